From an optimization exercise on the open Yosys and OpenROAD flow, aimed at small area and a short achievable clock period; shortcuts taken in it are not production practice. Where RTL was checked, it was by simulation tests only, not by an equivalence proof against the original. Order is by start time. A run may have started before the one above it ended, and the first run may already hold edits. Not every run is shown, and edits may drop behaviour that the tests do not exercise. No functional check of the RTL was part of runs 1 and 2.

==> design.v <==
`default_nettype none
module async_reg(clk, ena, rst, d, q);
parameter N = 1;
input wire clk, ena, rst;
input wire [N-1:0] d;
output logic [N-1:0] q;
always_ff @(posedge clk, posedge rst) begin
  if (rst) begin
    q <= 0;
  end
  else begin
    if (ena) begin
      q <= d;
    end
  end
end
endmodule
`timescale 1ns / 100ps
`default_nettype none
module tapped_delay_block(b, x_in, x_out, y_in, y_out, clk, ena, rst);
parameter N = 32;
input  wire  signed [N-1:0] b;      
input  wire  signed [N-1:0] x_in;   
input  wire  signed [N-1:0] y_in;   
output logic signed [N-1:0] x_out;  
output logic signed [N-1:0] y_out;  
input  wire                 clk;
input  wire                 ena;
input  wire                 rst;
async_reg #(.N(N)) REGISTER(   
    .clk(clk),
    .ena(ena),
    .rst(rst),
    .d(x_in),
    .q(x_out)
);
always_comb begin : output_logic
    y_out = (x_in * b) + y_in;   
end
endmodule
`default_nettype wire  
`timescale 1ns / 100ps
`default_nettype none
module fir_n(x_in, y_out, b, clk, ena, rst);
parameter DELAYS = 3;   
parameter N = 32;
input  wire  signed [N-1:0]            x_in;   
output logic signed [N-1:0]            y_out;  
input  wire         [(DELAYS+1)*N-1:0] b;      
input  wire                            clk;    
input  wire                            ena;
input  wire                            rst;
logic signed [N-1:0] x_in_sync;
async_reg #(.N(N)) SYNCHRONIZER_X_IN(
    .clk(clk),
    .ena(ena),
    .rst(rst),
    .d(x_in),
    .q(x_in_sync)
);
wire [DELAYS * N -1:0] x_wire;  
wire [DELAYS * N -1:0] y_wire;  
generate
    genvar i;
    for(i = 0; i <= DELAYS; i++) begin
        if (i == 0) begin
            tapped_delay_block #(.N(N)) TDB0(   
                .b(b         [N-1 : 0]),
                .x_in(x_in_sync),  
                .x_out(x_wire[N-1 : 0]),
                .y_in(0),  
                .y_out(y_wire[N-1 : 0]),
                .clk(clk),
                .ena(ena),
                .rst(rst)
            );
        end else if (i == DELAYS) begin
            tapped_delay_block #(.N(N)) TDBD(   
                .b(b         [(DELAYS+1)*N-1  :  DELAYS*N]),
                .x_in(x_wire [ DELAYS*N -1    : (DELAYS-1)*N]),
                .y_in(y_wire [ DELAYS*N -1    : (DELAYS-1)*N]),
                .y_out(y_out),  
                .clk(clk),
                .ena(ena),
                .rst(rst)
            );
        end else begin
            tapped_delay_block #(.N(N)) TDBI(   
                .b(b         [(i+1)*N-1 :  i*N]),
                .x_in(x_wire [ i*N-1    : (i-1)*N]),
                .x_out(x_wire[(i+1)*N-1 :  i*N]),
                .y_in(y_wire [ i*N -1   : (i-1)*N]),
                .y_out(y_wire[(i+1)*N-1 :  i*N]),
                .clk(clk),
                .ena(ena),
                .rst(rst)
            );
        end
    end
endgenerate
task print_io();
    $display("%d,%d", x_in, y_out);
endtask
endmodule
`default_nettype wire  
==> run.sh <==
#!/bin/bash
# synth_recipe.tcl (not shown) runs the flow's synth.tcl, then flattens the netlist and writes it again
# the make line also repeats each setting of config.mk as NAME=value (left out here)
make -C /OpenROAD-flow-scripts/flow DESIGN_CONFIG=/design/flow/config.mk WORK_HOME=/design/flow/orfs CLKGATE_MAP_FILE= SYNTH_SCRIPT=/design/flow/synth_recipe.tcl finish
==> config.mk <==
export PLATFORM = sky130hd
export DESIGN_NAME = fir_n
export DESIGN_NICKNAME = fir_n
export VERILOG_FILES = /design/flow/design.v
export SDC_FILE = /design/flow/constraint.sdc
export NUM_CORES = 4
export LEC_CHECK = 0
export CAP_MARGIN = 20
export CORE_MARGIN = 2
export CORE_UTILIZATION = 40
export PLACE_DENSITY = 0.6
export SLEW_MARGIN = 20
==> constraint.sdc <==
create_clock -name core_clock -period 16.0 [get_ports {clk}]
set_input_delay 3.2000 -clock core_clock [delete_from_list [all_inputs] [get_ports {clk}]]
set_output_delay 3.2000 -clock core_clock [all_outputs]
set_load 0.01 [all_outputs]
==> results of run 1 <==
-- Yosys cell counts (all sizes together) --
master	n
mux2	129
a221oi	1
a21o	13
nor2	16
o211ai	2
o21bai	4
o41ai	1
o21ai	13
xnor2	231
inv	2034
o2111ai	1
nand3b	1
a21oi	22
ha	573
nand2	1153
or3	2
o22ai	1
xor2	54
a21boi	2
fa	1796
nand4	2
xnor3	1
o21a	1
a31o	1
nor2b	4
nand2b	6
and2	966
and3	2
a311oi	1
dfrtp	128
clkbuf	367
nand3	3
o31ai	2
nor3	2
a211oi	1
a211o	1
buf	11
-- per-stage QoR --
step	util	std cells	setup TNS [ps]	setup WS, ps
floorplan	-	7548	0	1422
global placement	0.4360	9901	-79.99	-79.99
detailed placement	0.4360	9901	-106.8	-106.8
CTS	0.4399	9934	0	4.190
global route	0.4403	9935	0	14.69
finish	0.4403	9938	0	315.5
-- logic make-up (layout without fill, tap and decap cells) --
logic type | Yosys count | after routing | synth area share
AND/OR/NAND/NOR | 2157 | 2157 | 0.1502
adder cells (fa/ha/maj) | 2369 | 2369 | 0.6130
other | 0 | 4 | 0
AO/OA/AOI/OAI | 67 | 67 | 0.006047
flip-flops | 128 | 128 | 0.04553
XOR/XNOR | 286 | 286 | 0.03580
multiplexers | 129 | 129 | 0.02065
buffers and inverters | 2412 | 2473 | 0.1289
-- state kept, by name, indices dropped and copies added, names as in the netlist --
signal,flops
SYNCHRONIZER_X_IN.q,32
genblk1.genblk1.TDB0.REGISTER.q,32
genblk1.genblk1.genblk1.TDBI.REGISTER.q,64
-- cell type report --
type,count,share of cell area
multi-input cells,5008,0.7571
inverters,2034,0.09949
repair buffers,407,0.05499
flip-flops and latches,128,0.04174
well taps,2325,0.03788
clock buffers,18,0.005719
clock inverters,14,0.002965
diodes,4,0.0001304
-- placed cells by master, fill, tap and decap left out, types with 5 or more instances in the layout --
| cell type | synthesis | layout |
|---|---|---|
| a21o_1 | 13 | 13 |
| a21oi_1 | 21 | 21 |
| and2_1 | 966 | 966 |
| buf_12 | 0 | 53 |
| buf_4 | 1 | 158 |
| bufinv_16 | 0 | 5 |
| clkbuf_16 | 0 | 17 |
| clkdlybuf4s50_1 | 0 | 186 |
| dfrtp_1 | 128 | 126 |
| dlymetal6s2s_1 | 0 | 6 |
| fa_1 | 1796 | 1796 |
| ha_1 | 573 | 573 |
| inv_1 | 2034 | 2033 |
| inv_6 | 0 | 5 |
| mux2_2 | 129 | 129 |
| nand2_1 | 1153 | 1153 |
| nand2b_1 | 6 | 6 |
| nor2_1 | 16 | 16 |
| o21ai_0 | 12 | 12 |
| xnor2_1 | 231 | 228 |
| xor2_1 | 54 | 54 |
-- metal layers --
| metal | GRT usage | share of wire | vias up |
|---|---|---|---|
| met5 | 0 | 0 | - |
| met4 | 0.09312 | 0.042 | 0 |
| met3 | 0.03782 | 0.064 | 399 |
| met2 | 0.4206 | 0.48 | 1788 |
| met1 | 0.3324 | 0.41 | 26382 |
| li1 | - | - | 21200 |
-- repair_timing --
item,CTS,global route
resized for setup,2,17
setup buffers,1,0
pin swaps,1,1
hold buffers,0,0
cloned,0,0
setup endpoints to repair,3,8
-- path summary, 6_finish.rpt --
check	start	end	slack, ps
setup / recovery	b[67]	y_out[23]	320
hold / removal	genblk1[2].genblk1.genblk1.TDBI.REGISTER.q[31]	genblk1[2].genblk1.genblk1.TDBI.REGISTER.q[31]	520
setup reg to reg	SYNCHRONIZER_X_IN.q[13]	genblk1[0].genblk1.TDB0.REGISTER.q[13]	14510
hold reg to reg	genblk1[2].genblk1.genblk1.TDBI.REGISTER.q[31]	genblk1[2].genblk1.genblk1.TDBI.REGISTER.q[31]	520
max in group asynchronous	rst	genblk1[2].genblk1.genblk1.TDBI.REGISTER.q[1]	11160
min in group asynchronous	rst	SYNCHRONIZER_X_IN.q[0]	3350
==> run notes, run 1 <==
required arrival time at the worst endpoint=12800 ps; final hold slack=520.3 ps; Tightest Pin Transition=1169 ps; Reg area=3206 µm²; slowest stage delay, CP=640 ps; Root Driver=clkbuf_16; mean instance size in the synthesized netlist=9.321 µm²; Via Count=49769; 1st-iter DRT viols=3365; Routed Wire Length=218300 µm; Num CTS Buffers=17; type of the worst setup path=in -> out; Cells on Worst Hold Path=1; aggregate global-route resource usage=0.2522; clock-pin slew on the worst setup and hold paths=80 ps; via density per instance=5.008; class of the tightest hold or removal check=reg -> reg; Top-Level Pins=195; fraction of synthesized cell area taken by the top area cell type=0.5111; number of max-cap violations=0; Finished Cell Area=76790 µm²; maximum clock path buffer count=2; Slew Limit Headroom=0.2204; critical path endpoint category=primary output; most common cell type on the critical path=fa_1; fillers=16839; total die area=179300 µm²; Yosys reg bits=128; most area-hungry cell type in the Yosys netlist=fa_1; core box area=174400 µm²; synthesized netlist cell count=7548; Area Overhead vs Synth=9.148%; final critical-path required period=15680 ps; area of the mapped netlist=70350 µm²; register area share after synthesis=0.04553; period utilisation layout=0.9803; TritonCTS clock tree=built; Max Freq=0.06376 GHz; critical path launch point type=input port; total area of multi-input combinational cells=58140 µm²; slowest stage cell on the critical path=clkdlybuf4s50_1; number of clock sinks=128; initial standard-cell utilization of the core=0.4034; path depth of the worst reg2reg path=1; die extent in x=423.4 µm; total number of placement rows=153; overall overflow remaining after global route=0; Top delay family on crit path=adder cells; CP max FO=20; Remaining DRCs=0; pin count of the biggest net entering global routing=83; post-synth net total=10080; sum of buffers and inverters on the critical path=13; count of final max-slew check failures=0; Initial DRT Pass Iterations=6; arrival time of data at the critical path endpoint=12480 ps; average wire length per cell after detail routing=21.97 µm; Placer Congestion=0.9464; count of endpoints failing hold in the final timing report=0; final HPWL from detailed placement=185500 µm; share of post-route cells with drive strength above 1=0.05099; initial antenna violation count=3; Placed Instance Area=76040 µm²; worst clock skew=19.61 ps; number of distinct standard cells referenced by the synthesized netlist=42; logic depth of the worst setup path including buffers=35; global-route wire length before repair=339600 µm; # nets final=10128; outcome=complete, no violations; endpoints failing setup=0; die height=423.4 µm; number of synthesis warnings=2; number of global-route vias before repair=55712; Port Buffer Count=194; clock insertion delay at the later pin of the skew report=540 ps; unrepaired setup endpoints after global routing=no; antenna viol nets, final=0; Area contributors post-synth=fa_1 51%, inv_1 11%, ha_1 10%, and2_1 8.6%, nand2_1 6.2%; H-tree level count=4
Power of run 1 is not shown: default switching activity piles up to over one toggle a cycle in this logic, so the estimate is an artifact.
## Run 2: large edit since run 1, in outline
design.v: 105 -> 3467 lines; modules unchanged: 2
  fir_n: edited, 61 -> 3420 lines, shown in part
  fa_cell: new, 4 lines
  code outside the modules changed too, not shown
==> module fir_n as of run 2, first 54 of 3420 lines <==
module fir_n(x_in, y_out, b, clk, ena, rst);
input  wire [31:0]  x_in;
output wire [31:0]  y_out;
input  wire [127:0] b;
input  wire         clk;
input  wire         ena;
input  wire         rst;
logic [31:0] s0, s1, s2, s3;
always_ff @(posedge clk, posedge rst) begin
  if (rst) begin
    s0 <= '0; s1 <= '0; s2 <= '0; s3 <= '0;
  end else if (ena) begin
    s0 <= x_in; s1 <= s0; s2 <= s1; s3 <= s2;
  end
end
wire [15:0] one0, two0, neg0;
wire [31:0] c0 = b[31:0];
assign one0[0] = s0[0] ^ 1'b0;
assign two0[0] = (s0[1] ^ s0[0]) & ~one0[0];
assign neg0[0] = s0[1];
assign one0[1] = s0[2] ^ s0[1];
assign two0[1] = (s0[3] ^ s0[2]) & ~one0[1];
assign neg0[1] = s0[3];
assign one0[2] = s0[4] ^ s0[3];
assign two0[2] = (s0[5] ^ s0[4]) & ~one0[2];
assign neg0[2] = s0[5];
assign one0[3] = s0[6] ^ s0[5];
assign two0[3] = (s0[7] ^ s0[6]) & ~one0[3];
assign neg0[3] = s0[7];
assign one0[4] = s0[8] ^ s0[7];
assign two0[4] = (s0[9] ^ s0[8]) & ~one0[4];
assign neg0[4] = s0[9];
assign one0[5] = s0[10] ^ s0[9];
assign two0[5] = (s0[11] ^ s0[10]) & ~one0[5];
assign neg0[5] = s0[11];
assign one0[6] = s0[12] ^ s0[11];
assign two0[6] = (s0[13] ^ s0[12]) & ~one0[6];
assign neg0[6] = s0[13];
assign one0[7] = s0[14] ^ s0[13];
assign two0[7] = (s0[15] ^ s0[14]) & ~one0[7];
assign neg0[7] = s0[15];
assign one0[8] = s0[16] ^ s0[15];
assign two0[8] = (s0[17] ^ s0[16]) & ~one0[8];
assign neg0[8] = s0[17];
assign one0[9] = s0[18] ^ s0[17];
assign two0[9] = (s0[19] ^ s0[18]) & ~one0[9];
assign neg0[9] = s0[19];
assign one0[10] = s0[20] ^ s0[19];
assign two0[10] = (s0[21] ^ s0[20]) & ~one0[10];
assign neg0[10] = s0[21];
assign one0[11] = s0[22] ^ s0[21];
assign two0[11] = (s0[23] ^ s0[22]) & ~one0[11];
assign neg0[11] = s0[23];
assign one0[12] = s0[24] ^ s0[23];
==> module fa_cell as of run 2 <==
module fa_cell(input wire a, b, c, output wire s, co);
assign s = a ^ b ^ c;
assign co = (a & b) | (c & (a ^ b));
endmodule
--- a/config.mk
+++ b/config.mk
@@ -6,4 +6,5 @@
 export NUM_CORES = 4
 export LEC_CHECK = 0
+export ABC_AREA = 1
 export CAP_MARGIN = 20
 export CORE_MARGIN = 2
@@ -11,2 +12,4 @@
 export PLACE_DENSITY = 0.6
 export SLEW_MARGIN = 20
+export SYNTH_HIERARCHICAL = 1
+export SYNTH_MINIMUM_KEEP_SIZE = 0
==> run 2 against run 1 <==
Still clean on timing, DRC and antenna. Register-to-register slack worse by 280 ps. Area after synthesis is 31% lower. Clock-buffer cell count is 1 higher. Global-route usage is 13 points higher. Maximum frequency is 3.7% higher. First-iteration DRC count is 81% higher. Via count is 12% lower. Critical path depth is 10 lower. Wire length is 8.1% higher. Hold slack better by 32 ps. Final cell count is 30% lower. Largest cell class unchanged.
==> run notes, run 2 <==
class of the tightest hold or removal check=reg -> reg; number of hold buffers added after CTS=0; number of clock sinks=128; top library cells by usage in the layout, fill and taps aside=1093 x xor2_1, 964 x fa_1, 962 x o22ai_1; number of global-route vias before repair=43834; most common cell in the netlist=xor2_1; Initial DRT Pass Iterations=6; number of max-cap violations=0; initial standard-cell utilization of the core=0.4038; aggregate global-route resource usage=0.3777; number of flops mapped to enable cells by yosys=0; overall overflow remaining after global route=0; period utilisation layout=0.9456; required arrival time at the worst endpoint=12800 ps; post-synth net total=6620; clock insertion delay at the later pin of the skew report=530 ps; global-route wire length before repair=333700 µm; most instantiated flip-flop cell in the synthesis netlist=dfrtp_1; Area contributors post-synth=fa_1 40%, xor2_1 20%, o22ai_1 12%, dfrtp_1 6.6%, nand2_1 6.0%; # nets final=6518; via density per instance=6.277; outcome=complete, no violations; number of distinct standard cells referenced by the synthesized netlist=47; area of the mapped netlist=48450 µm²; clock-pin slew on the worst setup and hold paths=70 ps; Slew Limit Headroom=0.1593; critical path launch point type=input port; Routed Wire Length=236000 µm; CP max FO=18; Root Driver=clkbuf_16; Gates resized, CTS repair=0; TritonCTS clock tree=built; Area Overhead vs Synth=7.792%; Placer Congestion=1.036; synthesized netlist cell count=5432; die extent in x=352.0 µm; count of endpoints failing hold in the final timing report=0; Post-CTS Setup Repair Bufs=0; die height=352.0 µm; Tightest Pin Transition=1257 ps; initial antenna violation count=5; share of post-route cells with drive strength above 1=0.04997; type of the worst setup path=in -> out; final critical-path required period=15130 ps; critical path endpoint category=primary output; number of synthesis warnings=7; fraction of synthesized cell area taken by the top area cell type=0.3984; total number of placement rows=127; worst clock skew=14.03 ps; unrepaired setup endpoints after global routing=no; most used standard cells in the synthesized netlist=1094 x xor2_1, 964 x fa_1, 962 x o22ai_1; Top-Level Pins=195; commonest non-fill, non-tap cell in the layout=xor2_1; endpoints failing setup=0; H-tree level count=4; Remaining DRCs=0; Num CTS Buffers=17; most area-hungry cell type in the Yosys netlist=fa_1; core box area=120000 µm²; average wire length per cell after detail routing=33.93 µm; fraction of synthesis flops using an asynchronous set or reset pin=1.000; pin count of the biggest net entering global routing=104; Yosys reg bits=128; maximum clock path buffer count=2; arrival time of data at the critical path endpoint=11930 ps; Final TNS setup=0 ps; total die area=123900 µm²; 1st-iter DRT viols=6088; Via Count=43667; Max Freq=0.06610 GHz; mean instance size in the synthesized netlist=8.918 µm²; antenna viol nets, final=0; final HPWL from detailed placement=190500 µm; count of final max-slew check failures=0; Port Buffer Count=194; register area share after synthesis=0.06612
## run 2: cell types whose count changed after synthesis, moves of 49 or more
cell	delta
and2_1	-951
buf_1	+69
clkbuf_1	-49
fa_1	-832
ha_1	-512
inv_1	-1716
mux2_2	-121
nand2_1	-373
nand3_1	+160
nor2_1	+80
o21ai_0	+123
o22ai_1	+961
xnor2_1	-190
xor2_1	+1040
## run 2: worst max-delay path, cell delays in order
cell	delay, ps
clkdlybuf4s50_1	540
clkinv_1	660
o22ai_1	370
xor2_1	270
fa_1	460
fa_1	510
fa_1	470
fa_1	460
fa_1	450
fa_1	440
fa_1	390
fa_1	550
fa_1	430
ha_1	430
ha_1	440
nand2_1	120
nor4_1	380
nand4_1	140
nand2_1	140
a21oi_1	70
buf_4	210
inv_1	70
nand2_1	50
nand2_1	80
clkdlybuf4s50_1	560
## run 2: logic make-up after synthesis
group / count (synthesis) / share of synthesized area
compound gates: 1189 / 0.1492
xor+xnor: 1135 / 0.2052
fa+ha+maj: 1025 / 0.4141
buf+inv: 848 / 0.07028
flops: 128 / 0.06612
mux: 8 / 0.001860
simple gates: 1099 / 0.09326
## run 2: layer usage
| layer | global-route usage | part of all wire | vias up | routed length, µm |
|---|---|---|---|---|
| met3 | 0.1166 | 0.12 | 689 | 28750 |
| met5 | 0 | 0.00019 | - | 46 |
| li1 | - | - | 17843 | - |
| met4 | 0.2916 | 0.096 | 6 | 22550 |
| met1 | 0.4637 | 0.36 | 21877 | 84810 |
| met2 | 0.5531 | 0.42 | 3252 | 99860 |
## run 2: per-module statistics from Yosys (local to each module, per instance)
module   times used  flip-flops and latches
fir_n             1                     128
fa_cell         963                       0
## run 2: final cells by class
cell class                 instances  area, µm²
sequential                       128       3221
antenna                            2      5.005
clock inverter                    13      209.0
tap                             1612       2017
fill                           11799      67750
multi-input combinational       4456      41860
timing repair buffer             329       2959
inverter                         398       1508
clock buffer                      19      442.9
## run 2: metrics by stage
step / instances / cell area, µm² / hold WS, ps / worst slack, ps / util
finish: 6957 / 52220 / 552.5 / 870.4 / 0.4353
global route: 6955 / 52220 / 570.1 / 619.2 / 0.4352
CTS: 6955 / 52210 / 551.7 / 1040 / 0.4351
detailed placement: 6923 / 51550 / 543.3 / 1058 / 0.4297
global placement: 6923 / 51550 / 509.7 / 1092 / 0.4297
floorplan: 5432 / 48450 / 474.6 / 3085 / -
## run 2: final timing paths
kind	slack, ps	to	start	cells past startpoint
setup / recovery	870	y_out[31]	b[47]	25
hold / removal	550	s3[6]	s3[6]	2
setup reg to reg	14230	s3[15]	s2[15]	3
hold reg to reg	550	s3[6]	s3[6]	2
max in group asynchronous	11390	s0[7]	rst	3
min in group asynchronous	3190	s3[31]	rst	2
Power of run 2 is left out for the same reason.
--- run 3: outline of the changes from run 2 ---
design.v: 3467 -> 3595 lines; modules unchanged: 3
  fir_n: edited, 3420 -> 3548 lines, shown in part
==> module fir_n, changes in run 3, first 55 of 4021 lines <==
@@ -6,4 +6,37 @@
 input  wire         ena;
 input  wire         rst;
+wire [31:0] x_enc;
+assign x_enc[1] = x_in[1];
+assign x_enc[0] = x_in[0];
+assign x_enc[3] = x_in[3];
+assign x_enc[2] = x_in[2] ^ x_in[1];
+assign x_enc[5] = x_in[5];
+assign x_enc[4] = x_in[4] ^ x_in[3];
+assign x_enc[7] = x_in[7];
+assign x_enc[6] = x_in[6] ^ x_in[5];
+assign x_enc[9] = x_in[9];
+assign x_enc[8] = x_in[8] ^ x_in[7];
+assign x_enc[11] = x_in[11];
+assign x_enc[10] = x_in[10] ^ x_in[9];
+assign x_enc[13] = x_in[13];
+assign x_enc[12] = x_in[12] ^ x_in[11];
+assign x_enc[15] = x_in[15];
+assign x_enc[14] = x_in[14] ^ x_in[13];
+assign x_enc[17] = x_in[17];
+assign x_enc[16] = x_in[16] ^ x_in[15];
+assign x_enc[19] = x_in[19];
+assign x_enc[18] = x_in[18] ^ x_in[17];
+assign x_enc[21] = x_in[21];
+assign x_enc[20] = x_in[20] ^ x_in[19];
+assign x_enc[23] = x_in[23];
+assign x_enc[22] = x_in[22] ^ x_in[21];
+assign x_enc[25] = x_in[25];
+assign x_enc[24] = x_in[24] ^ x_in[23];
+assign x_enc[27] = x_in[27];
+assign x_enc[26] = x_in[26] ^ x_in[25];
+assign x_enc[29] = x_in[29];
+assign x_enc[28] = x_in[28] ^ x_in[27];
+assign x_enc[31] = x_in[31];
+assign x_enc[30] = x_in[30] ^ x_in[29];
 logic [31:0] s0, s1, s2, s3;
 always_ff @(posedge clk, posedge rst) begin
@@ -11,59 +44,61 @@
     s0 <= '0; s1 <= '0; s2 <= '0; s3 <= '0;
   end else if (ena) begin
-    s0 <= x_in; s1 <= s0; s2 <= s1; s3 <= s2;
+    s0 <= x_enc; s1 <= s0; s2 <= s1; s3 <= s2;
   end
 end
 wire [15:0] one0, two0, neg0;
 wire [31:0] c0 = b[31:0];
-assign one0[0] = s0[0] ^ 1'b0;
-assign two0[0] = (s0[1] ^ s0[0]) & ~one0[0];
+assign one0[0] = s0[0];
+assign two0[0] = (s0[1] ^ 1'b0) & ~s0[0];
 assign neg0[0] = s0[1];
-assign one0[1] = s0[2] ^ s0[1];
-assign two0[1] = (s0[3] ^ s0[2]) & ~one0[1];
+assign one0[1] = s0[2];
==> run 3 against run 2 <==
Final cell count decreased by 3.2%. First-iteration DRC count increased by 5.8%. Hold slack improved by 9.0 ps. Setup slack got worse by 430 ps. Global-route usage increased by 0.40 points. Synthesized cell count decreased by 2.8%. Critical path type unchanged. Largest cell class unchanged.
==> run notes, run 3 <==
register-to-register setup slack=14150 ps; type of the worst setup path=in -> out; initial antenna violation count=5; pin count of the biggest net entering global routing=92; Num CTS Buffers=17; die height=348.7 µm; antenna viol nets, final=0; total number of placement rows=126; number of synthesis warnings=7; endpoints failing setup=0; Final TNS setup=0 ps; Area contributors post-synth=fa_1 41%, xor2_1 19%, o22ai_1 13%, dfrtp_1 6.7%, nand2_1 5.3%; number of distinct standard cells referenced by the synthesized netlist=50; 1st-iter DRT viols=6443; critical path endpoint category=primary output; maximum clock path buffer count=2; number of hold buffers added after CTS=0; required arrival time at the worst endpoint=12800 ps; count of endpoints failing hold in the final timing report=0; register area share after synthesis=0.06738; # nets final=6350; aggregate global-route resource usage=0.3817; Via Count=43039; share of post-route cells with drive strength above 1=0.05932; overall overflow remaining after global route=0; Root Driver=clkbuf_16; Placer Congestion=1.058; Yosys reg bits=128; Slew Limit Headroom=0.2188; H-tree level count=4; unrepaired setup endpoints after global routing=no; average wire length per cell after detail routing=34.62 µm; top library cells by usage in the layout, fill and taps aside=1018 x xor2_1, 972 x o22ai_1, 962 x fa_1; fillers=11640; Initial DRT Pass Iterations=7; die extent in x=348.7 µm; commonest non-fill, non-tap cell in the layout=xor2_1; number of clock sinks=128; period utilisation layout=0.9725; Routed Wire Length=233000 µm; Crit. Startpoint=b[5]; class of the tightest hold or removal check=reg -> reg; worst clock skew=27.26 ps; final HPWL from detailed placement=188700 µm; number of flops mapped to enable cells by yosys=0; clock insertion delay at the later pin of the skew report=560 ps; initial standard-cell utilization of the core=0.4031; mean instance size in the synthesized netlist=9.000 µm²; critical path launch point type=input port; total die area=121600 µm²; CP max FO=17; outcome=complete, no violations; Tightest Pin Transition=1169 ps; Remaining DRCs=0; fraction of synthesized cell area taken by the top area cell type=0.4051; global-route wire length before repair=327700 µm; capturing instance or port of the critical path=y_out[28]; most common cell in the netlist=xor2_1; TritonCTS clock tree=built; critical register-to-register path startpoint=s1[13]; path depth of the worst reg2reg path=2; number of global-route vias before repair=42630; most instantiated flip-flop cell in the synthesis netlist=dfrtp_1; clock-pin slew on the worst setup and hold paths=70 ps; Top-Level Pins=195; count of final max-slew check failures=0; number of max-cap violations=0; destination of the worst register-to-register timing path=s1[13]; Gates resized, CTS repair=0; fraction of synthesis flops using an asynchronous set or reset pin=1.000; arrival time of data at the critical path endpoint=12360 ps; Post-CTS Setup Repair Bufs=0; post-synth net total=6453; Port Buffer Count=194; most area-hungry cell type in the Yosys netlist=fa_1; Max Freq=0.06427 GHz; area of the mapped netlist=47540 µm²; synthesized netlist cell count=5282; core box area=117900 µm²; via density per instance=6.394; most used standard cells in the synthesized netlist=1018 x xor2_1, 972 x o22ai_1, 962 x fa_1; final critical-path required period=15560 ps; Area Overhead vs Synth=7.807%
==> run 3: cell types whose count changed after synthesis, sizes merged, moves of 19 or more <==
| cell | change |
|---|---|
| and2 | -19 |
| inv | +40 |
| nand2 | -117 |
| nand3 | -47 |
| o21ai | +34 |
| o22ai | +21 |
| xor2 | -74 |
==> run 3: worst min-delay path by stage <==
stage            from  endpoint  cells past startpoint
2_1_floorplan  s0[31]    s1[31]                      2
3_3_place_gp   s2[20]    s3[20]                      2
3_5_place_dp   s2[20]    s3[20]                      2
4_1_cts        s2[20]    s3[20]                      2
5_1_grt        s2[22]    s3[22]                      2
6_report       s2[22]    s3[22]                      2
==> run 3: layout make-up <==
cell class | instances | area (µm²) | share of cell area
Inverter | 432 | 1629 | 0.03179
Timing Repair Buffer | 350 | 3134 | 0.06116
Multi-Input combinational cell | 4250 | 40750 | 0.7950
Sequential cell | 128 | 3214 | 0.06272
Antenna cell | 3 | 7.507 | 0.0001465
Tap cell | 1536 | 1922 | 0.03750
Clock buffer | 19 | 442.9 | 0.008643
Clock inverter | 13 | 153.9 | 0.003003
==> run 3: metal layers <==
| layer | vias to the layer above | wire [µm] | GRT usage | share of wire |
|---|---|---|---|---|
| met5 | - | 13 | 0 | 0.000056 |
| met2 | 3110 | 97100 | 0.5471 | 0.42 |
| met1 | 21957 | 86640 | 0.4897 | 0.37 |
| met4 | 2 | 20660 | 0.2701 | 0.089 |
| met3 | 626 | 28630 | 0.1157 | 0.12 |
| li1 | 17344 | - | - | - |
==> run 3: critical path: stages <==
cell and delay (ps):
clkdlybuf4s50_1 500, clkinv_1 600, buf_4 440, o22ai_1 190
xor2_1 150, fa_1 410, fa_1 520, fa_1 420
fa_1 410, fa_1 460, fa_1 450, fa_1 460
fa_1 400, fa_1 500, ha_1 470, nand4_1 290
nor3_1 330, nand3_1 270, nand3_1 260, nand3_1 110
nand2_1 240, a31oi_1 150, xor2_1 450, clkdlybuf4s50_1 640
==> run 3: stage by stage <==
step                worst slack (ps)  hold slack [ps]    util  std cells  area (µm²)
detailed placement             730.7            527.2  0.4294       6696       50640
finish                         439.8            561.5  0.4346       6731       51250
global route                   367.0            579.8  0.4345       6728       51240
CTS                            699.3            544.4  0.4345       6728       51240
global placement               616.4            525.4  0.4292       6695       50610
floorplan                       3026            474.2       -       5282       47540
==> run 3: cells by family (layout without fill, tap and decap cells) <==
logic type,count (synthesis),after routing,share of synthesized area
flops,128,128,0.06738
compound gates,1250,1250,0.1621
mux,1,1,0.0002106
xor+xnor,1066,1066,0.1967
buf+inv,904,814,0.07596
simple gates,925,925,0.08038
other cells,0,3,0
fa+ha+maj,1008,1008,0.4172
==> run 3: per-module statistics from Yosys (local to each module, per instance) <==
module / flops+latches / area, µm²
fir_n: 128 / 28300
fa_cell: 0 / 20.02
Power of run 3 is left out for the same reason.
==> run 4, diff against run 3 <==
==> flow/run.sh (new file) <==
#!/bin/bash
# The standard layout (standard.sh), with one change: the port buffers are
# plain buf_2 cells instead of buffer_ports' default pick (a clock delay
# buffer, clkdlybuf4s50_1, which is slower and twice the area).
set -euo pipefail
export BUFFER_PORTS_ARGS="-buffer_cell sky130_fd_sc_hd__buf_2"
bash standard.sh > standard.log 2>&1
==> standard.sh (new file) <==
#!/bin/bash
# synth_recipe.tcl (not shown) runs the flow's synth.tcl, then flattens the netlist and writes it again
# the make line also repeats each setting of config.mk as NAME=value (left out here)
make -C /OpenROAD-flow-scripts/flow DESIGN_CONFIG=/design/flow/config.mk WORK_HOME=/design/flow/orfs CLKGATE_MAP_FILE= SYNTH_SCRIPT=/design/flow/synth_recipe.tcl "${@:-finish}"
removed: run.sh
==> run 4 against run 3 <==
Global-route usage rose by 0.95 points. Die area is the same. Area after synthesis is the same. Sequential share of layout area is 0.15 points higher. First-iteration DRC count up 12%. Critical path type unchanged.
==> run notes, run 4 <==
outcome=complete, no violations; number of hold buffers added after CTS=0; Max Freq=0.06800 GHz; TritonCTS clock tree=built; final hold slack=520.5 ps; Top-Level Pins=195; number of synthesis warnings=7; type of the worst setup path=in -> out; slowest stage cell on the critical path=o22ai_1; synthesized netlist cell count=5282; initial antenna violation count=4; final critical-path required period=14700 ps; total area of multi-input combinational cells=40750 µm²; unrepaired setup endpoints after global routing=no; Root Driver=clkbuf_16; global-route wire length before repair=333300 µm; class of the tightest hold or removal check=reg -> reg; average wire length per cell after detail routing=35.62 µm; overall overflow remaining after global route=0; post-synth net total=6453; Initial DRT Pass Iterations=6; Final Non-Filler Cells=6699; Post-CTS Setup Repair Bufs=0; most common cell in the netlist=xor2_1; clock insertion delay at the later pin of the skew report=580 ps; Slew Limit Headroom=0.1944; required arrival time at the worst endpoint=12800 ps; count of final max-slew check failures=0; number of global-route vias before repair=42540; Area Overhead vs Synth=5.256%; die extent in x=348.7 µm; Num CTS Buffers=17; antenna viol nets, final=0; Routed Wire Length=238600 µm; fillers=11822; Placer Congestion=1.130; number of flops mapped to enable cells by yosys=0; critical path launch point type=input port; mean instance size in the synthesized netlist=9.000 µm²; most instantiated flip-flop cell in the synthesis netlist=dfrtp_1; initial standard-cell utilization of the core=0.4031; Gates resized, CTS repair=0; final HPWL from detailed placement=187900 µm; count of endpoints failing hold in the final timing report=0; Final TNS setup=0 ps; fraction of synthesis flops using an asynchronous set or reset pin=1.000; 1st-iter DRT viols=7188; via density per instance=6.485; Tightest Pin Transition=1200 ps; # nets final=6316; CP max FO=12; number of clock sinks=128; register area share after synthesis=0.06738; area of the mapped netlist=47540 µm²; total die area=121600 µm²; Reg area=3212 µm²; die height=348.7 µm; pin count of the biggest net entering global routing=74; most used standard cells in the synthesized netlist=1018 x xor2_1, 972 x o22ai_1, 962 x fa_1; worst clock skew=27.25 ps; clock-pin slew on the worst setup and hold paths=90 ps; H-tree level count=4; slowest stage delay, CP=700 ps; Yosys reg bits=128; Port Buffer Count=194; Via Count=43445; maximum clock path buffer count=2; Area contributors post-synth=fa_1 41%, xor2_1 19%, o22ai_1 13%, dfrtp_1 6.7%, nand2_1 5.3%; critical path endpoint category=primary output; aggregate global-route resource usage=0.3912; arrival time of data at the critical path endpoint=11500 ps; Remaining DRCs=0; commonest non-fill, non-tap cell in the layout=xor2_1; period utilisation layout=0.9191; number of max-cap violations=0; dpl cells=6661; endpoints failing setup=0; top library cells by usage in the layout, fill and taps aside=1018 x xor2_1, 972 x o22ai_1, 962 x fa_1; fraction of synthesized cell area taken by the top area cell type=0.4051; share of post-route cells with drive strength above 1=0.09015; total number of placement rows=126; most area-hungry cell type in the Yosys netlist=fa_1; number of distinct standard cells referenced by the synthesized netlist=50; core box area=117900 µm²
==> run 4: kinds of logic after synthesis <==
group                    after synthesis  share of synthesized area
multiplexers                           1                  0.0002106
AND/OR/NAND/NOR                      925                    0.08038
adder cells (fa/ha/maj)             1008                     0.4172
XOR/XNOR                            1066                     0.1967
AO/OA/AOI/OAI                       1250                     0.1621
buffers and inverters                904                    0.07596
flip-flops                           128                    0.06738
==> run 4: cell type report <==
| class | instances | share of cell area |
|---|---|---|
| Clock buffer | 18 | 0.008577 |
| Tap cell | 1536 | 0.03841 |
| Sequential cell | 128 | 0.06419 |
| Timing Repair Buffer | 316 | 0.03803 |
| Multi-Input combinational cell | 4250 | 0.8144 |
| Antenna cell | 5 | 0.0002501 |
| Clock inverter | 14 | 0.003601 |
| Inverter | 432 | 0.03256 |
==> run 4: critical path, delay by kind of cell <==
kind / cells / cell delay, ps
AO/OA/AOI/OAI: 1 / 700
AND/OR/NAND/NOR: 13 / 1730
adder cells (fa/ha/maj): 10 / 4810
XOR/XNOR: 1 / 180
buffers and inverters: 4 / 840
==> run 4: Yosys stat by module (local to each module, per instance) <==
module / cells inside / cell area (µm²) / copies in the design
fir_n: 4321 / 28300 / 1
fa_cell: 1 / 20.02 / 961
==> run 4: through the flow <==
step                      worst slack, ps  utilization  instance area (µm²)
after floorplan                      3026            -                47540
after detailed placement             1461       0.4188                49390
after CTS                            1436       0.4240                50000
after global placement               1499       0.4188                49380
final                                1295       0.4243                50040
after global routing                 1062       0.4242                50020
==> run 4: worst paths after layout <==
kind	startpoint	endpoint	slack, ps	cells after the start
setup / recovery	b[37]	y_out[31]	1300	29
hold reg to reg	s2[10]	s3[10]	520	2
min in group asynchronous	rst	s1[28]	2640	2
max in group asynchronous	rst	s1[1]	11970	3
hold / removal	s2[10]	s3[10]	520	2
setup reg to reg	s1[13]	s1[13]	14010	3
==> run 4: layer usage <==
metal / part of all wire / global-route usage / vias up
met4: 0.083 / 0.2552 / 0
li1: - / - / 17277
met3: 0.13 / 0.1182 / 648
met2: 0.41 / 0.5582 / 3505
met5: 0 / 0 / -
met1: 0.37 / 0.5125 / 22015
Power of run 4 is left out for the same reason.
==> run 5: too many edits to list; what changed since run 4 <==
design.v: 3595 -> 4086 lines; modules unchanged: 3
  fir_n: edited, 3548 -> 4003 lines, shown in part
  pp_cell: new, 3 lines
  dec_cell: new, 6 lines
  cninv_c: new, 3 lines
  pp0_cell: new, 3 lines
  inv_c: new, 3 lines
  nand2_c: new, 3 lines
  nor2_c: new, 3 lines
  aoi21_c: new, 3 lines
  oai21_c: new, 3 lines
  xor2_c: new, 3 lines
  xnor2_c: new, 3 lines
==> module fir_n, changes in run 5, first 54 of 6557 lines <==
@@ -6,37 +6,13 @@
 input  wire         ena;
 input  wire         rst;
-wire [31:0] x_enc;
-assign x_enc[1] = x_in[1];
-assign x_enc[0] = x_in[0];
-assign x_enc[3] = x_in[3];
-assign x_enc[2] = x_in[2] ^ x_in[1];
-assign x_enc[5] = x_in[5];
-assign x_enc[4] = x_in[4] ^ x_in[3];
-assign x_enc[7] = x_in[7];
-assign x_enc[6] = x_in[6] ^ x_in[5];
-assign x_enc[9] = x_in[9];
-assign x_enc[8] = x_in[8] ^ x_in[7];
-assign x_enc[11] = x_in[11];
-assign x_enc[10] = x_in[10] ^ x_in[9];
-assign x_enc[13] = x_in[13];
-assign x_enc[12] = x_in[12] ^ x_in[11];
-assign x_enc[15] = x_in[15];
-assign x_enc[14] = x_in[14] ^ x_in[13];
-assign x_enc[17] = x_in[17];
-assign x_enc[16] = x_in[16] ^ x_in[15];
-assign x_enc[19] = x_in[19];
-assign x_enc[18] = x_in[18] ^ x_in[17];
-assign x_enc[21] = x_in[21];
-assign x_enc[20] = x_in[20] ^ x_in[19];
-assign x_enc[23] = x_in[23];
-assign x_enc[22] = x_in[22] ^ x_in[21];
-assign x_enc[25] = x_in[25];
-assign x_enc[24] = x_in[24] ^ x_in[23];
-assign x_enc[27] = x_in[27];
-assign x_enc[26] = x_in[26] ^ x_in[25];
-assign x_enc[29] = x_in[29];
-assign x_enc[28] = x_in[28] ^ x_in[27];
-assign x_enc[31] = x_in[31];
-assign x_enc[30] = x_in[30] ^ x_in[29];
+wire [16:0] k;
+wire [31:0] x_rec;
+assign k[0] = 1'b0;
+genvar gi;
+generate for (gi = 0; gi < 16; gi = gi + 1) begin : rec
+  assign x_rec[2*gi]   = x_in[2*gi] ^ k[gi];
+  assign x_rec[2*gi+1] = x_in[2*gi+1] ^ (x_in[2*gi] & k[gi]);
+  assign k[gi+1]       = x_in[2*gi+1] & (x_in[2*gi] | k[gi]);
+end endgenerate
 logic [31:0] s0, s1, s2, s3;
 always_ff @(posedge clk, posedge rst) begin
@@ -44,3269 +20,3009 @@
     s0 <= '0; s1 <= '0; s2 <= '0; s3 <= '0;
   end else if (ena) begin
-    s0 <= x_enc; s1 <= s0; s2 <= s1; s3 <= s2;
+    s0 <= x_rec; s1 <= s0; s2 <= s1; s3 <= s2;
   end
 end
==> module pp_cell as of run 5 <==
module pp_cell(input wire p1, c, n1, cn, p2, cm, output wire q);
assign q = ~((p1 & c) | (n1 & cn) | (p2 & cm));
endmodule
==> module dec_cell as of run 5 <==
module dec_cell(input wire a, b, output wire p1, p2, n1, nn);
assign p1 = ~a & b;
assign p2 = a & ~b;
assign n1 = a & b;
assign nn = ~(p1 | p2);
endmodule
==> module cninv_c as of run 5 <==
module cninv_c(input wire a, output wire y);
assign y = ~a;
endmodule
==> module pp0_cell as of run 5 <==
module pp0_cell(input wire n1, c, p1, cn, p2, output wire q);
assign q = ~((n1 & c) | (p1 & cn) | p2);
endmodule
==> module inv_c as of run 5 <==
module inv_c(input wire a, output wire y);
assign y = ~a;
endmodule
==> module nand2_c as of run 5 <==
module nand2_c(input wire a, b, output wire y);
assign y = ~(a & b);
endmodule
==> module nor2_c as of run 5 <==
module nor2_c(input wire a, b, output wire y);
assign y = ~(a | b);
endmodule
==> module aoi21_c as of run 5 <==
module aoi21_c(input wire a, b, c, output wire y);
assign y = ~((a & b) | c);
endmodule
==> module oai21_c as of run 5 <==
module oai21_c(input wire a, b, c, output wire y);
assign y = ~((a | b) & c);
endmodule
==> module xor2_c as of run 5 <==
module xor2_c(input wire a, b, output wire y);
assign y = a ^ b;
endmodule
==> module xnor2_c as of run 5 <==
module xnor2_c(input wire a, b, output wire y);
assign y = ~(a ^ b);
endmodule
==> flow/run.sh (replaced) <==
#!/bin/bash
# Own flow: the standard layout (standard.sh) with three changes.
#  1. fir_n.sv's one-cell helper modules are tied to the library cells they
#     describe (fa_cell -> fa_1, pp_cell -> a222oi_1, pp2_cell -> a22oi_1),
#     see flow/cellmap.py; ABC does not find a222oi on its own.
#  2. The port buffers are buf_4 cells instead of buffer_ports' default pick
#     (clkdlybuf4s50_1, a clock delay cell: slower and twice the area).
#  3. The standard synthesis runs first, and the flip-flops of ours are
#     checked against it (same names and cell types).
# Every tool's output goes to a log file of its own in this folder.
set -euo pipefail
W=$(pwd)
R=orfs/results/sky130hd/fir_n/base

bash standard.sh synth > std_synth.log 2>&1
cp $R/1_2_yosys.v std_1_2_yosys.v
rm -rf orfs

python3 flow/cellmap.py design.v design_mapped.v > cellmap.log 2>&1
export BUFFER_PORTS_ARGS="-buffer_cell sky130_fd_sc_hd__buf_4"
bash standard.sh synth VERILOG_FILES=$W/design_mapped.v > synth.log 2>&1
python3 flow/regcheck.py std_1_2_yosys.v $R/1_2_yosys.v > regcheck.log 2>&1
bash standard.sh finish VERILOG_FILES=$W/design_mapped.v > standard.log 2>&1
==> flow/cellmap.py (new file) <==
#!/usr/bin/env python3
"""Rewrite the design so that the one-cell helper modules of fir_n.sv are
library cells: fa_cell -> sky130 fa_1 (c on CIN), pp_cell -> a222oi_1,
pp2_cell -> a22oi_1, pp0_cell -> a221oi_1,
and the gate helpers (inv_c, nand2_c, ...) -> their _1 cells.  Each keeps its function; only the mapping is fixed.
usage: cellmap.py IN.v OUT.v"""
import re, sys

WRAP = {
    'fa_cell': ('module fa_cell(input wire a, b, c, output wire s, co);\n'
                'sky130_fd_sc_hd__fa_1 fa (.A(a), .B(b), .CIN(c), .SUM(s), .COUT(co));\n'
                'endmodule\n'),
    'pp_cell': ('module pp_cell(input wire p1, c, n1, cn, p2, cm, output wire q);\n'
                'sky130_fd_sc_hd__a222oi_1 g (.A1(p1), .A2(c), .B1(n1), .B2(cn), .C1(p2), .C2(cm), .Y(q));\n'
                'endmodule\n'),
    'pp2_cell': ('module pp2_cell(input wire p1, c, n1, cn, output wire q);\n'
                 'sky130_fd_sc_hd__a22oi_1 g (.A1(p1), .A2(c), .B1(n1), .B2(cn), .Y(q));\n'
                 'endmodule\n'),
    'dec_cell': ('module dec_cell(input wire a, b, output wire p1, p2, n1, nn);\n'
                 'sky130_fd_sc_hd__nor2b_1 g1 (.A(a), .B_N(b), .Y(p1));\n'
                 'sky130_fd_sc_hd__nor2b_1 g2 (.A(b), .B_N(a), .Y(p2));\n'
                 'sky130_fd_sc_hd__and2_1 g3 (.A(a), .B(b), .X(n1));\n'
                 'sky130_fd_sc_hd__nor2_1 g4 (.A(p1), .B(p2), .Y(nn));\n'
                 'endmodule\n'),
    'pp0_cell': ('module pp0_cell(input wire n1, c, p1, cn, p2, output wire q);\n'
                 'sky130_fd_sc_hd__a221oi_1 g (.A1(n1), .A2(c), .B1(p1), .B2(cn), .C1(p2), .Y(q));\n'
                 'endmodule\n'),
}
for nm, cell, ins, out in [('inv_c', 'inv_1', 'A', 'Y'), ('cninv_c', 'inv_4', 'A', 'Y'), ('nand2_c', 'nand2_1', 'AB', 'Y'),
                           ('nor2_c', 'nor2_1', 'AB', 'Y'), ('aoi21_c', 'a21oi_1', ['A1', 'A2', 'B1'], 'Y'),
                           ('oai21_c', 'o21ai_1', ['A1', 'A2', 'B1'], 'Y'), ('xor2_c', 'xor2_1', 'AB', 'X'),
                           ('xnor2_c', 'xnor2_1', 'AB', 'Y')]:
    ports = 'abc'[:len(ins)]
    WRAP[nm] = ('module %s(input wire %s, output wire y);\n' % (nm, ', '.join(ports)) +
                'sky130_fd_sc_hd__%s g (%s, .%s(y));\n' % (cell, ', '.join('.%s(%s)' % (pin, pt) for pin, pt in zip(ins, ports)), out) +
                'endmodule\n')
t = open(sys.argv[1]).read()
for name, body in WRAP.items():
    pat = re.compile(r'\bmodule\s+' + name + r'\b.*?\bendmodule\b', re.S)
    t, n = pat.subn(body.rstrip('\n'), t)
    print(name, 'replaced', n)
    if n > 1 or (n == 0 and name in ('fa_cell', 'pp_cell')):
        sys.exit('module %s found %d times' % (name, n))
open(sys.argv[2], 'w').write(t)
==> flow/regcheck.py (new file) <==
#!/usr/bin/env python3
"""Compare the flip-flops of two netlists: same instance names, same cell
types (drive strength aside).  usage: regcheck.py STD.v OURS.v"""
import re, sys


def flops(path):
    t = open(path).read()
    out = {}
    for typ, name in re.findall(r'^\s*(sky130_fd_sc_hd__(?:df|dl|edf|sdf|sedf)\w*)\s+(\S+)\s*\(', t, re.M):
        out[name] = re.sub(r'_\d+$', '', typ)
    return out


a, b = flops(sys.argv[1]), flops(sys.argv[2])
print('standard', len(a), 'ours', len(b))
bad = [n for n in set(a) | set(b) if a.get(n) != b.get(n)]
for n in sorted(bad)[:20]:
    print('differs:', n, a.get(n), b.get(n))
sys.exit(1 if bad else 0)
--- a/config.mk
+++ b/config.mk
@@ -8,7 +8,9 @@
 export ABC_AREA = 1
 export CAP_MARGIN = 20
+export CELL_PAD_IN_SITES_DETAIL_PLACEMENT = 1
+export CELL_PAD_IN_SITES_GLOBAL_PLACEMENT = 2
 export CORE_MARGIN = 2
-export CORE_UTILIZATION = 40
-export PLACE_DENSITY = 0.6
+export CORE_UTILIZATION = 30
+export PLACE_DENSITY = 0.45
 export SLEW_MARGIN = 20
 export SYNTH_HIERARCHICAL = 1
==> run 5 against run 4 <==
Still clean. Register-to-register slack improved by 860 ps. Clock-buffer cell count grew 12. Wire length grew 18%. Critical endpoint unchanged. Highest routed layer unchanged.
==> run notes, run 5 <==
outcome=complete, no violations; final HPWL from detailed placement=221100 µm; period utilisation layout=0.8823; maximum clock path buffer count=3; number of global-route vias before repair=44991; unrepaired setup endpoints after global routing=no; most used standard cells in the synthesized netlist=1024 x a222oi_1, 963 x fa_1, 304 x nand2_1; number of max-cap violations=0; synthesized netlist cell count=3517; 1st-iter DRT viols=11847; Final TNS setup=0 ps; Num CTS Buffers=25; adder-cell area share of the yosys netlist=0.4973; TritonCTS clock tree=built; core box area=135600 µm²; number of distinct standard cells referenced by the synthesized netlist=23; clock-pin slew on the worst setup and hold paths=50 ps; Max Freq=0.07084 GHz; endpoints failing setup=0; Tightest Pin Transition=1308 ps; class of the tightest hold or removal check=reg -> reg; Top-Level Pins=195; # nets final=5061; via density per instance=7.621; Initial DRT Pass Iterations=17; worst clock skew=18.08 ps; xor and xnor fraction of the mapped netlist area=0.03351; register area share after synthesis=0.07806; Post-CTS Setup Repair Bufs=0; fraction of synthesis flops using an asynchronous set or reset pin=1.000; final critical-path required period=14120 ps; fillers=14802; CP max FO=31; Placer Congestion=1.085; antenna viol nets, final=0; Yosys reg bits=128; count of final max-slew check failures=0; die height=373.8 µm; Via Count=42938; Routed Wire Length=282000 µm; most area-hungry cell type in the Yosys netlist=fa_1; most common cell in the netlist=a222oi_1; combinational family with the most area after synthesis=adder cells; fraction of synthesized cell area taken by the top area cell type=0.4698; area of the mapped netlist=41030 µm²; top library cells by usage in the layout, fill and taps aside=1024 x a222oi_1, 963 x fa_1, 330 x buf_4; H-tree level count=4; Port Buffer Count=194; pin count of the biggest net entering global routing=75; average wire length per cell after detail routing=50.06 µm; critical path launch point type=input port; Gates resized, CTS repair=0; Area contributors post-synth=fa_1 47%, a222oi_1 25%, dfrtp_1 7.8%, xor2_1 2.9%, nand2_1 2.8%; number of hold buffers added after CTS=0; commonest non-fill, non-tap cell in the layout=a222oi_1; initial antenna violation count=2; count of endpoints failing hold in the final timing report=0; final hold slack=544.5 ps; die extent in x=373.8 µm; Slew Limit Headroom=0.1277; simple-gate area share of the yosys netlist=0.06989; Synth Area in Compound Gates=0.2876; type of the worst setup path=in -> out; total number of placement rows=135; arrival time of data at the critical path endpoint=10920 ps; share of post-route cells with drive strength above 1=0.1410; critical path endpoint category=primary output; Root Driver=clkbuf_16; initial standard-cell utilization of the core=0.3025; number of flops mapped to enable cells by yosys=0; number of synthesis warnings=7; post-synth net total=4733; number of clock sinks=128; overall overflow remaining after global route=0; most instantiated flip-flop cell in the synthesis netlist=dfrtp_1; Area Overhead vs Synth=13.13%; clock insertion delay at the later pin of the skew report=510 ps; required arrival time at the worst endpoint=12800 ps; mean instance size in the synthesized netlist=11.67 µm²; total die area=139800 µm²; multiplexer share of the synthesized area=0; aggregate global-route resource usage=0.3935; Remaining DRCs=0; global-route wire length before repair=384200 µm; core utilization of the finished layout=0.3423
run 5: cell count changes in the layout (fill, tap and decap cells not counted), sizes merged, moves of 106 or more:
cell,before,now
a222oi,0,1024
nor2b,0,128
inv,399,232
nand2,676,304
nand3,121,15
o22ai,984,0
xor2,1020,137
run 5: Yosys stat by module, one instance, submodules excluded, excerpt:
module,flip-flops and latches,copies in the design,cells
aoi21_c,0,72,1
dec_cell,0,64,4
fir_n,128,1,699
inv_c,0,8,1
nand2_c,0,52,1
pp0_cell,0,64,1
xnor2_c,0,20,1
xor2_c,0,137,1
run 5: area by class of cell:
cell class              instances  area [µm²]  share of cell area
clock inverters                 2       10.01           0.0002156
clock buffers                  30       674.4             0.01453
well taps                    1781        2228             0.04800
inverters                     233        1201             0.02587
flip-flops and latches        128        3203             0.06900
diodes                          3       7.507           0.0001617
multi-input cells            3127       36620              0.7889
repair buffers                330        2477             0.05337
run 5: per-stage QoR:
step	setup slack (ps)	instance area, µm²	cells
global route	1759	46420	5632
finish	1884	46420	5634
detailed placement	2054	45730	5599
CTS	2035	46410	5631
floorplan	3729	41030	3517
global placement	2052	45720	5598
run 5: worst max-delay path, stage by stage:
cell	delay (ps)
buf_4	320
inv_4	260
a222oi_1	710
fa_1	570
fa_1	730
fa_1	520
fa_1	420
fa_1	460
fa_1	450
fa_1	420
fa_1	520
fa_1	480
ha_1	380
ha_1	480
nand2_1	120
nor2_1	170
nand2_1	90
o21ai_1	140
a21oi_1	70
xnor2_1	200
buf_4	160
run 5: worst paths after layout:
path                            startpoint   endpoint  slack, ps  cells past startpoint
worst max-delay path                 b[65]  y_out[31]       1880                     21
worst min-delay path                s3[26]     s3[26]        540                      2
worst max register to register       s1[8]      s2[8]      14870                      2
worst min register to register      s3[26]     s3[26]        540                      2
max in group asynchronous              rst     s1[18]      11810                      3
min in group asynchronous              rst      s3[4]       2760                      2
run 5: cells by family (layout without fill, tap and decap cells):
logic type               count (synthesis)  count (layout)
flip-flops                             128             128
adder cells (fa/ha/maj)               1053            1053
XOR/XNOR                               157             157
other                                    0               3
AND/OR/NAND/NOR                        631             631
AO/OA/AOI/OAI                         1286            1286
buffers and inverters                  262             595
run 5: layer usage:
layer / wire length (µm) / up-vias / share of wire / global-route usage
met3: 29500 / 828 / 0.10 / 0.07153
met4: 29220 / 0 / 0.10 / 0.3243
met1: 97390 / 22577 / 0.35 / 0.4766
li1: - / 15651 / - / -
met2: 125900 / 3882 / 0.45 / 0.6119
met5: 0 / - / 0 / 0
Power of run 5 is left out for the same reason.
==> run 6, diff against run 5 <==
--- a/config.mk
+++ b/config.mk
@@ -8,9 +8,9 @@
 export ABC_AREA = 1
 export CAP_MARGIN = 20
-export CELL_PAD_IN_SITES_DETAIL_PLACEMENT = 1
-export CELL_PAD_IN_SITES_GLOBAL_PLACEMENT = 2
+export CELL_PAD_IN_SITES_DETAIL_PLACEMENT = 2
+export CELL_PAD_IN_SITES_GLOBAL_PLACEMENT = 3
 export CORE_MARGIN = 2
-export CORE_UTILIZATION = 30
-export PLACE_DENSITY = 0.45
+export CORE_UTILIZATION = 25
+export PLACE_DENSITY = 0.4
 export SLEW_MARGIN = 20
 export SYNTH_HIERARCHICAL = 1
==> run 6 against run 5 <==
Flip-flop and latch count unchanged. Cell area up 1.1%. Die area up 20%. Critical path depth unchanged. Sequential share of layout area down 0.075 points. Core utilization down 5.4 points. First-iteration DRC count down 3.0%. Synthesized cell count unchanged. Highest routed layer is now met5.
==> run notes, run 6 <==
mean instance size in the synthesized netlist=11.67 µm²; most common cell type on the critical path=fa_1; critical register-to-register path startpoint=s1[10]; Placer Congestion=0.9792; unrepaired setup endpoints after global routing=no; Synth Area in Compound Gates=0.2876; H-tree level count=4; critical path endpoint category=primary output; Root Driver=clkbuf_16; initial standard-cell utilization of the core=0.2518; global-route wire length before repair=422700 µm; count of endpoints failing hold in the final timing report=0; Final TNS setup=0 ps; total number of placement rows=148; average wire length per cell after detail routing=52.27 µm; pin count of the biggest net entering global routing=85; Placed Instance Area=46170 µm²; Reg area=3203 µm²; register-to-register setup slack=14760 ps; TritonCTS clock tree=built; fraction of synthesized cell area taken by the top area cell type=0.4698; Post-Place Worst Slack=1685 ps; type of the worst setup path=in -> out; class of the tightest hold or removal check=reg -> reg; cell breakdown of the critical path=buf_4 > inv_4 > a222oi_1 > fa_1 > fa_1 > fa_1 > fa_1 > fa_1 > fa_1 > fa_1 > fa_1 > fa_1 > ha_1 > ha_1 > a21oi_1 > o21ai_1 > a21oi_1 > o21ai_1 > a21oi_1 > xnor2_1 > buf_4; path depth of the worst reg2reg path=2; Tightest Pin Transition=1316 ps; fillers=17697; Finished Cell Area=46930 µm²; most common cell in the netlist=a222oi_1; initial antenna violation count=8; worst clock skew=22.27 ps; Via Count=42858; xor and xnor fraction of the mapped netlist area=0.03351; die extent in x=409.1 µm; number of hold buffers added after CTS=0; critical path launch point type=input port; number of max-cap violations=0; Area Overhead vs Synth=14.37%; Max Freq=0.06902 GHz; simple-gate area share of the yosys netlist=0.06989; share of post-route cells with drive strength above 1=0.1427; arrival time of data at the critical path endpoint=11290 ps; Top-Level Pins=195; required arrival time at the worst endpoint=12800 ps; number of global-route vias before repair=46260; antenna viol nets, final=0; Post-CTS Setup Repair Bufs=0; most area-hungry cell type in the Yosys netlist=fa_1; Gates resized, CTS repair=0; Routed Wire Length=314700 µm; clock-pin slew on the worst setup and hold paths=60 ps; number of flops mapped to enable cells by yosys=0; total die area=167400 µm²; overall overflow remaining after global route=0; Port Buffer Count=194; endpoints failing setup=0; # nets final=5050; die height=409.1 µm; period utilisation layout=0.9055; Cells on Worst Hold Path=2; Slew Limit Headroom=0.1224; Initial DRT Pass Iterations=14; multiplexer share of the synthesized area=0; Num CTS Buffers=25; clock insertion delay at the later pin of the skew report=500 ps; destination of the worst register-to-register timing path=s2[10]; via density per instance=7.118; final hold slack=555.0 ps; final HPWL from detailed placement=251100 µm; 1st-iter DRT viols=11494; area of the mapped netlist=41030 µm²; Yosys reg bits=128; commonest non-fill, non-tap cell in the layout=a222oi_1; combinational family with the most area after synthesis=adder cells; total area of multi-input combinational cells=36670 µm²; core box area=163000 µm²; slowest stage cell on the critical path=a222oi_1; hold endpoint=s3[29]; outcome=complete, no violations; number of distinct standard cells referenced by the synthesized netlist=23; number of clock sinks=128; number of synthesis warnings=7; slowest stage delay, CP=690 ps; CP max FO=24; PnR worst setup slack=1511 ps; top library cells by usage in the layout, fill and taps aside=1024 x a222oi_1, 963 x fa_1, 314 x buf_4; count of final max-slew check failures=0; synthesized netlist cell count=3517; aggregate global-route resource usage=0.3668; Area contributors post-synth=fa_1 47%, a222oi_1 25%, dfrtp_1 7.8%, xor2_1 2.9%, nand2_1 2.8%; most instantiated flip-flop cell in the synthesis netlist=dfrtp_1; fraction of synthesis flops using an asynchronous set or reset pin=1.000; adder-cell area share of the yosys netlist=0.4973; Remaining DRCs=0; post-synth net total=4733; startpoint of the tightest hold check path=s3[29]; most used standard cells in the synthesized netlist=1024 x a222oi_1, 963 x fa_1, 304 x nand2_1; final critical-path required period=14490 ps; maximum clock path buffer count=3; register area share after synthesis=0.07806
run 6: cell types whose count changed in the layout (fill, tap and decap cells not counted), moves of 2 or more:
| cell | delta |
|---|---|
| and2_1 | -5 |
| and2_2 | +5 |
| buf_2 | +5 |
| buf_4 | -16 |
| clkbuf_1 | -2 |
| clkbuf_8 | +2 |
| clkinv_2 | -2 |
| diode_2 | +3 |
| nor2b_1 | -8 |
| nor2b_2 | +4 |
| nor2b_4 | +4 |
run 6: area by class of cell:
class                           instances  share of cell area
Multi-Input combinational cell       3127              0.7813
Sequential cell                       128             0.06825
Tap cell                             2175             0.05799
Timing Repair Buffer                  319             0.05076
Inverter                              233             0.02562
Clock buffer                           30             0.01480
Clock inverter                          3           0.0009332
Antenna cell                            6           0.0003199
run 6: cell families (layout without fill, tap and decap cells):
kind of cell	Yosys count	count (layout)
AO/OA/AOI/OAI	1286	1286
adder cells (fa/ha/maj)	1053	1053
AND/OR/NAND/NOR	631	631
buffers and inverters	262	585
XOR/XNOR	157	157
flip-flops	128	128
other	0	6
run 6: per-layer routing:
metal | global-route usage | vias up | routed length (µm)
li1 | - | 15620 | -
met1 | 0.4576 | 23217 | 117000
met2 | 0.5939 | 3397 | 145600
met3 | 0.05272 | 618 | 27080
met4 | 0.2354 | 6 | 25040
met5 | 0 | - | 44
run 6: modules after synthesis, one instance, submodules excluded:
module    flip-flops and latches  cell area (µm²)  copies in the design  cells inside
xor2_c                         0            8.758                   137             1
pp_cell                        0            10.01                  1024             1
cninv_c                        0            6.256                   128             1
inv_c                          0            3.754                     8             1
xnor2_c                        0            8.758                    20             1
nand2_c                        0            3.754                    52             1
fir_n                        128             6324                     1           699
dec_cell                       0            22.52                    64             4
aoi21_c                        0            5.005                    72             1
oai21_c                        0            5.005                    52             1
fa_cell                        0            20.02                   963             1
nor2_c                         0            3.754                    42             1
pp0_cell                       0            8.758                    64             1
run 6: worst max path at each step:
stage,start,end,slack (ps),cells after the start
finish,b[8],y_out[31],1510,21
global route,b[8],y_out[31],1420,21
CTS,b[8],y_out[31],1670,21
detailed placement,b[8],y_out[31],1680,21
global placement,b[13],y_out[20],1560,20
floorplan,b[1],y_out[29],3730,19
run 6: worst max-delay path: cells and delay by family:
kind | cells | cell delay (ps)
xor gates and xnor gates | 1 | 210
buffers and inverters | 3 | 700
adders and majority gates | 11 | 5480
AOI/OAI and AO/OA | 6 | 1660
run 6: stage by stage:
step                cells    util
floorplan            3517       -
global placement     5976  0.2831
detailed placement   5980  0.2833
CTS                  6013  0.2878
global route         6015  0.2879
finish               6021  0.2880
Power of run 6 is left out for the same reason.
==> run 7, diff against run 6 <==
--- a/config.mk
+++ b/config.mk
@@ -8,9 +8,10 @@
 export ABC_AREA = 1
 export CAP_MARGIN = 20
-export CELL_PAD_IN_SITES_DETAIL_PLACEMENT = 2
-export CELL_PAD_IN_SITES_GLOBAL_PLACEMENT = 3
+export CELL_PAD_IN_SITES_DETAIL_PLACEMENT = 1
+export CELL_PAD_IN_SITES_GLOBAL_PLACEMENT = 2
 export CORE_MARGIN = 2
-export CORE_UTILIZATION = 25
-export PLACE_DENSITY = 0.4
+export CORE_UTILIZATION = 30
+export PLACE_DENSITY = 0.45
+export SETUP_SLACK_MARGIN = 2.6
 export SLEW_MARGIN = 20
 export SYNTH_HIERARCHICAL = 1
==> run 7 against run 6 <==
Die area down 17%. Non-clock buffer count is 15 higher. Setup slack better by 1100 ps. Cell area rose by 0.80%.
==> run notes, run 7 <==
destination of the worst register-to-register timing path=s2[8]; type of the worst setup path=in -> out; die height=373.8 µm; class of the tightest hold or removal check=reg -> reg; startpoint of the tightest hold check path=s3[26]; arrival time of data at the critical path endpoint=10220 ps; number of flops mapped to enable cells by yosys=0; hold endpoint=s3[26]; path depth of the worst reg2reg path=2; Yosys reg bits=128; number of max-cap violations=0; mean instance size in the synthesized netlist=11.67 µm²; H-tree level count=4; most used standard cells in the synthesized netlist=1024 x a222oi_1, 963 x fa_1, 304 x nand2_1; synthesized netlist cell count=3517; Top-Level Pins=195; Finished Cell Area=47310 µm²; area of the mapped netlist=41030 µm²; post-synth net total=4733; top library cells by usage in the layout, fill and taps aside=1024 x a222oi_1, 901 x fa_1, 302 x buf_4; maximum clock path buffer count=3; register-to-register setup slack=14920 ps; worst clock skew=15.97 ps; Placer Congestion=1.085; clock-pin slew on the worst setup and hold paths=50 ps; initial antenna violation count=1; Root Driver=clkbuf_16; count of endpoints failing hold in the final timing report=0; pin count of the biggest net entering global routing=75; total number of placement rows=135; most common cell in the netlist=a222oi_1; initial standard-cell utilization of the core=0.3025; CP max FO=25; antenna viol nets, final=0; number of synthesis warnings=7; # nets final=5065; fraction of synthesized cell area taken by the top area cell type=0.4698; core box area=135600 µm²; Area Overhead vs Synth=15.29%; fraction of synthesis flops using an asynchronous set or reset pin=1.000; share of post-route cells with drive strength above 1=0.1772; Slew Limit Headroom=0.1492; required arrival time at the worst endpoint=12800 ps; most instantiated flip-flop cell in the synthesis netlist=dfrtp_1; final HPWL from detailed placement=221100 µm; average wire length per cell after detail routing=50.15 µm; critical path endpoint category=primary output; Remaining DRCs=0; final critical-path required period=13420 ps; die extent in x=373.8 µm; Placed Instance Area=45730 µm²; total die area=139800 µm²; Area contributors post-synth=fa_1 47%, a222oi_1 25%, dfrtp_1 7.8%, xor2_1 2.9%, nand2_1 2.8%; count of final max-slew check failures=0; critical path launch point type=input port; via density per instance=7.617; Max Freq=0.07454 GHz; global-route wire length before repair=384500 µm; period utilisation layout=0.8385; outcome=complete, no violations; Initial DRT Pass Iterations=17; number of distinct standard cells referenced by the synthesized netlist=23; most area-hungry cell type in the Yosys netlist=fa_1; critical register-to-register path startpoint=s1[8]; Num CTS Buffers=25; Tightest Pin Transition=1276 ps; commonest non-fill, non-tap cell in the layout=a222oi_1; TritonCTS clock tree=built; overall overflow remaining after global route=0; number of global-route vias before repair=45071; Via Count=42953; Port Buffer Count=194; number of clock sinks=128; 1st-iter DRT viols=11660; clock insertion delay at the later pin of the skew report=500 ps; endpoints failing setup=0; register area share after synthesis=0.07806; aggregate global-route resource usage=0.3937; Routed Wire Length=282800 µm; unrepaired setup endpoints after global routing=yes; Final TNS setup=0 ps; Cells on Worst Hold Path=2
-- run 7: changes by cell type in the layout (fill, tap and decap cells not counted), sizes merged --
| cell | before | now |
|---|---|---|
| bufinv | 1 | 0 |
| inv | 234 | 232 |
| clkinv | 1 | 3 |
| buf | 319 | 334 |
| diode | 6 | 4 |
-- run 7: what timing repair did --
item,in CTS,in global routing
endpoints found under the setup margin,10,14
pin swaps,28,100
setup buffers,0,4
resized for setup,69,156
hold buffers,0,0
-- run 7: metrics by stage --
step	hold WS, ps	utilization	cells	worst slack, ps
2_1_floorplan	480.7	-	3517	3729
3_3_place_gp	510.1	0.3371	5598	2052
3_5_place_dp	533.2	0.3371	5599	2054
4_1_cts	542.6	0.3442	5631	2530
5_1_grt	570.3	0.3487	5636	2583
6_report	547.2	0.3488	5639	2585
-- run 7: worst max-delay path by stage --
stage / to / cells after the start / from
6_report: y_out[30] / 19 / b[7]
3_5_place_dp: y_out[31] / 21 / b[65]
5_1_grt: y_out[31] / 21 / b[16]
2_1_floorplan: y_out[29] / 19 / b[1]
4_1_cts: y_out[31] / 21 / b[34]
3_3_place_gp: y_out[26] / 21 / b[1]
-- run 7: worst max-delay path, stage by stage --
cell	delay (ps)
buf_6	210
inv_4	200
a222oi_1	920
fa_1	600
fa_1	470
fa_1	440
fa_1	450
fa_1	390
fa_1	490
fa_1	730
ha_1	310
ha_1	340
a21oi_1	270
o21ai_1	170
a21oi_1	280
o21ai_1	220
a21oi_1	230
xnor2_1	140
buf_4	140
-- run 7: area by class of cell --
| type | instances | area (µm²) |
|---|---|---|
| inverter | 233 | 1274 |
| clock inverter | 2 | 10.01 |
| fill | 14736 | 88330 |
| tap | 1781 | 2228 |
| sequential | 128 | 3203 |
| clock buffer | 30 | 674.4 |
| antenna | 4 | 10.01 |
| timing repair buffer | 334 | 2661 |
| multi-input combinational | 3127 | 37240 |
-- run 7: cells by family (layout without fill, tap and decap cells) --
kind of cell / Yosys count / in the layout / share of synthesized area
compound gates: 1286 / 1286 / 0.2876
fa+ha+maj: 1053 / 1053 / 0.4973
simple gates: 631 / 631 / 0.06989
buf+inv: 262 / 599 / 0.03366
xor+xnor: 157 / 157 / 0.03351
flops: 128 / 128 / 0.07806
other cells: 0 / 4 / 0
-- run 7: modules after synthesis, one instance, submodules excluded, excerpt --
module | area, µm² | flops+latches | cells inside | copies in the design
fa_cell | 20.02 | 0 | 1 | 963
fir_n | 6324 | 128 | 699 | 1
dec_cell | 22.52 | 0 | 4 | 64
pp0_cell | 8.758 | 0 | 1 | 64
nand2_c | 3.754 | 0 | 1 | 52
xor2_c | 8.758 | 0 | 1 | 137
cninv_c | 6.256 | 0 | 1 | 128
nor2_c | 3.754 | 0 | 1 | 42
aoi21_c | 5.005 | 0 | 1 | 72
-- run 7: metal layers --
metal,routed length [µm],GRT usage
met5,0,0.0006861
met1,97520,0.4756
met3,29460,0.07181
met4,29770,0.3257
met2,126000,0.6128
Power of run 7 is left out for the same reason.
==> run 8, diff against run 7 <==
--- a/config.mk
+++ b/config.mk
@@ -12,6 +12,8 @@
 export CORE_MARGIN = 2
 export CORE_UTILIZATION = 30
+export CTS_BUF_LIST = sky130_fd_sc_hd__clkbuf_4 sky130_fd_sc_hd__clkbuf_8
+export CTS_CLUSTER_DIAMETER = 100
+export CTS_CLUSTER_SIZE = 30
 export PLACE_DENSITY = 0.45
-export SETUP_SLACK_MARGIN = 2.6
 export SLEW_MARGIN = 20
 export SYNTH_HIERARCHICAL = 1
==> run 8 against run 7 <==
Setup slack worse by 700 ps. Global-route usage down 0.069 points. Sequential share of layout area up 0.17 points. First-iteration DRC count rose by 5.3%. Register-to-register slack got worse by 40 ps. Via count decreased by 0.31%. Clock-buffer cell count unchanged. Non-clock buffer count fell by 4. Critical path type unchanged. Highest routed layer unchanged.
==> run notes, run 8 <==
outcome=complete, no violations; final critical-path required period=14110 ps; final HPWL from detailed placement=221100 µm; endpoints failing setup=0; combinational family with the most area after synthesis=adder cells; total die area=139800 µm²; destination of the worst register-to-register timing path=s2[11]; post-synth net total=4733; maximum clock path buffer count=3; Synth Area in Compound Gates=0.2876; Root Driver=clkbuf_8; most common cell in the netlist=a222oi_1; critical register-to-register path startpoint=s1[11]; number of synthesis warnings=7; initial standard-cell utilization of the core=0.3025; Tightest Pin Transition=1222 ps; most instantiated flip-flop cell in the synthesis netlist=dfrtp_1; multiplexer share of the synthesized area=0; core utilization of the finished layout=0.3403; Via Count=42821; Remaining DRCs=0; die extent in x=373.8 µm; register area share after synthesis=0.07806; most used standard cells in the synthesized netlist=1024 x a222oi_1, 963 x fa_1, 304 x nand2_1; number of global-route vias before repair=45058; count of final max-slew check failures=0; cell breakdown of the critical path=buf_4 > inv_4 > a222oi_1 > fa_1 > fa_1 > fa_1 > fa_1 > fa_1 > fa_1 > fa_1 > fa_1 > fa_1 > ha_1 > ha_1 > nand2_1 > nor2_1 > nand2_1 > o21ai_1 > a21oi_1 > xnor2_1 > buf_4; register-to-register setup slack=14880 ps; global-route wire length before repair=384000 µm; Yosys reg bits=128; PnR worst setup slack=1889 ps; total number of placement rows=135; Initial DRT Pass Iterations=22; count of endpoints failing hold in the final timing report=0; fillers=14834; share of post-route cells with drive strength above 1=0.1416; Final TNS setup=0 ps; number of clock sinks=128; most common cell type on the critical path=fa_1; die height=373.8 µm; hold endpoint=s3[26]; path depth of the worst reg2reg path=2; simple-gate area share of the yosys netlist=0.06989; Num CTS Buffers=25; Gates resized, CTS repair=0; clock insertion delay at the later pin of the skew report=540 ps; required arrival time at the worst endpoint=12800 ps; clock-pin slew on the worst setup and hold paths=70 ps; xor and xnor fraction of the mapped netlist area=0.03351; commonest non-fill, non-tap cell in the layout=a222oi_1; slowest stage cell on the critical path=a222oi_1; CP max FO=31; overall overflow remaining after global route=0; class of the tightest hold or removal check=reg -> reg; aggregate global-route resource usage=0.3930; Finished Cell Area=46160 µm²; via density per instance=7.595; Max Freq=0.07087 GHz; startpoint of the tightest hold check path=s3[26]; fraction of synthesis flops using an asynchronous set or reset pin=1.000; antenna viol nets, final=0; most area-hungry cell type in the Yosys netlist=fa_1; Placed Instance Area=45730 µm²; Post-Place Worst Slack=2054 ps; initial antenna violation count=3; Slew Limit Headroom=0.1851; period utilisation layout=0.8819; unrepaired setup endpoints after global routing=no; top library cells by usage in the layout, fill and taps aside=1024 x a222oi_1, 963 x fa_1, 330 x buf_4; Port Buffer Count=194; adder-cell area share of the yosys netlist=0.4973; arrival time of data at the critical path endpoint=10910 ps; worst clock skew=32.24 ps; H-tree level count=4; number of flops mapped to enable cells by yosys=0; Area contributors post-synth=fa_1 47%, a222oi_1 25%, dfrtp_1 7.8%, xor2_1 2.9%, nand2_1 2.8%; critical path endpoint category=primary output; number of distinct standard cells referenced by the synthesized netlist=23; mean instance size in the synthesized netlist=11.67 µm²; Post-CTS Setup Repair Bufs=0; number of max-cap violations=0; Top-Level Pins=195; slowest stage delay, CP=730 ps; critical path launch point type=input port; area of the mapped netlist=41030 µm²; core box area=135600 µm²; average wire length per cell after detail routing=50.03 µm; TritonCTS clock tree=built; fraction of synthesized cell area taken by the top area cell type=0.4698; Placer Congestion=1.085; Cells on Worst Hold Path=2; 1st-iter DRT viols=12278; Routed Wire Length=282100 µm; Area Overhead vs Synth=12.49%; number of hold buffers added after CTS=0; pin count of the biggest net entering global routing=75; # nets final=5061; synthesized netlist cell count=3517; type of the worst setup path=in -> out
## run 8: cell type report
cell class / count / area, µm² / area share
diodes: 7 / 17.52 / 0.0003795
clock buffers: 30 / 400.4 / 0.008674
clock inverters: 2 / 10.01 / 0.0002169
inverters: 233 / 1201 / 0.02602
multi-input cells: 3127 / 36620 / 0.7934
flip-flops and latches: 128 / 3203 / 0.06939
well taps: 1781 / 2228 / 0.04828
repair buffers: 330 / 2477 / 0.05367
## run 8: per-module statistics from Yosys (local to each module, per instance), excerpt
module	flops+latches	times used
nand2_c	0	52
fir_n	128	1
inv_c	0	8
xnor2_c	0	20
pp0_cell	0	64
pp_cell	0	1024
## run 8: how the worst max path moves through the flow
stage	from	to	slack, ps	cells after the start
3_5_place_dp	b[65]	y_out[31]	2050	21
2_1_floorplan	b[1]	y_out[29]	3730	19
4_1_cts	b[65]	y_out[31]	2040	21
6_report	b[65]	y_out[31]	1890	21
3_3_place_gp	b[1]	y_out[26]	2050	21
5_1_grt	b[65]	y_out[31]	1700	21
## run 8: worst max-delay path, delay by kind of cell
| kind | cells | cell delay (ps) |
|---|---|---|
| simple gates | 3 | 380 |
| fa+ha+maj | 11 | 5410 |
| buf+inv | 3 | 740 |
| compound gates | 3 | 930 |
| xor+xnor | 1 | 200 |
## run 8: per-stage QoR
| stage | hold slack [ps] | cells |
|---|---|---|
| finish | 551.0 | 5638 |
| CTS | 551.2 | 5631 |
| global placement | 510.1 | 5598 |
| floorplan | 480.7 | 3517 |
| detailed placement | 533.2 | 5599 |
| global route | 575.8 | 5633 |
## run 8: layer usage
layer | vias to the layer above | part of all wire | wire, µm | track usage
li1 | 15652 | - | - | -
met1 | 22495 | 0.35 | 98130 | 0.4739
met2 | 3899 | 0.45 | 126100 | 0.6111
met3 | 775 | 0.10 | 28870 | 0.07259
met4 | 0 | 0.10 | 29000 | 0.3275
met5 | - | 0 | 0 | 0
## run 8: cell families after synthesis
family,Yosys count
AO/OA/AOI/OAI,1286
adder cells (fa/ha/maj),1053
AND/OR/NAND/NOR,631
buffers and inverters,262
XOR/XNOR,157
flip-flops,128
Power of run 8 is left out for the same reason.
==> run 9, diff against run 8 <==
--- a/config.mk
+++ b/config.mk
@@ -16,4 +16,5 @@
 export CTS_CLUSTER_SIZE = 30
 export PLACE_DENSITY = 0.45
+export SETUP_SLACK_MARGIN = 3.1
 export SLEW_MARGIN = 20
 export SYNTH_HIERARCHICAL = 1
==> run 9 against run 8 <==
Still clean. Critical path type unchanged. Core utilization is 1.6 points higher. Largest cell class unchanged. Via count up 0.49%. Die area unchanged. Non-clock buffer count rose by 26. Final cell count increased by 0.43%.
==> run notes, run 9 <==
top library cells by usage in the layout, fill and taps aside=1024 x a222oi_1, 818 x fa_1, 295 x buf_4; antenna viol nets, final=0; Routed Wire Length=283900 µm; period utilisation layout=0.8232; Yosys reg bits=128; count of endpoints failing hold in the final timing report=0; required arrival time at the worst endpoint=12800 ps; most used standard cells in the synthesized netlist=1024 x a222oi_1, 963 x fa_1, 304 x nand2_1; most common cell in the netlist=a222oi_1; number of clock sinks=128; H-tree level count=4; final critical-path required period=13170 ps; register area share after synthesis=0.07806; worst clock skew=34.23 ps; Area contributors post-synth=fa_1 47%, a222oi_1 25%, dfrtp_1 7.8%, xor2_1 2.9%, nand2_1 2.8%; Final TNS setup=0 ps; global-route wire length before repair=385600 µm; die height=373.8 µm; Initial DRT Pass Iterations=17; unrepaired setup endpoints after global routing=yes; initial standard-cell utilization of the core=0.3025; number of synthesis warnings=7; fillers=14663; commonest non-fill, non-tap cell in the layout=a222oi_1; average wire length per cell after detail routing=50.15 µm; total number of placement rows=135; number of flops mapped to enable cells by yosys=0; Top delay family on crit path=adder cells; initial antenna violation count=2; class of the tightest hold or removal check=reg -> reg; area of the mapped netlist=41030 µm²; slowest stage cell on the critical path=a222oi_1; via density per instance=7.600; arrival time of data at the critical path endpoint=9970 ps; sum of buffers and inverters on the critical path=4; Slew Limit Headroom=0.1229; overall overflow remaining after global route=0; number of max-cap violations=0; most area-hungry cell type in the Yosys netlist=fa_1; aggregate global-route resource usage=0.3948; type of the worst setup path=in -> out; final HPWL from detailed placement=221100 µm; core box area=135600 µm²; fraction of synthesis flops using an asynchronous set or reset pin=1.000; post-synth net total=4733; slowest stage delay, CP=930 ps; number of distinct standard cells referenced by the synthesized netlist=23; maximum clock path buffer count=3; critical path endpoint category=primary output; 1st-iter DRT viols=11946; Tightest Pin Transition=1316 ps; Max Freq=0.07592 GHz; Root Driver=clkbuf_8; pin count of the biggest net entering global routing=75; total die area=139800 µm²; critical path launch point type=input port; Area Overhead vs Synth=17.85%; Via Count=43031; share of post-route cells with drive strength above 1=0.2270; Placer Congestion=1.085; number of global-route vias before repair=45149; Port Buffer Count=194; Top-Level Pins=195; most instantiated flip-flop cell in the synthesis netlist=dfrtp_1; clock insertion delay at the later pin of the skew report=550 ps; die extent in x=373.8 µm; Remaining DRCs=0; clock-pin slew on the worst setup and hold paths=70 ps; cell breakdown of the critical path=buf_6 > inv_4 > a222oi_1 > fa_1 > fa_2 > fa_2 > fa_2 > fa_1 > fa_2 > fa_2 > fa_1 > fa_2 > ha_4 > ha_4 > a21oi_4 > buf_4 > o21ai_2 > a21oi_2 > o21ai_2 > a21oi_2 > xnor2_1 > buf_4; Num CTS Buffers=25; count of final max-slew check failures=0; most common cell type on the critical path=fa_2; endpoints failing setup=0; outcome=complete, no violations; CP max FO=11; fraction of synthesized cell area taken by the top area cell type=0.4698; # nets final=5088; TritonCTS clock tree=built; mean instance size in the synthesized netlist=11.67 µm²; synthesized netlist cell count=3517
[run 9: logic make-up (layout without fill, tap and decap cells)]
family          Yosys count  in the layout  share of synthesized area
fa+ha+maj              1053           1053                     0.4973
compound gates         1286           1286                     0.2876
buf+inv                 262            622                    0.03366
flops                   128            128                    0.07806
simple gates            631            631                    0.06989
other cells               0              4                          0
xor+xnor                157            157                    0.03351
[run 9: final cells by class]
| cell class | instances | area, µm² | area share |
|---|---|---|---|
| tap | 1781 | 2228 | 0.04608 |
| sequential | 128 | 3203 | 0.06624 |
| multi-input combinational | 3127 | 38040 | 0.7865 |
| timing repair inverter | 1 | 8.758 | 0.0001811 |
| antenna | 4 | 10.01 | 0.0002070 |
| timing repair buffer | 356 | 3083 | 0.06375 |
| clock buffer | 30 | 400.4 | 0.008279 |
| clock inverter | 2 | 10.01 | 0.0002070 |
| inverter | 233 | 1379 | 0.02851 |
[run 9: stage by stage]
| stage | hold WS, ps | util | area, µm² | setup slack (ps) | cells |
|---|---|---|---|---|---|
| after floorplan | 480.7 | - | 41030 | 3729 | 3517 |
| after global placement | 510.1 | 0.3371 | 45720 | 2052 | 5598 |
| after detailed placement | 533.2 | 0.3371 | 45730 | 2054 | 5599 |
| after CTS | 551.2 | 0.3506 | 47560 | 2754 | 5644 |
| after global routing | 575.8 | 0.3565 | 48350 | 2662 | 5659 |
| final | 543.2 | 0.3565 | 48360 | 2829 | 5662 |
[run 9: worst min-delay path, stage by stage (launching register included)]
cell	delay [ps]
dfrtp_1	380
nand2_1	60
o21ai_0	60
[run 9: worst paths after layout]
check / from / endpoint / slack, ps / depth (start not counted)
hold reg to reg: s3[26] / s3[26] / 540 / 2
min in group asynchronous: rst / s3[4] / 2720 / 2
hold / removal: s3[26] / s3[26] / 540 / 2
setup / recovery: b[85] / y_out[28] / 2830 / 22
max in group asynchronous: rst / s0[25] / 11870 / 3
setup reg to reg: s1[8] / s2[8] / 14870 / 2
[run 9: repair_timing]
| action | CTS | global route |
|---|---|---|
| hold buffers | 0 | 0 |
| setup endpoints to repair | 19 | 19 |
| cloned | 0 | 2 |
| setup buffers | 13 | 11 |
| pin swaps | 185 | 204 |
| resized for setup | 343 | 186 |
[run 9: modules after synthesis, one instance, submodules excluded]
module / copies in the design / cells inside
aoi21_c: 72 / 1
cninv_c: 128 / 1
dec_cell: 64 / 4
fa_cell: 963 / 1
fir_n: 1 / 699
inv_c: 8 / 1
nand2_c: 52 / 1
nor2_c: 42 / 1
oai21_c: 52 / 1
pp0_cell: 64 / 1
pp_cell: 1024 / 1
xnor2_c: 20 / 1
xor2_c: 137 / 1
[run 9: per-layer routing]
layer,vias up,track usage,share of wire
met5,-,0.004803,0.00032
met4,2,0.3290,0.11
met3,816,0.06781,0.10
met2,3895,0.6131,0.44
met1,22588,0.4795,0.34
li1,15730,-,-
Power of run 9 is left out for the same reason.
==> run 10, diff against run 9 <==
--- a/flow/run.sh
+++ b/flow/run.sh
@@ -4,5 +4,5 @@
 #     describe (fa_cell -> fa_1, pp_cell -> a222oi_1, pp2_cell -> a22oi_1),
 #     see flow/cellmap.py; ABC does not find a222oi on its own.
-#  2. The port buffers are buf_4 cells instead of buffer_ports' default pick
+#  2. The port buffers are buf_2 cells instead of buffer_ports' default pick
 #     (clkdlybuf4s50_1, a clock delay cell: slower and twice the area).
 #  3. The standard synthesis runs first, and the flip-flops of ours are
@@ -18,5 +18,5 @@
 
 python3 flow/cellmap.py design.v design_mapped.v > cellmap.log 2>&1
-export BUFFER_PORTS_ARGS="-buffer_cell sky130_fd_sc_hd__buf_4"
+export BUFFER_PORTS_ARGS="-buffer_cell sky130_fd_sc_hd__buf_2"
 bash standard.sh synth VERILOG_FILES=$W/design_mapped.v > synth.log 2>&1
 python3 flow/regcheck.py std_1_2_yosys.v $R/1_2_yosys.v > regcheck.log 2>&1
--- a/config.mk
+++ b/config.mk
@@ -16,5 +16,5 @@
 export CTS_CLUSTER_SIZE = 30
 export PLACE_DENSITY = 0.45
-export SETUP_SLACK_MARGIN = 3.1
+export SETUP_SLACK_MARGIN = 2.8
 export SLEW_MARGIN = 20
 export SYNTH_HIERARCHICAL = 1
==> run 10 against run 9 <==
Global-route usage is 0.17 points lower. Non-clock buffer count is 25 lower. Via count hardly changed. Wire length is 0.20% lower. Clock-buffer cell count is 1 lower. Cell area is 2.1% lower. Hold slack better by 3.2 ps. Synthesized cell count stayed put. Largest cell class unchanged.
==> run notes, run 10 <==
Routed Wire Length=283400 µm; Top-Level Pins=195; share of post-route cells with drive strength above 1=0.2018; Yosys reg bits=128; antenna viol nets, final=0; initial antenna violation count=6; fraction of synthesis flops using an asynchronous set or reset pin=1.000; Max Freq=0.07397 GHz; worst clock skew=24.95 ps; path depth of the worst reg2reg path=2; pin count of the biggest net entering global routing=77; Final TNS setup=0 ps; average wire length per cell after detail routing=50.28 µm; synthesized netlist cell count=3517; area of the mapped netlist=41030 µm²; CP max FO=11; total die area=139800 µm²; outcome=complete, no violations; aggregate global-route resource usage=0.3931; core box area=135600 µm²; critical path launch point type=input port; mean instance size in the synthesized netlist=11.67 µm²; top library cells by usage in the layout, fill and taps aside=1024 x a222oi_1, 871 x fa_1, 286 x nand2_1; type of the worst setup path=in -> out; overall overflow remaining after global route=0; Tightest Pin Transition=1471 ps; number of hold buffers added after CTS=0; H-tree level count=4; required arrival time at the worst endpoint=12800 ps; Area contributors post-synth=fa_1 47%, a222oi_1 25%, dfrtp_1 7.8%, xor2_1 2.9%, nand2_1 2.8%; Remaining DRCs=0; arrival time of data at the critical path endpoint=10320 ps; via density per instance=7.630; Root Driver=clkbuf_8; commonest non-fill, non-tap cell in the layout=a222oi_1; fraction of synthesized cell area taken by the top area cell type=0.4698; post-synth net total=4733; clock insertion delay at the later pin of the skew report=530 ps; number of clock sinks=128; # nets final=5062; Placer Congestion=1.061; fillers=14712; unrepaired setup endpoints after global routing=yes; destination of the worst register-to-register timing path=s2[14]; most used standard cells in the synthesized netlist=1024 x a222oi_1, 963 x fa_1, 304 x nand2_1; Num CTS Buffers=25; register area share after synthesis=0.07806; most instantiated flip-flop cell in the synthesis netlist=dfrtp_1; initial standard-cell utilization of the core=0.3025; Via Count=43002; count of final max-slew check failures=0; final HPWL from detailed placement=220800 µm; Slew Limit Headroom=0.01956; Initial DRT Pass Iterations=17; final critical-path required period=13520 ps; number of flops mapped to enable cells by yosys=0; die height=373.8 µm; Port Buffer Count=194; Crit. Startpoint=b[85]; count of endpoints failing hold in the final timing report=0; number of global-route vias before repair=44981; class of the tightest hold or removal check=reg -> reg; die extent in x=373.8 µm; number of distinct standard cells referenced by the synthesized netlist=23; global-route wire length before repair=384000 µm; Area Overhead vs Synth=15.35%; critical path endpoint category=primary output; number of max-cap violations=0; register-to-register setup slack=14870 ps; TritonCTS clock tree=built; most area-hungry cell type in the Yosys netlist=fa_1; 1st-iter DRT viols=12655; maximum clock path buffer count=3; number of synthesis warnings=7; period utilisation layout=0.8449; total number of placement rows=135; endpoints failing setup=0; capturing instance or port of the critical path=y_out[27]; clock-pin slew on the worst setup and hold paths=70 ps; most common cell in the netlist=a222oi_1; critical register-to-register path startpoint=s1[14]
==> run 10: cell count changes in the layout (fill, tap and decap cells not counted), moves of 7 or more <==
cell / delta
buf_4: -123
buf_2: +113
fa_1: +53
fa_2: -53
inv_4: +16
inv_6: -10
nand2_1: +9
o21ai_1: +7
o21ai_2: -7
==> run 10: cell type report <==
class	count	area, µm²	share of cell area
multi-input cells	3127	37730	0.7972
flip-flops and latches	128	3203	0.06767
repair buffers	331	2445	0.05165
well taps	1781	2228	0.04708
inverters	233	1296	0.02739
clock buffers	29	380.4	0.008036
clock inverters	2	35.03	0.0007402
diodes	5	12.51	0.0002643
==> run 10: per-module statistics from Yosys (local to each module, per instance), excerpt <==
module,flip-flops and latches,cells inside
fir_n,128,699
dec_cell,0,4
fa_cell,0,1
pp_cell,0,1
xnor2_c,0,1
pp0_cell,0,1
xor2_c,0,1
cninv_c,0,1
aoi21_c,0,1
oai21_c,0,1
nand2_c,0,1
inv_c,0,1
==> run 10: worst max-delay path: stages <==
cell	delay (ps)
buf_12	110
inv_8	50
a222oi_1	1190
fa_1	650
fa_2	480
fa_2	360
fa_2	370
fa_1	490
fa_2	360
fa_2	350
fa_1	500
fa_2	690
ha_4	240
ha_4	280
nand2_4	110
o21ai_4	80
a21oi_2	170
o21ai_2	80
a21oi_2	220
xnor2_1	160
buf_2	150
==> run 10: kinds of logic (layout without fill, tap and decap cells) <==
group           Yosys count  after routing  synth area share
compound gates         1286           1286            0.2876
fa+ha+maj              1053           1053            0.4973
simple gates            631            631           0.06989
buf+inv                 262            595           0.03366
xor+xnor                157            157           0.03351
flops                   128            128           0.07806
other cells               0              5                 0
==> run 10: per-stage QoR <==
step / util / cell area (µm²) / setup slack [ps] / hold WS [ps] / instances
after floorplan: - / 41030 / 3729 / 480.7 / 3517
after global placement: 0.3332 / 45190 / 1719 / 518.5 / 5591
after detailed placement: 0.3332 / 45200 / 1709 / 523.3 / 5593
after CTS: 0.3440 / 46660 / 2760 / 543.0 / 5626
after global routing: 0.3489 / 47320 / 2526 / 567.1 / 5632
final: 0.3490 / 47330 / 2482 / 546.4 / 5636
==> run 10: worst min path at each step <==
stage,startpoint,end,slack [ps],cells after the start
floorplan,s3[11],s3[11],480,2
global placement,s3[31],s3[31],520,2
detailed placement,s3[31],s3[31],520,2
CTS,s3[31],s3[31],540,2
global route,s3[30],s3[30],570,2
finish,s3[7],s3[7],550,2
==> run 10: what timing repair did <==
action                                  CTS  global route
pin swaps                               133            97
resized for setup                       304           151
endpoints found under the setup margin   17            17
buffers inserted                          2             4
==> run 10: routing by layer <==
layer / global-route usage / part of all wire
met5: 0 / 0.00011
met4: 0.3085 / 0.097
met1: 0.4769 / 0.35
met2: 0.6217 / 0.45
met3: 0.06574 / 0.10
Power of run 10 is left out for the same reason.
==> run 11, diff against run 10 <==
--- a/flow/run.sh
+++ b/flow/run.sh
@@ -4,5 +4,5 @@
 #     describe (fa_cell -> fa_1, pp_cell -> a222oi_1, pp2_cell -> a22oi_1),
 #     see flow/cellmap.py; ABC does not find a222oi on its own.
-#  2. The port buffers are buf_2 cells instead of buffer_ports' default pick
+#  2. The port buffers are buf_4 cells instead of buffer_ports' default pick
 #     (clkdlybuf4s50_1, a clock delay cell: slower and twice the area).
 #  3. The standard synthesis runs first, and the flip-flops of ours are
@@ -18,5 +18,5 @@
 
 python3 flow/cellmap.py design.v design_mapped.v > cellmap.log 2>&1
-export BUFFER_PORTS_ARGS="-buffer_cell sky130_fd_sc_hd__buf_2"
+export BUFFER_PORTS_ARGS="-buffer_cell sky130_fd_sc_hd__buf_4"
 bash standard.sh synth VERILOG_FILES=$W/design_mapped.v > synth.log 2>&1
 python3 flow/regcheck.py std_1_2_yosys.v $R/1_2_yosys.v > regcheck.log 2>&1
--- a/config.mk
+++ b/config.mk
@@ -16,5 +16,5 @@
 export CTS_CLUSTER_SIZE = 30
 export PLACE_DENSITY = 0.45
-export SETUP_SLACK_MARGIN = 2.8
+export SETUP_SLACK_MARGIN = 2.6
 export SLEW_MARGIN = 20
 export SYNTH_HIERARCHICAL = 1
==> run 11 against run 10 <==
Still clean. Clock-buffer cell count grew 1. Setup slack improved by 100 ps. Wire length down 0.31%. Core utilization decreased by 0.24 points. Non-clock buffer count is 1 higher. Area after synthesis unchanged. Via count decreased by 0.41%. Clock skew grew 8.7 ps. Critical endpoint unchanged. Largest cell class unchanged.
==> run notes, run 11 <==
number of synthesis warnings=7; pin count of the biggest net entering global routing=75; class of the tightest hold or removal check=reg -> reg; initial antenna violation count=3; area of the mapped netlist=41030 µm²; die height=373.8 µm; worst clock skew=33.66 ps; adder-cell area share of the yosys netlist=0.4973; Final TNS setup=0 ps; number of global-route vias before repair=45135; TritonCTS clock tree=built; Num CTS Buffers=25; initial standard-cell utilization of the core=0.3025; endpoints failing setup=0; # nets final=5063; Remaining DRCs=0; combinational family with the most area after synthesis=adder cells; critical path launch point type=input port; Reg area=3203 µm²; clock-pin slew on the worst setup and hold paths=70 ps; die extent in x=373.8 µm; total die area=139800 µm²; average wire length per cell after detail routing=50.09 µm; Placed Instance Area=45730 µm²; final hold slack=547.0 ps; number of flops mapped to enable cells by yosys=0; final critical-path required period=13410 ps; commonest non-fill, non-tap cell in the layout=a222oi_1; most common cell type on the critical path=fa_1; most common cell in the netlist=a222oi_1; critical path endpoint category=primary output; 1st-iter DRT viols=11909; overall overflow remaining after global route=0; required arrival time at the worst endpoint=12800 ps; share of post-route cells with drive strength above 1=0.1765; fraction of synthesis flops using an asynchronous set or reset pin=1.000; Cells on Worst Hold Path=2; clock insertion delay at the later pin of the skew report=550 ps; antenna viol nets, final=0; Port Buffer Count=194; total area of multi-input combinational cells=37230 µm²; post-synth net total=4733; global-route wire length before repair=384100 µm; Synth Area in Compound Gates=0.2876; period utilisation layout=0.8384; top library cells by usage in the layout, fill and taps aside=1024 x a222oi_1, 904 x fa_1, 302 x buf_4; count of final max-slew check failures=0; number of distinct standard cells referenced by the synthesized netlist=23; Initial DRT Pass Iterations=22; final HPWL from detailed placement=221100 µm; mean instance size in the synthesized netlist=11.67 µm²; maximum clock path buffer count=3; multiplexer share of the synthesized area=0; Area contributors post-synth=fa_1 47%, a222oi_1 25%, dfrtp_1 7.8%, xor2_1 2.9%, nand2_1 2.8%; arrival time of data at the critical path endpoint=10210 ps; slowest stage cell on the critical path=a222oi_1; core box area=135600 µm²; number of clock sinks=128; most area-hungry cell type in the Yosys netlist=fa_1; H-tree level count=4; total number of placement rows=135; Routed Wire Length=282500 µm; most instantiated flip-flop cell in the synthesis netlist=dfrtp_1; cell breakdown of the critical path=buf_4 > inv_4 > a222oi_1 > fa_1 > fa_1 > fa_2 > fa_1 > fa_1 > fa_1 > fa_1 > fa_1 > fa_2 > ha_4 > ha_4 > nand2_2 > nor2_4 > nand2_1 > nor2_1 > a21oi_2 > xnor2_1 > buf_4; slowest stage delay, CP=950 ps; most used standard cells in the synthesized netlist=1024 x a222oi_1, 963 x fa_1, 304 x nand2_1; Slew Limit Headroom=0.07786; count of endpoints failing hold in the final timing report=0; Via Count=42824; aggregate global-route resource usage=0.3934; xor and xnor fraction of the mapped netlist area=0.03351; number of max-cap violations=0; Finished Cell Area=47000 µm²; type of the worst setup path=in -> out; CP max FO=12; Max Freq=0.07455 GHz; Tightest Pin Transition=1383 ps; fillers=14767; Yosys reg bits=128; register area share after synthesis=0.07806; Placer Congestion=1.085; simple-gate area share of the yosys netlist=0.06989; core utilization of the finished layout=0.3465; fraction of synthesized cell area taken by the top area cell type=0.4698; Top-Level Pins=195; outcome=complete, no violations; unrepaired setup endpoints after global routing=yes; Root Driver=clkbuf_8; via density per instance=7.593; path depth of the worst reg2reg path=2; synthesized netlist cell count=3517; Area Overhead vs Synth=14.55%
[run 11: stage by stage]
| step | setup WS (ps) | cells |
|---|---|---|
| after floorplan | 3729 | 3517 |
| after global placement | 2052 | 5598 |
| after detailed placement | 2054 | 5599 |
| after CTS | 2530 | 5631 |
| after global routing | 2576 | 5635 |
| final | 2586 | 5640 |
[run 11: modules after synthesis, one instance, submodules excluded]
module	cell area [µm²]	copies in the design
xor2_c	8.758	137
nand2_c	3.754	52
pp_cell	10.01	1024
inv_c	3.754	8
pp0_cell	8.758	64
aoi21_c	5.005	72
xnor2_c	8.758	20
cninv_c	6.256	128
fa_cell	20.02	963
fir_n	6324	1
oai21_c	5.005	52
nor2_c	3.754	42
dec_cell	22.52	64
[run 11: final cells by class]
cell class              instances  area share
well taps                    1781     0.04741
diodes                          7   0.0003727
multi-input cells            3127      0.7921
inverters                     233     0.02710
repair buffers                332     0.05611
clock inverters                 2   0.0002130
clock buffers                  30    0.008518
flip-flops and latches        128     0.06814
[run 11: worst max-delay path, delay by kind of cell]
| kind | cells | cell delay (ps) |
|---|---|---|
| xor+xnor | 1 | 190 |
| simple gates | 4 | 500 |
| fa+ha+maj | 11 | 4800 |
| compound gates | 2 | 1050 |
| buf+inv | 3 | 460 |
[run 11: cell families (layout without fill, tap and decap cells)]
group                      after synthesis  after routing
DFF                                    128            128
other                                    0              7
buffers and inverters                  262            597
AOI/OAI and AO/OA                     1286           1286
adders and majority gates             1053           1053
xor gates and xnor gates               157            157
and+or+nand+nor                        631            631
[run 11: worst paths after layout]
check / start / to / slack (ps)
min in group asynchronous: rst / s3[4] / 2720
worst min-delay path: s3[26] / s3[26] / 550
worst max-delay path: b[84] / y_out[27] / 2590
worst max register to register: s1[11] / s2[11] / 14900
worst min register to register: s3[26] / s3[26] / 550
max in group asynchronous: rst / s0[24] / 11860
[run 11: repair_timing]
item | in CTS | in global routing
hold buffers | 0 | 0
setup buffers | 0 | 2
setup endpoints to repair | 10 | 14
gates cloned | 0 | 0
gates resized for setup | 69 | 152
pin swaps | 28 | 107
[run 11: per-layer routing]
layer  routed length (µm)  GRT usage  up-vias
li1                     -          -    15670
met1                97070     0.4716    22532
met2               126100     0.6132     3789
met3                29190    0.07479      827
met4                29840     0.3282        6
met5                  273          0        -
Power of run 11 is left out for the same reason.

## what the ideal ports hide
How much do the figures lean on ideal ports? The routed layouts below were timed once more, with nothing changed but the port constraints. Step 1, drivers: a clkbuf_16 drives clk and a buf_2 each remaining input, both assumed. Step 2 moves the port delays by t, midway between the first and last clock arrival at a register: inputs arrive t later, outputs are due t later. That takes back most of the time a late clock gives input paths. a / b / c = no drivers / after step 1 / after step 2; a / b = the first two.
run | t, ns | setup slack, ns | hold slack, ns | worst setup path after step 2 | worst data-port slew with drivers (ns)
run 1 | 0.601 | 0.316 / 0.294 / 0.294 | 0.520 / 0.520 / 0.520 | input to output | 0.11
run 2 | 0.609 | 0.870 / 0.837 / 0.837 | 0.553 / 0.553 / 0.553 | input to output | 0.07
run 3 | 0.615 | 0.440 / 0.403 / 0.403 | 0.561 / 0.561 / 0.561 | input to output | 0.05
run 4 | 0.647 | 1.295 / 1.272 / 1.272 | 0.521 / 0.521 / 0.521 | input to output | 0.07
run 5 | 0.558 | 1.884 / 1.856 / 1.856 | 0.545 / 0.545 / 0.545 | input to output | 0.09
run 6 | 0.551 | 1.511 / 1.483 / 1.483 | 0.555 / 0.555 / 0.555 | input to output | 0.22
run 7 | 0.556 | 2.585 / 2.540 / 2.540 | 0.547 / 0.547 / 0.547 | input to output | 0.09
run 8 | 0.582 | 1.889 / 1.861 / 1.861 | 0.551 / 0.551 / 0.551 | input to output | 0.10
run 9 | 0.587 | 2.829 / 2.772 / 2.772 | 0.543 / 0.543 / 0.543 | input to output | 0.15
run 10 | 0.568 | 2.482 / 2.412 / 2.412 | 0.546 / 0.546 / 0.546 | input to output | 0.11
run 11 | 0.582 | 2.586 / 2.558 / 2.558 | 0.547 / 0.547 / 0.547 | input to output | 0.09
After both steps every run listed still meets setup and hold. For run 10, which loses most, drivers alone change the setup slack by -0.070 ns; drivers and shift together by -0.070 ns.
